This design comes from an exercise in tuning for small area and a short achievable clock period on the open sky130 flow, not from production work. In this exercise RTL edits were held to simulation tests only and were not proved equivalent to the original. The runs stand in the order in which they began. Some may have run side by side, so a run need not build on the results above it, and the first need not be the original design. Some runs may be left out. An edit can pass the tests and still lose a function that they never use. Power figures rest on the tool's default switching activity, not on a simulated workload.

**flow/run.sh**
```bash
#!/bin/bash
# synth_recipe.tcl (not shown) runs the flow's synth.tcl, then flattens the netlist and writes it again
# the make line also repeats each setting of config.mk as NAME=value (left out here)
make -C /OpenROAD-flow-scripts/flow DESIGN_CONFIG=/design/flow/config.mk WORK_HOME=/design/flow/orfs CLKGATE_MAP_FILE= SYNTH_SCRIPT=/design/flow/synth_recipe.tcl finish
```
**flow/config.mk**
```make
export PLATFORM = sky130hd
export DESIGN_NAME = regFile_alu
export DESIGN_NICKNAME = regFile_alu
export VERILOG_FILES = /design/flow/design.v
export SDC_FILE = /design/flow/constraint.sdc
export NUM_CORES = 4
export LEC_CHECK = 0
export CAP_MARGIN = 20
export CORE_MARGIN = 2
export CORE_UTILIZATION = 45
export PLACE_DENSITY = 0.6
export SLEW_MARGIN = 20
```
**flow/constraint.sdc**
```tcl
create_clock -name core_clock -period 4.0 [get_ports {clk}]
set_input_delay 0.8000 -clock core_clock [delete_from_list [all_inputs] [get_ports {clk}]]
set_output_delay 0.8000 -clock core_clock [all_outputs]
set_load 0.01 [all_outputs]
```
**flow/design.v**
```verilog
module regFile_alu(
	input clk,				 
   input regWrite,		 
   input [4:0] rs1,		 
   input [4:0] rs2,		 
   input [4:0] rd,		 
   input [31:0] data,	 
   output reg [31:0] rv1,	 
   output reg [31:0] rv2,	 
	input [3:0]  control,
	input [1:0] mux,				 
	output reg [31:0] immGen,
	output reg [31:0] result,
	output reg [1:0]  zero
   );
	reg [31:0] registers [0:31];
	always @(posedge clk) begin 
		rv1 <= (rs1 == 0) ? 32'd0 : registers[rs1];
		rv2 <= (rs2 == 0) ? 32'd0 : registers[rs2];
		if(regWrite && rd != 0) begin
			registers[rd] <= data;
			if(rs1 == rd)
				rv1 <= data;
			if(rs2 == rd)
				rv2 <= data;
		end
	end
	always @(posedge clk) begin
		case(control)
			4'b0000: result <= rv1 & rv2;
			4'b0001: result <= rv1 | rv2;
			4'b0010: result <= rv1 + rv2;
			4'b0110: result <= rv1 - rv2;
			default: result <= 0;
		endcase
		if(result == 0)
			zero <= 1;					 
		else
			zero <= 0;					 
		immGen = 543254;				 
		if(mux == 1)
			result  <= rv1 + immGen;	 
	end
endmodule
```
==> results of run 1 <==
==> cells by family (layout without fill, tap and decap cells) <==
group,Yosys count,in the layout,synth area share [%]
other cells,2,67,0.01370
xor+xnor,86,86,1.375
compound gates,585,585,7.697
simple gates,563,563,4.959
fa+ha+maj,65,65,1.365
mux,704,704,22.25
flops,1121,1121,59.66
buf+inv,324,727,2.680
==> metal layers <==
metal	track usage [%]	part of all wire (%)	up-vias
met2	45.41	47	1938
met5	0	0.046	-
met1	39.83	40	18790
met4	9.932	3.4	12
li1	-	-	14960
met3	4.863	9.2	331
==> layout make-up <==
type                    instances  share of cell area (%)
repair buffers                482                   7.081
clock inverters                60                   1.051
flip-flops and latches       1121                   50.59
inverters                      25                  0.1452
multi-input cells            2068                   32.82
well taps                    1625                   3.146
diodes                          2                0.007745
clock buffers                 160                   5.158
==> critical path: stages (launching register included) <==
cell,delay [ps]
dfxtp_1,320
or4_4,540
or3_1,440
buf_4,180
o31ai_1,230
xor2_1,190
ha_1,280
a21o_1,190
a31o_2,220
a211oi_1,230
o211ai_1,120
buf_4,170
a311oi_2,250
xor2_1,200
o211ai_1,100
==> flip-flops by register name, indices dropped and copies added, names as in the netlist <==
name	flops
zero	1
rv2	32
registers	1024
result	32
rv1	32
==> worst paths after layout <==
kind           endpoint  slack (ps)
min reg2reg     zero[0]         520
min             zero[0]         520
max          result[24]         220
max reg2reg  result[24]         220
==> through the flow <==
| step | hold WS (ps) | power (mW) | worst slack, ps |
|---|---|---|---|
| floorplan | 538.5 | 16.02 | 15.89 |
| global placement | 515.1 | 18.11 | -296.0 |
| detailed placement | 514.4 | 18.13 | -266.4 |
| CTS | 523.4 | 29.35 | 146.4 |
| global route | 558.8 | 30.16 | 13.88 |
| finish | 524.6 | 29.22 | 215.8 |
==> power by group <==
part	internal, mW	switching (mW)	total (mW)	leakage (nW)
registers	13.1	0.354	13.4	10.1
clock network	6.66	4.64	11.3	1.97
logic	2.06	2.41	4.47	9.60
total	21.8	7.41	29.2	21.6
==> synth_stat cells, types with 25 or more instances <==
master	number	area [sq um]
o211ai_1	29	217.7
clkbuf_1	165	619.3
a21oi_1	98	490.5
edfxtp_1	1024	30750
o21ai_0	55	275.3
nand3_1	25	125.1
ha_1	35	437.9
nor2_1	94	352.8
maj3_1	29	290.3
nand4_1	65	406.6
mux2i_1	243	2432
buf_4	46	345.3
o2111ai_1	49	429.2
a31oi_1	64	400.4
nor2b_1	60	375.4
o31ai_1	29	217.7
buf_2	64	320.3
xnor2_1	53	464.2
nand2_1	232	870.8
mux4_2	406	9144
o221ai_1	28	245.2
a221oi_1	53	464.2
mux2_2	55	619.3
a32o_1	32	320.3
xor2_1	33	289.0
dfxtp_1	97	1942
inv_1	25	93.84
==> layout by cell type, fill, tap and decap left out, types with 24 or more instances in the layout <==
cell type	synthesis	layout
maj3_1	29	29
xor2_1	33	33
clkdlybuf4s50_1	0	118
o221ai_1	28	28
nor2b_1	60	55
a221oi_1	53	53
conb_1	2	65
nor2_4	0	32
o211ai_1	29	29
a31oi_1	64	64
nand2_1	232	231
clkbuf_16	0	120
mux2_2	55	55
a21oi_1	98	96
a32o_1	32	32
buf_4	46	280
buf_2	64	24
nand3_1	25	25
inv_1	25	24
o21ai_0	55	54
o31ai_1	29	29
mux2i_1	243	243
nand4_1	65	65
edfxtp_1	1024	1024
a21o_1	24	24
xnor2_1	53	53
dfxtp_1	97	97
o2111ai_1	49	49
buf_12	0	55
mux4_2	406	406
ha_1	35	35
nor2_1	94	62
==> qor.csv, run 1 <==
stage,metric,value,unit
final_layout,final_area,0.06462,sq mm
die,io_pins,185,
detailed_routing,drtAntennaViolNets,0,
yosys,ys_seq_area_share,59.66,%
final_layout,regArea,0.03269,sq mm
sta,rsz0062_at_grt,false,
place,dp.cells,5321,
worst_setup_path,reg2regPathDepth,14,
final_layout,utilization,53.30,%
clock_network,cts-resized-gates,0,
sta,min_period_over_period,94.61,%
worst_setup_path,critPathLaunchType,flop,
yosys,avgSynthCellArea,15.88,sq um
power,ir_drop,434.8,uV
clock_network,cts_hold_buf,0,
grt,overflow,0,
sta,slew_headroom,20.07,%
die,die_width,353.0,microns
die,num_rows,128,
yosys,postSynth.asyncResetShare,0,%
detailed_routing,vias_per_cell,6.499,
status,status,"complete, no violations",
detailed_routing,wire_per_inst,32.42,microns
yosys,synth_cell_types,68,
final_layout,drive_gt1_share,27.35,%
flow_run,maxCapViolCount,0,
worst_setup_path,startpoint,rv2[4],
grt,grt_pass1_vias,35300,
grt,grt_use_total,28.51,%
yosys,synth_area,0.05480,sq mm
die,coreArea,0.1212,sq mm
sta,setup-tns-final,0,ps
final_layout,nNetsFinal,3905,
clock_network,htreeDepth,3,
sta,finClkSkew,29.28,ps
grt,grt_start_max_net_pins,74,
sta,drv_slew,0,
worst_setup_path,crit_required,4600,ps
worst_setup_path,arrival,4380,ps
worst_setup_path,cp_max_fo,6,
clock_network,cts_root_buf,clkbuf_16,
yosys,yosysWarnings,1,
place,place_congestion,0.9220,
place,place_area,0.06070,sq mm
clock_network,clock_sinks,1121,
worst_setup_path,end_kind,flop,
detailed_routing,vias,36030,
sta,timing.fmax,264.3,MHz
final_layout,area_growth,17.92,%
clock_network,cts_tree,built,
final_layout,num-fill-cells,9765,
die,start_util,45.20,%
clock_network,cts.clk_slew.worst_paths,60,ps
clock_network,numCtsBuffers,116,
power,p_leak,21.64,nW
detailed_routing,drt_iter0_drc,4735,
sta,tightest_slew,1189,ps
yosys,synth-edff-count,1024,
grt,grt_pass1_wl,254900,microns
place,dp_hpwl,113200,microns
power,power_density,452.1,mW/mm^2
yosys,ys.flop_type,edfxtp_1,
die,die_area,0.1246,sq mm
sta,setup_violations,0,
place,portBuffers,151,
worst_setup_path,timing.rr.start,rv2[4],
clock_network,clock_latency,750,ps
die,die_h,353.0,microns
worst_setup_path,path_class,reg -> reg,
sta,final_hold_viol_count,0,
grt,antenna_found_initial,14,
clock_network,clockBufferDepth,3,
final_layout,multiInputGateArea,0.02121,sq mm
detailed_routing,drc,0,
yosys,synthCells,3450,
final_layout,layout.cells.non_filler,5543,
worst_hold_path,hold_path.class,reg -> reg,
clock_network,post-cts-setup-buffers,0,
worst_hold_path,min-delay-start,result[5],
detailed_routing,drt-pass1-iter-count,5,
yosys,ys_ff_latch,1121,
detailed_routing,drt_wl_total,179700,microns
sta,period_needed,3784,ps
worst_hold_path,hold_depth,3,
==> run 2: changes to the inputs <==
==> flow/design.v (replaced) <==
module regFile_alu(
	input clk,
	input regWrite,
	input [4:0] rs1,
	input [4:0] rs2,
	input [4:0] rd,
	input [31:0] data,
	output reg [31:0] rv1,
	output reg [31:0] rv2,
	input [3:0]  control,
	input [1:0] mux,
	output [31:0] immGen,
	output reg [31:0] result,
	output [1:0]  zero
   );
	localparam [31:0] IMM = 32'd543254;
	wire we = regWrite & (rd != 5'd0);
	wire wt1 = we & (rs1 == rd);	 
	wire wt2 = we & (rs2 == rd);	 
	wire [31:0] q [1:31];
	reg  [31:0] rd1, rd2;	 
	genvar k;
	generate
		for (k = 1; k < 32; k = k + 1) begin : g
			reg [31:0] r;
			always @(posedge clk)
				if (we && rd == k)
					r <= data;
			assign q[k] = r;
		end
	endgenerate
	integer i;
	always @* begin
		rd1 = 32'd0;
		rd2 = 32'd0;
		for (i = 1; i < 32; i = i + 1) begin
			rd1 = rd1 | (q[i] & {32{rs1 == i}});
			rd2 = rd2 | (q[i] & {32{rs2 == i}});
		end
	end
	always @(posedge clk) begin
		rv1 <= wt1 ? data : rd1;
		rv2 <= wt2 ? data : rd2;
	end
	function [31:0] padd(input [31:0] a, input [31:0] b, input ci);
		reg [31:0] g, p, gn, pn;
		integer l, n;
		begin
			g = a & b;
			p = a ^ b;
			g[0] = g[0] | (p[0] & ci);
			gn = g; pn = p;
			for (l = 0; l < 5; l = l + 1) begin
				for (n = 0; n < 32; n = n + 1)
					if (n[l]) begin
						gn[n] = g[n] | (p[n] & g[((n >> l) << l) - 1]);
						pn[n] = p[n] & p[((n >> l) << l) - 1];
					end
				g = gn; p = pn;
			end
			padd = (a ^ b) ^ {g[30:0], ci};
		end
	endfunction
	wire [31:0] sum_add = padd(rv1, rv2, 1'b0);
	wire [31:0] sum_sub = padd(rv1, ~rv2, 1'b1);
	wire [31:0] sum_imm = padd(rv1, IMM, 1'b0);
	reg [31:0] alu;
	always @* begin
		if (mux == 2'b01)
			alu = sum_imm;
		else case (control)
			4'b0000: alu = rv1 & rv2;
			4'b0001: alu = rv1 | rv2;
			4'b0010: alu = sum_add;
			4'b0110: alu = sum_sub;
			default: alu = 32'd0;
		endcase
	end
	reg z;
	always @(posedge clk) begin
		result <= alu;
		z <= (result == 32'd0);
	end
	assign zero = {1'b0, z};
	assign immGen = IMM;
endmodule
--- a/flow/config.mk
+++ b/flow/config.mk
@@ -9,4 +9,5 @@
 export CORE_MARGIN = 2
 export CORE_UTILIZATION = 45
 export PLACE_DENSITY = 0.6
+export SETUP_SLACK_MARGIN = 2.0
 export SLEW_MARGIN = 20
==> qor.csv, run 2 <==
stage,metric,value,unit
worst_hold_path,hold_depth,4,
yosys,ys_top_cells_by_area,"edfxtp_1, a22oi_1, a221oi_1, a22o_1, dfxtp_1",
yosys,avgSynthCellArea,13.66,sq um
final_layout,area_growth,35.66,%
clock_network,cts_tree,built,
power,power_density,445.4,mW/mm^2
clock_network,clock_sinks,1089,
worst_setup_path,critPathMaxStageDelay,470,ps
die,die_h,332.3,microns
worst_setup_path,end_kind,flop,
clock_network,htreeDepth,3,
power,ir_drop,361.7,uV
final_layout,largest_reg_flops,992,
detailed_routing,vias_per_cell,7.678,
sta,fin_hold_ws,553.3,ps
yosys,ys.flop_type,edfxtp_1,
grt,grt_start_max_net_pins,41,
detailed_routing,vias,43910,
grt,overflow,0,
detailed_routing,drc,0,
yosys,synthCells,3551,
sta,rsz0062_at_grt,true,
worst_setup_path,crit_required,4630,ps
worst_setup_path,path_depth,12,
worst_setup_path,cp_max_fo,5,
sta,drv_slew,0,
place,place_congestion,0.9669,
grt,grt_pass1_vias,40200,
place,place_area,0.05536,sq mm
die,num_rows,120,
clock_network,cts_root_buf,clkbuf_16,
worst_setup_path,critPathLaunchType,flop,
place,dp_hpwl,135700,microns
clock_network,clockBufferDepth,3,
yosys,postSynth.asyncResetShare,0,%
sta,final_hold_viol_count,0,
yosys,synth_area,0.04852,sq mm
detailed_routing,drt_iter0_drc,9742,
yosys,netlist.area_leader.share,61.40,%
power,total_power,29.31,mW
die,die_width,332.3,microns
clock_network,clock_latency,750,ps
final_layout,layout_commonest_cell,edfxtp_1,
die,coreArea,0.1071,sq mm
worst_setup_path,cpLargestDelayFamily,compound AO/OA/AOI/OAI gates,
clock_network,numCtsBuffers,112,
yosys,synth-edff-count,992,
yosys,ys_ff_latch,1089,
grt,grt_pass1_wl,331700,microns
detailed_routing,drtAntennaViolNets,0,
worst_hold_path,hold_path.class,in -> reg,
worst_setup_path,path_class,reg -> reg,
worst_setup_path,cpMostUsedCell,fa_2,
final_layout,nNetsFinal,4364,
sta,slew_headroom,23.52,%
detailed_routing,drt-pass1-iter-count,11,
final_layout,layout.cells.non_filler,5719,
worst_setup_path,worstPathCellList,"ha_4, inv_2, fa_2, nor2b_4, o311ai_4, a2111oi_4, or3_4, fa_2, mux2i_1, xnor2_1, o221ai_1, a21boi_1",
worst_setup_path,crit_slowest_cell,or3_4,
detailed_routing,drt_wl_total,253600,microns
clock_network,cts.clk_slew.worst_paths,60,ps
grt,grt_use_total,43.60,%
yosys,yosysWarnings,1,
final_layout,layout_common_cells,"edfxtp_1, a22oi_1, buf_4",
sta,setup_violations,0,
yosys,synth_cell_types,76,
yosys,synthTopCellsByCount,"edfxtp_1, a22oi_1, a221oi_1",
yosys,yosysTopAreaCell,edfxtp_1,
die,io_pins,185,
worst_setup_path,reg2regPathDepth,12,
sta,period_needed,3145,ps
detailed_routing,wire_per_inst,44.34,microns
sta,timing.fmax,318.0,MHz
sta,finClkSkew,43.06,ps
grt,antenna_found_initial,18,
die,start_util,45.32,%
sta,tightest_slew,1144,ps
status,status,"complete, no violations",
power,p_leak,22.70,nW
final_layout,drive_gt1_share,35.28,%
final_layout,top_register,g.r,
worst_setup_path,arrival,3770,ps
yosys,ys_seq_area_share,65.40,%
place,dp.cells,5112,
die,die_area,0.1105,sq mm
yosys,synth_most_common_cell,edfxtp_1,
sta,min_period_over_period,78.62,%
place,portBuffers,151,
flow_run,maxCapViolCount,0,
clock_network,cts_hold_buf,0,
worst_setup_path,path_buf_inv,1,
final_layout,final_area,0.06582,sq mm
[run 2: changes by cell type in the layout (fill, tap and decap cells not counted), moves of 98 or more]
cell | previous run | this run
nand2_1 | 231 | 41
mux2i_1 | 243 | 24
a221oi_2 | 0 | 145
a22o_1 | 0 | 243
buf_6 | 1 | 206
a22oi_1 | 23 | 393
mux4_2 | 406 | 0
buf_12 | 55 | 153
[run 2: path summary, 6_finish.rpt]
path / startpoint / to / slack (ps)
worst min register to register: result[20] / z / 560
worst max register to register: rv2[0] / result[17] / 860
worst max-delay path: rv2[0] / result[17] / 860
worst min-delay path: control[0] / result[27] / 550
[run 2: worst register-to-register path, cell delays in order (launching register included)]
cell and delay [ps]:
dfxtp_4 390, ha_4 140, inv_2 30, fa_2 320, nor2b_4 140, o311ai_4 360, a2111oi_4 170, or3_4 470
fa_2 340, mux2i_1 170, xnor2_1 160, o221ai_1 160, a21boi_1 180
[run 2: logic make-up after synthesis]
logic type,count (synthesis),synth area share (%)
compound gates,1226,20.01
flops,1089,65.40
simple gates,665,6.850
buf+inv,385,3.329
fa+ha+maj,108,2.940
xor+xnor,49,0.8846
mux,27,0.5648
other cells,2,0.01548
[run 2: area by class of cell]
cell class                      instances  area (sq um)
Tap cell                             1403          1755
Fill cell                            7900         41240
Multi-Input combinational cell       2108         18350
Clock buffer                          137          3028
Antenna cell                           16         40.04
Timing Repair Buffer                  788          9256
Clock inverter                         76         996.0
Inverter                              102         390.4
Sequential cell                      1089         32000
[run 2: through the flow]
stage / utilization [%] / worst slack, ps / TNS, ps
final: 61.48 / 855.3 / 0
after global routing: 61.45 / 795.6 / 0
after CTS: 58.96 / 949.5 / 0
after detailed placement: 51.71 / -174.2 / -305.7
after global placement: 51.70 / -150.3 / -242.6
after floorplan: - / 1033 / 0
[run 2: timing repair]
action / in CTS / in global routing
pin swaps: 125 / 189
resized for setup: 885 / 280
gates cloned: 10 / 9
buffers inserted: 230 / 127
endpoints found under the setup margin: 1137 / 218
[run 2: layer usage]
| metal | vias to the layer above | routed length, microns | GRT usage, % | share of wire [%] |
|---|---|---|---|---|
| li1 | 16090 | - | - | - |
| met1 | 20750 | 79300 | 52.06 | 31 |
| met2 | 5340 | 101800 | 62.36 | 40 |
| met3 | 1717 | 45860 | 19.38 | 18 |
| met4 | 14 | 26540 | 31.79 | 10 |
| met5 | - | 105 | 0 | 0.041 |
[run 2: power breakdown]
part / internal [mW] / switching [mW] / total, mW
combinational: 2.05 / 2.58 / 4.64
sequential: 12.8 / 0.436 / 13.2
clock: 6.70 / 4.77 / 11.5
total: 21.5 / 7.79 / 29.3
--- run 3: outline of the changes from run 2 ---
flow/design.v: 86 -> 4128 lines; modules unchanged: 0
  regFile_alu: edited, 86 -> 4110 lines, shown in part
  c_inv: new, 1 line
  c_nand2: new, 1 line
  c_nand3: new, 1 line
  c_nand4: new, 1 line
  c_nor2: new, 1 line
  c_or3: new, 1 line
  c_and2: new, 1 line
  c_and2b: new, 1 line
  c_xor2: new, 1 line
  c_xnor2: new, 1 line
  c_a21oi: new, 1 line
  c_o21ai: new, 1 line
  c_a22oi: new, 3 lines
  c_a222oi: new, 3 lines
==> module regFile_alu, changes in run 3, first 63 of 4149 lines <==
@@ -15,67 +15,65 @@
    );
 	localparam [31:0] IMM = 32'd543254;
 	wire we = regWrite & (rd != 5'd0);
+	wire [31:1] wek;	 
+	wire [31:1] sel1, sel2;	 
 	wire wt1 = we & (rs1 == rd);	 
 	wire wt2 = we & (rs2 == rd);	 
-	wire [31:0] q [1:31];
-	reg  [31:0] rd1, rd2;	 
+	wire [31:0] rn1, rn2;	 
 	genvar k;
 	generate
-		for (k = 1; k < 32; k = k + 1) begin : g
-			reg [31:0] r;
-			always @(posedge clk)
-				if (we && rd == k)
-					r <= data;
-			assign q[k] = r;
+		for (k = 1; k < 32; k = k + 1) begin : dec
+			assign wek[k] = we & (rd == k);
+			assign sel1[k] = (rs1 == k) & ~wek[k];
+			assign sel2[k] = (rs2 == k) & ~wek[k];
 		end
 	endgenerate
-	integer i;
-	always @* begin
-		rd1 = 32'd0;
-		rd2 = 32'd0;
-		for (i = 1; i < 32; i = i + 1) begin
-			rd1 = rd1 | (q[i] & {32{rs1 == i}});
-			rd2 = rd2 | (q[i] & {32{rs2 == i}});
-		end
-	end
+	reg [31:0] r1, r2, r3, r4, r5, r6, r7, r8, r9, r10, r11, r12, r13, r14, r15, r16,
+	           r17, r18, r19, r20, r21, r22, r23, r24, r25, r26, r27, r28, r29, r30, r31;
 	always @(posedge clk) begin
-		rv1 <= wt1 ? data : rd1;
-		rv2 <= wt2 ? data : rd2;
+		if (wek[1]) r1 <= data;
+		if (wek[2]) r2 <= data;
+		if (wek[3]) r3 <= data;
+		if (wek[4]) r4 <= data;
+		if (wek[5]) r5 <= data;
+		if (wek[6]) r6 <= data;
+		if (wek[7]) r7 <= data;
+		if (wek[8]) r8 <= data;
+		if (wek[9]) r9 <= data;
+		if (wek[10]) r10 <= data;
+		if (wek[11]) r11 <= data;
+		if (wek[12]) r12 <= data;
+		if (wek[13]) r13 <= data;
+		if (wek[14]) r14 <= data;
+		if (wek[15]) r15 <= data;
+		if (wek[16]) r16 <= data;
+		if (wek[17]) r17 <= data;
+		if (wek[18]) r18 <= data;
+		if (wek[19]) r19 <= data;
+		if (wek[20]) r20 <= data;
+		if (wek[21]) r21 <= data;
+		if (wek[22]) r22 <= data;
+		if (wek[23]) r23 <= data;
+		if (wek[24]) r24 <= data;
==> module c_inv as of run 3 <==
module c_inv(input a, output y); assign y = ~a; endmodule
==> module c_nand2 as of run 3 <==
module c_nand2(input a, input b, output y); assign y = ~(a & b); endmodule
==> module c_nand3 as of run 3 <==
module c_nand3(input a, input b, input c, output y); assign y = ~(a & b & c); endmodule
==> module c_nand4 as of run 3 <==
module c_nand4(input a, input b, input c, input d, output y); assign y = ~(a & b & c & d); endmodule
==> module c_nor2 as of run 3 <==
module c_nor2(input a, input b, output y); assign y = ~(a | b); endmodule
==> module c_or3 as of run 3 <==
module c_or3(input a, input b, input c, output y); assign y = a | b | c; endmodule
==> module c_and2 as of run 3 <==
module c_and2(input a, input b, output y); assign y = a & b; endmodule
==> module c_and2b as of run 3 <==
module c_and2b(input a, input bn, output y); assign y = a & ~bn; endmodule
==> module c_xor2 as of run 3 <==
module c_xor2(input a, input b, output y); assign y = a ^ b; endmodule
==> module c_xnor2 as of run 3 <==
module c_xnor2(input a, input b, output y); assign y = ~(a ^ b); endmodule
==> module c_a21oi as of run 3 <==
module c_a21oi(input a1, input a2, input b1, output y); assign y = ~((a1 & a2) | b1); endmodule
==> module c_o21ai as of run 3 <==
module c_o21ai(input a1, input a2, input b1, output y); assign y = ~((a1 | a2) & b1); endmodule
==> module c_a22oi as of run 3 <==
module c_a22oi(input a1, input a2, input b1, input b2, output y);
	assign y = ~((a1 & a2) | (b1 & b2));
endmodule
==> module c_a222oi as of run 3 <==
module c_a222oi(input a1, input a2, input b1, input b2, input c1, input c2, output y);
	assign y = ~((a1 & a2) | (b1 & b2) | (c1 & c2));
endmodule
--- a/flow/config.mk
+++ b/flow/config.mk
@@ -11,3 +11,5 @@
 export PLACE_DENSITY = 0.6
 export SETUP_SLACK_MARGIN = 2.0
 export SLEW_MARGIN = 20
+export SYNTH_HIERARCHICAL = 1
+export SYNTH_MINIMUM_KEEP_SIZE = 0
==> qor.csv, run 3 <==
stage,metric,value,unit
status,status,"complete, no violations",
yosys,yosysTopAreaCell,edfxtp_1,
clock_network,numCtsBuffers,110,
yosys,ys_top_cells_by_area,"edfxtp_1, a222oi_1, dfxtp_1, a21oi_2, xnor2_1",
sta,setup_ws,1156,ps
power,power_density,478.8,mW/mm^2
yosys,synth_most_common_cell,edfxtp_1,
detailed_routing,drc,0,
power,p_leak,21.92,nW
yosys,avgSynthCellArea,14.46,sq um
grt,grt_pass1_wl,286300,microns
yosys,postSynth.asyncResetShare,0,%
worst_setup_path,end_kind,flop,
detailed_routing,vias,41680,
final_layout,layout_common_cells,"edfxtp_1, a222oi_1, buf_4",
place,place_ws,77.50,ps
grt,antenna_found_initial,18,
worst_setup_path,timing.rr.start,rv1[4],
clock_network,clockBufferDepth,3,
die,coreArea,0.1054,sq mm
power,total_power,31.23,mW
yosys,synth_area,0.04794,sq mm
sta,period_needed,2844,ps
yosys,ys.flop_type,edfxtp_1,
worst_setup_path,arrival,3420,ps
die,die_h,330.4,microns
yosys,synth_cell_types,36,
worst_setup_path,cpLargestDelayFamily,simple AND/OR/NAND/NOR gates,
die,die_width,330.4,microns
sta,timing.fmax,351.6,MHz
worst_hold_path,worstHoldEndpoint,z,
yosys,synthMuxAreaShare,0,%
die,num_rows,119,
detailed_routing,drt-pass1-iter-count,14,
yosys,synthCells,3315,
worst_setup_path,worst_r2r_endpoint,result[26],
clock_network,clock_latency,710,ps
worst_setup_path,crit_required,4580,ps
grt,grt_start_max_net_pins,34,
final_layout,area_growth,36.05,%
sta,min_period_over_period,71.10,%
die,start_util,45.48,%
worst_setup_path,rrSetupSlack,1440,ps
worst_setup_path,path_buf_inv,6,
grt,grt_use_total,37.20,%
detailed_routing,vias_per_cell,7.192,
worst_setup_path,crit_slowest_cell,or3_1,
worst_hold_path,hold_depth,3,
place,dp_hpwl,128000,microns
worst_setup_path,worstPathCellList,"buf_8, buf_6, nand2b_4, nor4b_4, buf_4, nor4_4, clkbuf_16, buf_4, buf_4, a222oi_1, nand4_1, or3_1",
worst_setup_path,cpMostUsedCell,buf_4,
final_layout,drive_gt1_share,35.31,%
detailed_routing,wire_per_inst,36.88,microns
sta,finClkSkew,24.96,ps
final_layout,nNetsFinal,4362,
clock_network,clock_sinks,1089,
place,portBuffers,151,
detailed_routing,drtAntennaViolNets,0,
worst_setup_path,critPathLaunchType,input port,
sta,drv_slew,0,
clock_network,cts_root_buf,clkbuf_16,
yosys,synthXorXnorAreaFrac,3.033,%
worst_setup_path,reg2regPathDepth,11,
yosys,netlist.area_leader.share,62.13,%
clock_network,cts_tree,built,
sta,rsz0062_at_grt,true,
clock_network,htreeDepth,3,
grt,overflow,0,
detailed_routing,drt_iter0_drc,10410,
sta,final_hold_viol_count,0,
grt,grt_pass1_vias,39660,
worst_hold_path,min-delay-start,result[14],
yosys,yosysWarnings,7,
yosys,synth_adder_area_share,0.6681,%
yosys,synth-edff-count,992,
worst_setup_path,critPathMaxStageDelay,450,ps
place,place_congestion,1.025,
clock_network,cts_hold_buf,0,
yosys,ys_seq_area_share,66.18,%
clock_network,cts.clk_slew.worst_paths,70,ps
final_layout,layout_commonest_cell,edfxtp_1,
yosys,synth_top_family_by_area,compound AO/OA/AOI/OAI gates,
worst_setup_path,path_class,in -> reg,
yosys,ys_ff_latch,1089,
die,io_pins,185,
flow_run,maxCapViolCount,0,
sta,setup_violations,0,
yosys,synth-compound-area-share,19.88,%
yosys,synthTopCellsByCount,"edfxtp_1, a222oi_1, nand2_1",
worst_setup_path,cp_max_fo,5,
power,ir_drop,345.6,uV
detailed_routing,drt_wl_total,213700,microns
worst_setup_path,startpoint,rd[1],
sta,tightest_slew,891.0,ps
sta,slew_headroom,40.41,%
yosys,synthSimpleGateAreaFrac,8.712,%
die,die_area,0.1092,sq mm
worst_hold_path,hold_path.class,reg -> reg,
==> run 3: worst max path at each step <==
stage | end | slack (ps) | cells after the start
after global placement | rv2[2] | 60 | 10
after CTS | rv2[20] | 1350 | 11
after global routing | rv2[7] | 1190 | 11
final | rv2[5] | 1160 | 12
after floorplan | rv1[0] | -230 | 8
after detailed placement | rv2[2] | 80 | 10
==> run 3: per-layer routing <==
metal	global-route usage (%)	routed length (microns)	up-vias	part of all wire, %
met5	0	97	-	0.045
met4	22.73	15030	14	7.0
met1	46.08	72110	20500	34
met3	10.27	30360	795	14
li1	-	-	16690	-
met2	58.17	96100	3673	45
==> run 3: metrics by stage <==
step / setup TNS, ps / hold slack (ps) / util, % / instances / instance area [sq um]
floorplan: -11770 / 544.0 / - / 3474 / 48860
global placement: 0 / 502.0 / 51.84 / 5204 / 54650
detailed placement: 0 / 514.1 / 51.85 / 5204 / 54660
CTS: 0 / 531.9 / 59.20 / 5677 / 62410
global route: 0 / 569.8 / 61.87 / 5792 / 65220
finish: 0 / 524.2 / 61.87 / 5795 / 65230
==> run 3: cell families (layout without fill, tap and decap cells) <==
family,count (synthesis),in the layout
adders and majority gates,32,32
other,2,164
buffers and inverters,148,1075
xor gates and xnor gates,166,166
AOI/OAI and AO/OA,1037,1037
and+or+nand+nor,841,841
DFF,1089,1089
==> run 3: layout make-up <==
cell class                      count  area [sq um]
Fill cell                        7830         40190
Antenna cell                        3         7.507
Timing Repair Buffer              780          8092
Inverter                           89         339.1
Clock inverter                     75         877.1
Sequential cell                  1089         31980
Multi-Input combinational cell   2237         19320
Clock buffer                      131          2873
Tap cell                         1391          1740
==> run 3: what timing repair did <==
item / CTS / global route
gates cloned: 16 / 4
endpoints found under the setup margin: 1125 / 190
setup buffers: 251 / 111
pin swaps: 165 / 246
resized for setup: 914 / 386
==> run 3: where the power goes <==
group | internal (mW) | leakage, nW | switching, mW | total (mW)
logic | 2.97 | 10.3 | 4.25 | 7.22
clock network | 6.29 | 1.81 | 4.47 | 10.8
registers | 12.8 | 9.77 | 0.500 | 13.3
==> run 3: tightest hold or removal path: cells and delay by family, from the launching register on <==
kind	cells	cell delay (ps)
simple gates	3	150
flops	1	330
==> run 3: modules after synthesis (local to each module, per instance) <==
module       cell area, sq um  flip-flops and latches  times used
c_inv                   3.754                       0          88
c_and2                  6.256                       0          31
c_nand4                 6.256                       0         128
c_nor2                  3.754                       0         171
regFile_alu             33630                    1089           1
c_a21oi                 8.758                       0         175
c_nand3                 5.005                       0          64
c_a222oi                10.01                       0         736
c_nand2                 3.754                       0         194
c_xor2                  8.758                       0          60
c_or3                   6.256                       0          64
c_xnor2                 8.758                       0          96
c_o21ai                 5.005                       0         126
--- run 4: outline of the changes from run 3 ---
flow/design.v: 4128 -> 7948 lines; modules unchanged: 14
  regFile_alu: edited, 4110 -> 7928 lines, shown in part
  c_a22o: new, 1 line
  c_o211a: new, 1 line
==> module regFile_alu, changes in run 4, first 52 of 6179 lines <==
@@ -14,54 +14,70 @@
 	output [1:0]  zero
    );
 	localparam [31:0] IMM = 32'd543254;
-	wire we = regWrite & (rd != 5'd0);
-	wire [31:1] wek;	 
-	wire [31:1] sel1, sel2;	 
-	wire wt1 = we & (rs1 == rd);	 
-	wire wt2 = we & (rs2 == rd);	 
-	wire [31:0] rn1, rn2;	 
+	wire [3:0] pan1, pan2, qan;
+	wire [7:0] pbn1, pbn2, qbn;
 	genvar k;
 	generate
-		for (k = 1; k < 32; k = k + 1) begin : dec
-			assign wek[k] = we & (rd == k);
-			assign sel1[k] = (rs1 == k) & ~wek[k];
-			assign sel2[k] = (rs2 == k) & ~wek[k];
+		for (k = 0; k < 4; k = k + 1) begin : pda
+			assign pan1[k] = ~(rs1[1:0] == k);
+			assign pan2[k] = ~(rs2[1:0] == k);
+			assign qan[k] = ~(regWrite & (rd[1:0] == k));
+		end
+		for (k = 0; k < 8; k = k + 1) begin : pdb
+			assign pbn1[k] = ~(rs1[4:2] == k);
+			assign pbn2[k] = ~(rs2[4:2] == k);
+			assign qbn[k] = ~(rd[4:2] == k);
+		end
+	endgenerate
+	wire [31:1] wek, wekn;	 
+	generate
+		for (k = 1; k < 32; k = k + 1) begin : wdec
+			assign wek[k] = ~(qan[k % 4] | qbn[k / 4]);
+			assign wekn[k] = qan[k % 4] | qbn[k / 4];
 		end
 	endgenerate
+	wire we = regWrite & (rd != 5'd0);
+	wire wt1 = we & (rs1 == rd);	 
+	wire wt2 = we & (rs2 == rd);	 
+	wire nwt1 = ~wt1, nwt2 = ~wt2;
+	wire [31:1] sel1, sel2;	 
+	wire [31:0] rn1, rn2;	 
 	reg [31:0] r1, r2, r3, r4, r5, r6, r7, r8, r9, r10, r11, r12, r13, r14, r15, r16,
 	           r17, r18, r19, r20, r21, r22, r23, r24, r25, r26, r27, r28, r29, r30, r31;
+	wire [31:0] d1, d2, d3, d4, d5, d6, d7, d8, d9, d10, d11, d12, d13, d14, d15, d16,
+	            d17, d18, d19, d20, d21, d22, d23, d24, d25, d26, d27, d28, d29, d30, d31;
 	always @(posedge clk) begin
-		if (wek[1]) r1 <= data;
-		if (wek[2]) r2 <= data;
-		if (wek[3]) r3 <= data;
-		if (wek[4]) r4 <= data;
-		if (wek[5]) r5 <= data;
==> module c_a22o as of run 4 <==
module c_a22o(input a1, input a2, input b1, input b2, output y); assign y = (a1 & a2) | (b1 & b2); endmodule
==> module c_o211a as of run 4 <==
module c_o211a(input a1, input a2, input b1, input c1, output y); assign y = (a1 | a2) & b1 & c1; endmodule
--- a/flow/config.mk
+++ b/flow/config.mk
@@ -8,8 +8,10 @@
 export CAP_MARGIN = 20
 export CORE_MARGIN = 2
 export CORE_UTILIZATION = 45
+export CTS_CLUSTER_DIAMETER = 60
+export CTS_CLUSTER_SIZE = 30
 export PLACE_DENSITY = 0.6
-export SETUP_SLACK_MARGIN = 2.0
+export SETUP_SLACK_MARGIN = 1.7
 export SLEW_MARGIN = 20
 export SYNTH_HIERARCHICAL = 1
 export SYNTH_MINIMUM_KEEP_SIZE = 0
==> qor.csv, run 4 <==
stage,metric,value,unit
sta,finClkSkew,33.12,ps
worst_hold_path,min-delay-start,r8[1],
detailed_routing,vias,50040,
worst_setup_path,arrival,3020,ps
die,die_area,0.1076,sq mm
sta,slew_headroom,24.24,%
die,coreArea,0.1038,sq mm
detailed_routing,vias_per_cell,7.454,
yosys,synthMuxAreaShare,0,%
power,p_leak,24.03,nW
worst_setup_path,crit_slowest_cell,a222oi_1,
clock_network,clock_sinks,1089,
worst_setup_path,worstPathCellList,"buf_6, nand2b_4, buf_8, nor2_2, buf_4, a222oi_1, nand3_2, o21ai_4, nand3_1",
sta,rsz0062_at_grt,true,
place,place_congestion,1.010,
yosys,yosysWarnings,7,
detailed_routing,drtAntennaViolNets,0,
die,start_util,45.54,%
worst_setup_path,end_kind,flop,
yosys,synthXorXnorAreaFrac,3.076,%
detailed_routing,wire_per_inst,34.97,microns
power,power_density,570.6,mW/mm^2
yosys,synth_cell_types,37,
worst_setup_path,critPathLaunchType,input port,
sta,setup_violations,0,
yosys,ys_top_cells_by_area,"dfxtp_1, a22o_1, a222oi_1, nand2_1, a21oi_2",
detailed_routing,drt_iter0_drc,12550,
final_layout,area_growth,25.23,%
die,die_h,328.1,microns
worst_setup_path,critPathMaxStageDelay,710,ps
detailed_routing,drc,0,
place,dp_hpwl,141300,microns
final_layout,utilization,57.03,%
yosys,yosysTopAreaCell,dfxtp_1,
status,status,"complete, no violations",
die,die_width,328.1,microns
final_layout,layout_commonest_cell,dfxtp_1,
die,io_pins,185,
worst_hold_path,hold_depth,1,
sta,period_needed,2425,ps
yosys,postSynth.asyncResetShare,0,%
place,dp.cells,6398,
final_layout,num-fill-cells,9072,
flow_run,maxCapViolCount,0,
worst_setup_path,timing.rr.start,rv2[3],
yosys,netlist.area_leader.share,46.12,%
worst_setup_path,worst_r2r_endpoint,result[15],
power,total_power,33.77,mW
worst_setup_path,rrSetupSlack,1650,ps
detailed_routing,drt-pass1-iter-count,17,
worst_hold_path,hold_path.class,reg -> reg,
grt,grt_pass1_vias,45910,
yosys,avgSynthCellArea,10.13,sq um
clock_network,clock_latency,720,ps
sta,setup_ws,1575,ps
power,ir_drop,523.0,uV
yosys,synth-edff-count,0,
yosys,synth-compound-area-share,37.89,%
grt,grt_start_max_net_pins,35,
die,num_rows,118,
worst_setup_path,reg2regPathDepth,9,
place,place_area,0.05316,sq mm
sta,tightest_slew,1135,ps
yosys,ys.flop_type,dfxtp_1,
clock_network,htreeDepth,3,
yosys,synth_area,0.04727,sq mm
final_layout,final_area,0.05919,sq mm
yosys,ys_ff_latch,1089,
grt,overflow,0,
grt,antenna_found_initial,9,
worst_setup_path,path_class,in -> reg,
clock_network,clockBufferDepth,3,
detailed_routing,drt_wl_total,234800,microns
yosys,synth_adder_area_share,0.6777,%
final_layout,regArea,0.02204,sq mm
sta,min_period_over_period,60.62,%
clock_network,numCtsBuffers,92,
final_layout,multiInputGateArea,0.02671,sq mm
sta,drv_slew,0,
yosys,synthTopCellsByCount,"dfxtp_1, a22o_1, a222oi_1",
place,portBuffers,151,
sta,timing.fmax,412.4,MHz
yosys,ys_seq_area_share,46.12,%
worst_hold_path,worstHoldEndpoint,r8[1],
final_layout,layout.cells.non_filler,6713,
worst_setup_path,crit_required,4590,ps
final_layout,nNetsFinal,5310,
sta,fin_hold_ws,498.8,ps
sta,final_hold_viol_count,0,
clock_network,cts_root_buf,clkbuf_16,
yosys,synth_top_family_by_area,compound AO/OA/AOI/OAI gates,
final_layout,layout_common_cells,"dfxtp_1, a22o_1, a222oi_1",
clock_network,cts_hold_buf,0,
clock_network,cts.clk_slew.worst_paths,80,ps
yosys,synthSimpleGateAreaFrac,10.62,%
yosys,synth_most_common_cell,dfxtp_1,
final_layout,drive_gt1_share,20.82,%
clock_network,cts_tree,built,
sta,setup-tns-final,0,ps
yosys,synthCells,4668,
grt,grt_pass1_wl,329000,microns
grt,grt_use_total,41.24,%
worst_setup_path,cp_max_fo,13,
place,place_ws,75.26,ps
run 4: power by group:
part	internal [mW]	switching, mW	leakage (nW)
sequential	13.1	2.21	9.10
clock	4.89	4.98	1.59
combinational	3.65	4.93	13.3
run 4: area by class of cell:
type	count	share of cell area (%)
multi-input cells	3455	45.12
diodes	1	0.004228
flip-flops and latches	1089	37.23
repair inverters	1	0.01268
well taps	1380	2.917
repair buffers	511	8.491
clock buffers	103	4.130
clock inverters	68	1.355
inverters	105	0.7356
run 4: worst max-delay path: cells and delay by family:
family	cells	cell delay (ps)
buffers and inverters	3	470
AOI/OAI and AO/OA	2	1000
and+or+nand+nor	4	730
run 4: worst max-delay path by stage:
stage,depth (start not counted),end,slack [ps],startpoint
2_1_floorplan,6,rv1[0],980,rs1[4]
3_3_place_gp,10,rv1[0],60,rs1[3]
3_5_place_dp,9,rv1[0],80,rs1[3]
4_1_cts,2,rv1[9],1590,rv1[9]
5_1_grt,9,result[15],1580,rv2[3]
6_report,9,rv1[27],1580,rs1[0]
run 4: modules after synthesis (local to each module, per instance), a selection:
module | flops+latches | copies in the design
c_nand2 | 0 | 450
c_inv | 0 | 88
c_and2 | 0 | 31
regFile_alu | 1089 | 1
c_nand4 | 0 | 32
c_a22o | 0 | 992
c_xnor2 | 0 | 96
c_a222oi | 0 | 640
c_nor2 | 0 | 233
c_xor2 | 0 | 60
c_o21ai | 0 | 254
c_a21oi | 0 | 175
run 4: per-layer routing:
| layer | GRT usage, % | vias up | part of all wire [%] |
|---|---|---|---|
| li1 | - | 20640 | - |
| met1 | 53.23 | 24210 | 37 |
| met2 | 60.07 | 4342 | 41 |
| met3 | 13.05 | 840 | 15 |
| met4 | 24.69 | 8 | 7.2 |
| met5 | 0 | - | 0.025 |
run 4: logic make-up (layout without fill, tap and decap cells):
logic type / after synthesis / after routing
and+or+nand+nor: 1154 / 1162
xor gates and xnor gates: 166 / 166
AOI/OAI and AO/OA: 2062 / 2062
buffers and inverters: 163 / 788
adders and majority gates: 32 / 32
DFF: 1089 / 1089
other: 2 / 34
run 4: timing repair:
item,4_1_cts,5_1_grt
gates resized for setup,415,164
pin swaps,38,43
cloned,12,5
setup buffers,80,46
setup endpoints to repair,788,314
==> run 5: too many edits to list; what changed since run 4 <==
flow/design.v: 7948 -> 7434 lines; modules unchanged: 16
  regFile_alu: edited, 7928 -> 7414 lines, shown in part
==> module regFile_alu, changes in run 5, first 126 of 9667 lines <==
@@ -192,61 +192,61 @@
 	wire n_93;
 	wire n_94;
 	wire n_95;
-	wire n_96;
+	wire i_96;
 	wire n_97;
 	wire n_98;
-	wire n_99;
+	wire i_99;
 	wire n_100;
-	wire n_101;
+	wire i_101;
 	wire n_102;
 	wire n_103;
 	wire n_104;
-	wire n_105;
+	wire i_105;
 	wire n_106;
-	wire n_107;
+	wire i_107;
 	wire n_108;
 	wire n_109;
 	wire n_110;
-	wire n_111;
+	wire i_111;
 	wire n_112;
-	wire n_113;
+	wire i_113;
 	wire n_114;
 	wire n_115;
 	wire n_116;
-	wire n_117;
+	wire i_117;
 	wire n_118;
-	wire n_119;
+	wire i_119;
 	wire n_120;
 	wire n_121;
 	wire n_122;
-	wire n_123;
+	wire i_123;
 	wire n_124;
-	wire n_125;
-	wire i_126;
+	wire i_125;
+	wire n_126;
 	wire n_127;
 	wire n_128;
-	wire n_129;
+	wire i_129;
 	wire n_130;
-	wire n_131;
+	wire i_131;
 	wire n_132;
 	wire n_133;
 	wire n_134;
-	wire n_135;
+	wire i_135;
 	wire n_136;
-	wire n_137;
+	wire i_137;
 	wire n_138;
 	wire n_139;
 	wire n_140;
 	wire n_141;
-	wire n_142;
+	wire i_142;
 	wire n_143;
 	wire n_144;
 	wire n_145;
 	wire n_146;
 	wire n_147;
-	wire n_148;
+	wire i_148;
 	wire n_149;
-	wire n_150;
+	wire i_150;
 	wire n_151;
 	wire n_152;
 	wire n_153;
@@ -254,9 +254,9 @@
 	wire n_155;
 	wire n_156;
 	wire n_157;
-	wire n_158;
+	wire i_158;
 	wire n_159;
-	wire n_160;
+	wire i_160;
 	wire n_161;
 	wire n_162;
 	wire n_163;
@@ -264,15 +264,15 @@
 	wire n_165;
 	wire n_166;
 	wire n_167;
-	wire n_168;
+	wire i_168;
 	wire n_169;
-	wire n_170;
+	wire i_170;
 	wire n_171;
 	wire n_172;
 	wire n_173;
 	wire n_174;
 	wire n_175;
-	wire n_176;
+	wire i_176;
 	wire n_177;
 	wire n_178;
 	wire n_179;
@@ -281,9 +281,9 @@
 	wire n_182;
 	wire n_183;
 	wire n_184;
-	wire n_185;
-	wire i_186;
-	wire n_187;
+	wire i_185;
+	wire n_186;
+	wire i_187;
 	wire n_188;
 	wire n_189;
 	wire n_190;
@@ -300,7 +300,7 @@
removed: flow/run.sh
==> flow/flow/run.sh (new file) <==
#!/bin/bash
# The standard layout (standard.sh), with two resizer settings changed:
# the ports get plain buffers (buf_2) instead of the delay cells the
# default pick lands on, and gate sizing may change a cell's footprint.
# make's full output goes to standard.log here; ORFS keeps each step's log
# under orfs/logs/.
set -euo pipefail
bash standard.sh MATCH_CELL_FOOTPRINT=0 \
  "BUFFER_PORTS_ARGS=-buffer_cell sky130_fd_sc_hd__buf_2" finish > standard.log 2>&1
==> flow/standard.sh (new file) <==
#!/bin/bash
# synth_recipe.tcl (not shown) runs the flow's synth.tcl, then flattens the netlist and writes it again
# the make line also repeats each setting of config.mk as NAME=value (left out here)
make -C /OpenROAD-flow-scripts/flow DESIGN_CONFIG=/design/flow/config.mk WORK_HOME=/design/flow/orfs CLKGATE_MAP_FILE= SYNTH_SCRIPT=/design/flow/synth_recipe.tcl "${@:-finish}"
==> qor.csv, run 5 <==
stage,metric,value,unit
status,status,"complete, no violations",
die,io_pins,185,
final_layout,drive_gt1_share,21.36,%
yosys,ys_ff_latch,1089,
yosys,synth_most_common_cell,dfxtp_1,
yosys,yosysTopAreaCell,dfxtp_1,
detailed_routing,vias_per_cell,7.424,
worst_setup_path,arrival,3010,ps
yosys,ys_seq_area_share,47.50,%
yosys,ys.flop_type,dfxtp_1,
yosys,synth_cell_types,37,
worst_setup_path,worstPathCellList,"buf_4, nand2b_4, buf_12, nor2_2, buf_12, a222oi_1, nand3_2, o21ai_4, nand3_1",
power,p_seq_share,47.6,%
clock_network,cts_root_buf,clkbuf_16,
worst_setup_path,path_class,in -> reg,
worst_setup_path,crit_required,4580,ps
final_layout,area_growth,23.45,%
worst_setup_path,cp_max_fo,32,
detailed_routing,drt_iter0_drc,11790,
worst_setup_path,crit_slowest_cell,a222oi_1,
grt,grt_start_max_net_pins,41,
detailed_routing,drt_wl_total,222400,microns
detailed_routing,drt-pass1-iter-count,15,
power,p_sw,11.13,mW
sta,setup-tns-final,0,ps
flow_run,maxCapViolCount,0,
clock_network,cts_tree,built,
power,p_clk_share,31.7,%
power,p_comb_share,20.7,%
place,place_area,0.05028,sq mm
sta,timing.fmax,412.1,MHz
grt,antenna_found_initial,12,
clock_network,cts.clk_slew.worst_paths,80,ps
yosys,synthTopCellsByCount,"dfxtp_1, a22o_1, a222oi_1",
yosys,ys_top_cells_by_area,"dfxtp_1, a22o_1, a222oi_1, nand2_1, nand3_1",
detailed_routing,drc,0,
clock_network,cts_hold_buf,0,
detailed_routing,drtAntennaViolNets,0,
power,total_power,32.50,mW
clock_network,clock_latency,720,ps
final_layout,layout_commonest_cell,dfxtp_1,
sta,setup_violations,0,
sta,period_needed,2427,ps
yosys,postSynth.asyncResetShare,0,%
sta,slew_headroom,25.70,%
clock_network,clockBufferDepth,3,
sta,drv_slew,0,
final_layout,layout_common_cells,"dfxtp_1, a22o_1, a222oi_1",
power,ir_drop,430.0,uV
sta,fin_hold_ws,484.0,ps
grt,grt_use_total,40.61,%
die,num_rows,117,
detailed_routing,wire_per_inst,34.90,microns
worst_setup_path,cpMostUsedCell,buf_12,
sta,finClkSkew,27.62,ps
grt,overflow,0,
clock_network,htreeDepth,3,
yosys,avgSynthCellArea,10.39,sq um
die,start_util,45.24,%
place,portBuffers,151,
worst_hold_path,hold_path.class,in -> reg,
die,die_width,323.4,microns
yosys,yosysWarnings,7,
final_layout,num-fill-cells,8873,
worst_setup_path,end_kind,flop,
yosys,netlist.area_leader.share,47.50,%
die,coreArea,0.1014,sq mm
yosys,synth_area,0.04590,sq mm
clock_network,numCtsBuffers,97,
clock_network,clock_sinks,1089,
die,die_h,323.4,microns
power,power_density,573.7,mW/mm^2
grt,grt_pass1_wl,312100,microns
power,intPower,21.37,mW
worst_setup_path,critPathMaxStageDelay,510,ps
grt,grt_pass1_vias,42820,
place,place_congestion,1.006,
place,dp_hpwl,128000,microns
sta,rsz0062_at_grt,true,
worst_setup_path,critPathLaunchType,input port,
yosys,synthCells,4416,
die,die_area,0.1046,sq mm
detailed_routing,vias,47300,
power,p_leak,23.31,nW
power,switching_share,34.24,%
yosys,synth-edff-count,0,
sta,final_hold_viol_count,0,
sta,tightest_slew,1115,ps
sta,min_period_over_period,60.66,%
final_layout,nNetsFinal,4968,
final_layout,final_area,0.05666,sq mm
## run 5: cells by family (layout without fill, tap and decap cells)
family                     Yosys count  in the layout  share of synthesized area (%)
DFF                               1089           1089                          47.50
other                                2             42                        0.01636
xor gates and xnor gates           166            166                          3.168
adders and majority gates           32             32                         0.6979
buffers and inverters              177            711                          1.764
and+or+nand+nor                   1011           1025                          9.768
AOI/OAI and AO/OA                 1939           1939                          37.09
## run 5: Yosys stat by module (local to each module, per instance)
module / area, sq um / flip-flops and latches / cells
c_a21oi: 8.758 / 0 / 1
c_a22o: 8.758 / 0 / 1
c_xnor2: 8.758 / 0 / 1
c_and2: 6.256 / 0 / 1
c_nand4: 6.256 / 0 / 1
c_inv: 3.754 / 0 / 1
c_xor2: 8.758 / 0 / 1
c_nand3: 5.005 / 0 / 1
c_a222oi: 10.01 / 0 / 1
regFile_alu: 23430 / 1089 / 1361
c_nor2: 3.754 / 0 / 1
c_o21ai: 5.005 / 0 / 1
c_nand2: 3.754 / 0 / 1
## run 5: layer usage
layer  GRT usage [%]  share of wire [%]  vias to the layer above
met3           13.08                 14                      793
li1                -                  -                    19570
met1           51.47                 37                    23070
met4           27.58                8.1                       12
met5               0              0.096                        -
met2           58.58                 41                     3858
## run 5: area by class of cell
cell class	count	area [sq um]	share of cell area, %
clock inverters	76	1006	1.775
inverters	119	494.2	0.8723
flip-flops and latches	1089	21960	38.77
repair inverters	3	22.52	0.03975
diodes	9	22.52	0.03975
multi-input cells	3195	25660	45.29
clock buffers	105	2479	4.375
repair buffers	408	3296	5.817
well taps	1368	1712	3.021
## run 5: per-stage QoR
step | setup slack (ps) | util, % | std cells
3_3_place_gp | 422.0 | 49.56 | 6062
6_report | 1573 | 55.85 | 6372
3_5_place_dp | 403.5 | 49.56 | 6062
2_1_floorplan | 981.3 | - | 4447
4_1_cts | 1684 | 54.62 | 6319
5_1_grt | 1648 | 55.83 | 6363
## run 5: path summary, 6_finish.rpt
| check | start | end | slack [ps] | cells after the start |
|---|---|---|---|---|
| max reg2reg | rv1[0] | result[26] | 1750 | 13 |
| min | mux[1] | result[26] | 480 | 4 |
| max | rs1[1] | rv1[25] | 1570 | 9 |
| min reg2reg | r5[2] | r5[2] | 490 | 1 |
## run 5: power by group through the flow
stage | clock network, mW | logic, mW | registers (mW)
floorplan | 0 | 4.20 | 14.8
global placement | 0 | 5.85 | 15.4
detailed placement | 0 | 5.97 | 15.4
CTS | 10.3 | 6.32 | 15.2
global route | 10.7 | 7.21 | 15.7
finish | 10.3 | 6.74 | 15.5
## run 5: critical path, delay by kind of cell
| family | cells | cell delay, ps |
|---|---|---|
| AND/OR/NAND/NOR | 4 | 750 |
| buffers and inverters | 3 | 540 |
| AO/OA/AOI/OAI | 2 | 890 |
## run 5: what timing repair did
action | 4_1_cts | 5_1_grt
endpoints found under the setup margin | 321 | 148
hold endpoints to repair | 0 | 0
pin swaps | 39 | 47
gates resized for setup | 256 | 174
cloned | 17 | 3
setup buffers | 59 | 41
==> run 6: too many edits to list; what changed since run 5 <==
flow/design.v: 7434 -> 7987 lines; modules unchanged: 16
  regFile_alu: edited, 7414 -> 7966 lines, shown in part
  c_or2: new, 1 line
==> module regFile_alu, changes in run 6, first 92 of 4681 lines <==
@@ -29,18 +29,12 @@
 			assign qbn[k] = ~(rd[4:2] == k);
 		end
 	endgenerate
-	wire [31:1] wek, wekn;	 
-	generate
-		for (k = 1; k < 32; k = k + 1) begin : wdec
-			assign wek[k] = ~(qan[k % 4] | qbn[k / 4]);
-			assign wekn[k] = qan[k % 4] | qbn[k / 4];
-		end
-	endgenerate
+	wire [31:1] weka, wekb, wekna, weknb;
 	wire we = regWrite & (rd != 5'd0);
 	wire wt1 = we & (rs1 == rd);	 
 	wire wt2 = we & (rs2 == rd);	 
 	wire nwt1 = ~wt1, nwt2 = ~wt2;
-	wire [31:1] sel1, sel2;	 
+	wire [31:1] sel1a, sel1b, sel2a, sel2b;	 
 	wire [31:0] rn1, rn2;	 
 	reg [31:0] r1, r2, r3, r4, r5, r6, r7, r8, r9, r10, r11, r12, r13, r14, r15, r16,
 	           r17, r18, r19, r20, r21, r22, r23, r24, r25, r26, r27, r28, r29, r30, r31;
@@ -3179,6 +3173,192 @@
 	wire n_3080;
 	wire n_3081;
 	wire n_3082;
+	wire n_3083;
+	wire n_3084;
+	wire n_3085;
+	wire n_3086;
+	wire n_3087;
+	wire n_3088;
+	wire n_3089;
+	wire n_3090;
+	wire n_3091;
+	wire n_3092;
+	wire n_3093;
+	wire n_3094;
+	wire n_3095;
+	wire n_3096;
+	wire n_3097;
+	wire n_3098;
+	wire n_3099;
+	wire n_3100;
+	wire n_3101;
+	wire n_3102;
+	wire n_3103;
+	wire n_3104;
+	wire n_3105;
+	wire n_3106;
+	wire n_3107;
+	wire n_3108;
+	wire n_3109;
+	wire n_3110;
+	wire n_3111;
+	wire n_3112;
+	wire n_3113;
+	wire n_3114;
+	wire n_3115;
+	wire n_3116;
+	wire n_3117;
+	wire n_3118;
+	wire n_3119;
+	wire n_3120;
+	wire n_3121;
+	wire n_3122;
+	wire n_3123;
+	wire n_3124;
+	wire n_3125;
+	wire n_3126;
+	wire n_3127;
+	wire n_3128;
+	wire n_3129;
+	wire n_3130;
+	wire n_3131;
+	wire n_3132;
+	wire n_3133;
+	wire n_3134;
+	wire n_3135;
+	wire n_3136;
+	wire n_3137;
+	wire n_3138;
+	wire n_3139;
+	wire n_3140;
+	wire n_3141;
+	wire n_3142;
+	wire n_3143;
+	wire n_3144;
+	wire n_3145;
+	wire n_3146;
+	wire n_3147;
+	wire n_3148;
+	wire n_3149;
==> module c_or2 as of run 6 <==
module c_or2(input a, input b, output y); assign y = a | b; endmodule
--- a/flow/config.mk
+++ b/flow/config.mk
@@ -7,10 +7,10 @@
 export LEC_CHECK = 0
 export CAP_MARGIN = 20
 export CORE_MARGIN = 2
-export CORE_UTILIZATION = 45
+export CORE_UTILIZATION = 50
 export CTS_CLUSTER_DIAMETER = 60
 export CTS_CLUSTER_SIZE = 30
-export PLACE_DENSITY = 0.6
+export PLACE_DENSITY = 0.65
 export SETUP_SLACK_MARGIN = 1.7
 export SLEW_MARGIN = 20
 export SYNTH_HIERARCHICAL = 1
==> qor.csv, run 6 <==
stage,metric,value,unit
worst_setup_path,crit_slowest_cell,a222oi_1,
die,die_area,0.09537,sq mm
detailed_routing,drt_wl_total,200700,microns
grt,grt_use_total,39.81,%
yosys,postSynth.asyncResetShare,0,%
clock_network,cts.clk_slew.worst_paths,90,ps
sta,setup-tns-final,0,ps
sta,period_needed,2446,ps
clock_network,numCtsBuffers,82,
detailed_routing,drt-pass1-iter-count,15,
sta,drv_slew,0,
worst_setup_path,cpMostUsedCell,nand3_1,
detailed_routing,drt_iter0_drc,13160,
status,status,"complete, no violations",
worst_setup_path,cp-endpoint,rv2[26],
detailed_routing,wire_per_inst,31.44,microns
worst_setup_path,worst_r2r_endpoint,result[24],
grt,overflow,0,
grt,antenna_found_initial,7,
worst_setup_path,arrival,3020,ps
final_layout,regArea,0.02197,sq mm
yosys,ys_top_cells_by_area,"dfxtp_1, a22o_1, a222oi_1, nand2_1, nand3_1",
worst_setup_path,crit_required,4570,ps
yosys,synth_area,0.04646,sq mm
die,start_util,50.60,%
final_layout,layout_common_cells,"dfxtp_1, a22o_1, a222oi_1",
sta,rsz0062_at_grt,true,
place,place_ws,488.3,ps
die,num_rows,111,
worst_setup_path,worstPathCellList,"buf_12, or3b_4, buf_4, nor2_2, a222oi_1, nand3_1, o21ai_2, nand3_1",
die,io_pins,185,
final_layout,nNetsFinal,5125,
yosys,yosysWarnings,7,
worst_hold_path,hold_path.class,reg -> reg,
yosys,synthTopCellsByCount,"dfxtp_1, a22o_1, a222oi_1",
detailed_routing,drtAntennaViolNets,0,
worst_setup_path,path_depth,8,
worst_setup_path,critPathLaunchType,input port,
worst_setup_path,cp_max_fo,7,
sta,final_hold_viol_count,0,
final_layout,num-fill-cells,7651,
place,place_congestion,0.9737,
final_layout,drive_gt1_share,20.26,%
yosys,netlist.area_leader.share,46.93,%
clock_network,htreeDepth,3,
power,p_sw,10.79,mW
detailed_routing,vias_per_cell,7.432,
final_layout,area_growth,20.81,%
power,power_density,563.1,mW/mm^2
worst_setup_path,path_class,in -> reg,
final_layout,layout_commonest_cell,dfxtp_1,
final_layout,multiInputGateArea,0.02570,sq mm
clock_network,cts_tree,built,
sta,setup_ws,1554,ps
yosys,yosysTopAreaCell,dfxtp_1,
power,ir_drop,419.0,uV
yosys,synth-edff-count,0,
clock_network,cts_root_buf,clkbuf_16,
power,p_comb_share,21.8,%
worst_setup_path,startpoint,rs2[4],
place,portBuffers,151,
power,switching_share,34.16,%
power,p_clk_share,29.1,%
power,p_leak,23.15,nW
worst_setup_path,path_buf_inv,2,
yosys,ys_seq_area_share,46.93,%
yosys,synthCells,4520,
worst_setup_path,timing.rr.start,rv1[0],
yosys,ys.flop_type,dfxtp_1,
worst_setup_path,reg2regPathDepth,13,
clock_network,clock_latency,710,ps
power,p_seq_share,49.1,%
sta,setup_violations,0,
grt,grt_pass1_wl,287600,microns
die,die_h,308.8,microns
die,coreArea,0.09180,sq mm
clock_network,clock_sinks,1089,
sta,timing.fmax,408.9,MHz
sta,tightest_slew,1098,ps
detailed_routing,drc,0,
clock_network,cts_hold_buf,0,
sta,slew_headroom,26.80,%
place,dp_hpwl,126100,microns
worst_setup_path,rrSetupSlack,1640,ps
sta,min_period_over_period,61.14,%
yosys,ys_ff_latch,1089,
sta,finClkSkew,34.72,ps
flow_run,maxCapViolCount,0,
yosys,synth_most_common_cell,dfxtp_1,
grt,grt_pass1_vias,42020,
detailed_routing,vias,47440,
yosys,synth_cell_types,33,
worst_setup_path,end_kind,flop,
clock_network,clockBufferDepth,3,
power,intPower,20.81,mW
worst_setup_path,cpLargestDelayFamily,compound AO/OA/AOI/OAI gates,
yosys,avgSynthCellArea,10.28,sq um
worst_setup_path,critPathMaxStageDelay,690,ps
grt,grt_start_max_net_pins,34,
die,die_width,308.8,microns
[run 6: power by group through the flow]
stage	clock network, mW	registers (mW)	logic (mW)
2_1_floorplan	0	14.8	4.24
3_3_place_gp	0	15.4	5.72
3_5_place_dp	0	15.4	5.86
4_1_cts	9.22	15.3	6.43
5_1_grt	9.59	15.7	7.40
6_report	9.20	15.5	6.89
[run 6: cell families (layout without fill, tap and decap cells)]
family                   Yosys count  count (layout)  synth area share, %
AO/OA/AOI/OAI                   1938            1938                36.62
AND/OR/NAND/NOR                 1139            1146                10.96
flip-flops                      1089            1089                46.93
XOR/XNOR                         166             166                3.130
buffers and inverters            154             735                1.651
adder cells (fa/ha/maj)           32              32               0.6895
other                              2              34              0.01617
[run 6: worst min-delay path by stage]
| stage | from | end | slack [ps] | cells past startpoint |
|---|---|---|---|---|
| floorplan | r10[0] | r10[0] | 460 | 1 |
| detailed placement | r14[0] | r14[0] | 480 | 1 |
| CTS | mux[1] | result[27] | 480 | 4 |
| finish | r31[7] | r31[7] | 500 | 1 |
| global route | r22[8] | r22[8] | 510 | 1 |
| global placement | r7[25] | r7[25] | 470 | 1 |
[run 6: per-layer routing]
layer	track usage [%]	vias to the layer above	share of wire [%]
met3	12.07	605	15
met2	58.28	3938	42
met4	14.09	12	4.4
met1	55.35	22900	39
met5	0.3033	-	0.053
li1	-	19990	-
[run 6: Yosys stat by module (local to each module, per instance), a selection]
module	cell area (sq um)	cells	flops+latches
c_a222oi	10.01	1	0
c_xnor2	8.758	1	0
c_inv	3.754	1	0
c_xor2	8.758	1	0
c_o21ai	5.005	1	0
c_nand3	5.005	1	0
c_a21oi	8.758	1	0
c_nand2	3.754	1	0
c_nor2	3.754	1	0
[run 6: per-stage QoR]
| stage | instances | power, mW | hold WS (ps) | area, sq um | util [%] |
|---|---|---|---|---|---|
| global route | 6382 | 32.70 | 512.9 | 56120 | 61.13 |
| floorplan | 4551 | 19.00 | 459.9 | 46980 | - |
| CTS | 6314 | 30.95 | 475.3 | 54940 | 59.85 |
| global placement | 6084 | 21.12 | 471.9 | 50330 | 54.83 |
| finish | 6383 | 31.60 | 496.9 | 56120 | 61.13 |
| detailed placement | 6084 | 21.25 | 476.5 | 50340 | 54.84 |
[run 6: repair_timing]
| item | 4_1_cts | 5_1_grt |
|---|---|---|
| endpoints found under the setup margin | 141 | 220 |
| cloned | 3 | 7 |
| gates resized for setup | 232 | 139 |
| pin swaps | 39 | 74 |
| setup buffers | 74 | 61 |
[run 6: final cells by class]
| cell class | instances | area share [%] |
|---|---|---|
| repair buffers | 480 | 6.276 |
| multi-input cells | 3315 | 45.79 |
| clock buffers | 92 | 3.852 |
| clock inverters | 61 | 1.456 |
| flip-flops and latches | 1089 | 39.15 |
| inverters | 102 | 0.7023 |
| well taps | 1243 | 2.771 |
| diodes | 1 | 0.004459 |
## Run 7: large edit since run 6, in outline
flow/design.v: 7987 -> 8019 lines; modules unchanged: 17
  regFile_alu: edited, 7966 -> 7998 lines, shown in part
==> module regFile_alu, changes in run 7, first 127 of 9263 lines <==
@@ -625,30 +625,30 @@
 	wire n_532;
 	wire n_533;
 	wire n_534;
-	wire n_535;
-	wire n_536;
-	wire n_537;
-	wire n_538;
-	wire n_539;
-	wire n_540;
-	wire n_541;
-	wire n_542;
+	wire i_535;
+	wire i_536;
+	wire i_537;
+	wire i_538;
+	wire i_539;
+	wire i_540;
+	wire i_541;
+	wire i_542;
 	wire n_543;
 	wire n_544;
-	wire n_545;
+	wire i_545;
 	wire n_546;
 	wire n_547;
 	wire n_548;
-	wire n_549;
+	wire i_549;
 	wire n_550;
-	wire n_551;
+	wire i_551;
 	wire n_552;
 	wire n_553;
-	wire n_554;
-	wire i_555;
+	wire i_554;
+	wire n_555;
 	wire n_556;
-	wire i_557;
-	wire n_558;
+	wire n_557;
+	wire i_558;
 	wire n_559;
 	wire n_560;
 	wire n_561;
@@ -657,67 +657,67 @@
 	wire n_564;
 	wire n_565;
 	wire n_566;
-	wire i_567;
-	wire n_568;
+	wire n_567;
+	wire i_568;
 	wire n_569;
 	wire i_570;
 	wire n_571;
 	wire n_572;
-	wire i_573;
-	wire n_574;
+	wire n_573;
+	wire i_574;
 	wire n_575;
-	wire i_576;
-	wire n_577;
+	wire n_576;
+	wire i_577;
 	wire n_578;
 	wire n_579;
-	wire i_580;
+	wire n_580;
 	wire n_581;
-	wire n_582;
+	wire i_582;
 	wire n_583;
-	wire i_584;
-	wire n_585;
-	wire i_586;
+	wire n_584;
+	wire i_585;
+	wire n_586;
 	wire n_587;
-	wire n_588;
+	wire i_588;
 	wire n_589;
 	wire n_590;
-	wire n_591;
-	wire i_592;
+	wire i_591;
+	wire n_592;
 	wire n_593;
-	wire n_594;
+	wire i_594;
 	wire n_595;
-	wire i_596;
+	wire n_596;
 	wire n_597;
 	wire n_598;
 	wire n_599;
-	wire n_600;
+	wire i_600;
 	wire n_601;
-	wire n_602;
+	wire i_602;
 	wire n_603;
 	wire n_604;
-	wire i_605;
+	wire n_605;
 	wire n_606;
-	wire n_607;
+	wire i_607;
 	wire n_608;
-	wire i_609;
-	wire n_610;
+	wire n_609;
+	wire i_610;
 	wire n_611;
-	wire n_612;
+	wire i_612;
 	wire n_613;
 	wire n_614;
 	wire n_615;
 	wire n_616;
-	wire i_617;
+	wire n_617;
 	wire n_618;
-	wire i_619;
--- a/flow/config.mk
+++ b/flow/config.mk
@@ -8,8 +8,8 @@
 export CAP_MARGIN = 20
 export CORE_MARGIN = 2
 export CORE_UTILIZATION = 50
-export CTS_CLUSTER_DIAMETER = 60
-export CTS_CLUSTER_SIZE = 30
+export CTS_CLUSTER_DIAMETER = 100
+export CTS_CLUSTER_SIZE = 25
 export PLACE_DENSITY = 0.65
 export SETUP_SLACK_MARGIN = 1.7
 export SLEW_MARGIN = 20
==> qor.csv, run 7 <==
stage,metric,value,unit
yosys,ys_top_cells_by_area,"dfxtp_1, a22o_1, a222oi_1, nand2_1, nand3_1",
sta,period_needed,2557,ps
sta,timing.fmax,391.0,MHz
worst_setup_path,arrival,3120,ps
yosys,netlist.area_leader.share,47.08,%
flow_run,maxCapViolCount,0,
die,io_pins,185,
grt,antenna_found_initial,1,
final_layout,multiInputGateArea,0.02533,sq mm
detailed_routing,drt-pass1-iter-count,15,
clock_network,clockBufferDepth,3,
yosys,synth_area,0.04631,sq mm
clock_network,clock_latency,680,ps
yosys,yosysWarnings,7,
worst_setup_path,worst_r2r_endpoint,result[25],
place,dp.cells,6059,
worst_setup_path,end_kind,flop,
sta,setup_violations,0,
power,power_density,522.7,mW/mm^2
yosys,postSynth.asyncResetShare,0,%
grt,grt_pass1_wl,292000,microns
final_layout,regArea,0.02197,sq mm
yosys,synthTopCellsByCount,"dfxtp_1, a22o_1, a222oi_1",
worst_setup_path,cp_max_fo,7,
place,dp_hpwl,132100,microns
place,portBuffers,151,
die,die_area,0.09507,sq mm
final_layout,layout_commonest_cell,dfxtp_1,
detailed_routing,wire_per_inst,32.97,microns
power,ir_drop,356.5,uV
clock_network,htreeDepth,2,
sta,slew_headroom,21.46,%
yosys,synthCells,4536,
yosys,ys.flop_type,dfxtp_1,
place,place_congestion,0.9709,
detailed_routing,vias,47180,
worst_setup_path,cp-endpoint,rv2[8],
final_layout,drive_gt1_share,17.84,%
yosys,synth_cell_types,32,
detailed_routing,drt_iter0_drc,13480,
sta,final_hold_viol_count,0,
die,start_util,50.52,%
sta,tightest_slew,1178,ps
sta,rsz0062_at_grt,true,
final_layout,layout.cells.non_filler,6254,
power,p_leak,22.18,nW
sta,finClkSkew,26.84,ps
grt,overflow,0,
grt,grt_start_max_net_pins,36,
die,die_h,308.3,microns
yosys,synth-edff-count,0,
die,die_width,308.3,microns
sta,setup_ws,1443,ps
yosys,ys_seq_area_share,47.08,%
detailed_routing,drt_wl_total,206200,microns
final_layout,num-fill-cells,7799,
grt,grt_use_total,41.06,%
worst_setup_path,path_class,in -> reg,
clock_network,cts_tree,built,
detailed_routing,vias_per_cell,7.544,
yosys,avgSynthCellArea,10.21,sq um
clock_network,clock_sinks,1089,
worst_setup_path,crit_required,4560,ps
worst_setup_path,critPathLaunchType,input port,
sta,min_period_over_period,63.93,%
worst_hold_path,hold_path.class,reg -> reg,
detailed_routing,drc,0,
clock_network,cts.clk_slew.worst_paths,110,ps
sta,drv_slew,0,
yosys,ys_ff_latch,1089,
die,coreArea,0.09166,sq mm
yosys,synth_most_common_cell,dfxtp_1,
die,num_rows,111,
status,status,"complete, no violations",
grt,grt_pass1_vias,41550,
yosys,yosysTopAreaCell,dfxtp_1,
worst_setup_path,timing.rr.start,rv1[13],
place,place_ws,468.8,ps
worst_setup_path,reg2regPathDepth,11,
final_layout,area_growth,17.33,%
worst_setup_path,startpoint,rs2[4],
clock_network,numCtsBuffers,51,
detailed_routing,drtAntennaViolNets,0,
final_layout,layout_common_cells,"dfxtp_1, a22o_1, a222oi_1",
final_layout,n_antenna_cell,0,
final_layout,nNetsFinal,5118,
worst_setup_path,rrSetupSlack,1620,ps
clock_network,cts_root_buf,clkbuf_16,
sta,setup-tns-final,0,ps
## run 7: cell count changes after synthesis, sizes merged
cell,change
o21ai,+34
inv,+16
and2,-31
xor2,+5
xnor2,-5
a21oi,-34
nand2,+33
nor2,-2
## run 7: power breakdown
group	leakage [nW]	switching (mW)	total (mW)	internal (mW)
Sequential	9.09	2.50	15.6	13.1
Clock	0.670	3.67	6.01	2.34
Combinational	12.4	3.56	6.79	3.23
Total	22.2	9.73	28.4	18.7
## run 7: layout make-up
cell class	count	share of cell area (%)
clock buffer	51	2.349
clock inverter	7	0.1543
inverter	118	0.8359
multi-input combinational	3314	46.61
sequential	1089	40.44
tap	1186	2.731
timing repair buffer	489	6.881
## run 7: repair_timing
action | CTS | global route
pin swaps | 66 | 124
hold buffers | 0 | 0
setup buffers | 56 | 74
endpoints found under the setup margin | 182 | 190
cloned | 5 | 2
resized for setup | 192 | 182
## run 7: cells by family (layout without fill, tap and decap cells)
group / after synthesis / after routing / synth area share (%)
and+or+nand+nor: 1139 / 1145 / 10.83
DFF: 1089 / 1089 / 47.08
adders and majority gates: 32 / 32 / 0.6917
buffers and inverters: 170 / 665 / 1.786
xor gates and xnor gates: 166 / 166 / 3.139
AOI/OAI and AO/OA: 1938 / 1938 / 36.46
other: 2 / 33 / 0.01622
## run 7: Yosys stat by module, one instance, submodules excluded
module       times used  flops+latches  area, sq um
regFile_alu           1           1089        23140
c_a222oi            640              0        10.01
c_a21oi              69              0        8.758
c_a22o              992              0        8.758
c_xnor2              73              0        8.758
c_xor2               83              0        8.758
c_nand4              32              0        6.256
c_or2                62              0        6.256
c_nand3             256              0        5.005
c_o21ai             237              0        5.005
c_inv               118              0        3.754
c_nand2             424              0        3.754
c_nor2              271              0        3.754
## run 7: worst min path at each step
stage / from / end / slack (ps) / cells after the start
final: r31[0] / r31[0] / 510 / 1
after CTS: r8[26] / r8[26] / 510 / 1
after global routing: r1[31] / r1[31] / 520 / 1
after detailed placement: r31[22] / r31[22] / 480 / 1
after global placement: r1[31] / r1[31] / 470 / 1
after floorplan: r10[0] / r10[0] / 460 / 1
## run 7: critical path, cell delays in order
cell and delay [ps]:
buf_6 100, buf_6 120, or3b_4 240, buf_12 160
nor2_4 90, buf_6 120, a222oi_1 740, nand3_1 320
o21ai_4 330, nand3_2 90
## run 7: metrics by stage
| step | power, mW | utilization (%) | area (sq um) | hold WS [ps] |
|---|---|---|---|---|
| 2_1_floorplan | 18.96 | - | 46820 | 459.9 |
| 3_3_place_gp | 21.25 | 54.80 | 50230 | 473.1 |
| 3_5_place_dp | 21.38 | 54.81 | 50240 | 475.9 |
| 4_1_cts | 27.61 | 57.65 | 52850 | 505.3 |
| 5_1_grt | 29.45 | 59.28 | 54340 | 518.8 |
| 6_report | 28.40 | 59.28 | 54340 | 507.0 |
## run 7: layer usage
metal	up-vias	share of wire, %	global-route usage [%]
li1	19890	-	-
met1	22830	40	58.73
met2	3953	40	57.06
met3	504	16	13.96
met4	2	4.0	14.03
met5	-	0.0058	0.1034
--- run 8: outline of the changes from run 7 ---
flow/design.v: 8019 -> 8374 lines; modules unchanged: 17
  regFile_alu: edited, 7998 -> 8353 lines, shown in part
==> module regFile_alu, changes in run 8, first 77 of 8513 lines <==
@@ -14,21 +14,6 @@
 	output [1:0]  zero
    );
 	localparam [31:0] IMM = 32'd543254;
-	wire [3:0] pan1, pan2, qan;
-	wire [7:0] pbn1, pbn2, qbn;
-	genvar k;
-	generate
-		for (k = 0; k < 4; k = k + 1) begin : pda
-			assign pan1[k] = ~(rs1[1:0] == k);
-			assign pan2[k] = ~(rs2[1:0] == k);
-			assign qan[k] = ~(regWrite & (rd[1:0] == k));
-		end
-		for (k = 0; k < 8; k = k + 1) begin : pdb
-			assign pbn1[k] = ~(rs1[4:2] == k);
-			assign pbn2[k] = ~(rs2[4:2] == k);
-			assign qbn[k] = ~(rd[4:2] == k);
-		end
-	endgenerate
 	wire [31:1] weka, wekb, wekna, weknb;
 	wire we = regWrite & (rd != 5'd0);
 	wire wt1 = we & (rs1 == rd);	 
@@ -73,16 +58,20 @@
 		r30 <= d30;
 		r31 <= d31;
 	end
+	reg [31:0] x1, x2;
+	wire [31:0] xn1, xn2;
 	always @(posedge clk) begin
 		rv1 <= rn1;
 		rv2 <= rn2;
+		x1 <= xn1;
+		x2 <= xn2;
 	end
 	wire sel_imm = (mux == 2'b01);
 	wire sel_add = ~sel_imm & (control == 4'b0010);
 	wire sel_sub = ~sel_imm & (control == 4'b0110);
 	wire sel_and = ~sel_imm & (control == 4'b0000);
 	wire sel_or  = ~sel_imm & (control == 4'b0001);
-	wire [31:0] lgn = ~(({32{sel_and}} & rv1 & rv2) | ({32{sel_or}} & (rv1 | rv2)));
+	wire [31:0] lgn = ~(({32{sel_and}} & x1 & x2) | ({32{sel_or}} & (x1 | x2)));
 	wire [31:0] alu;
 	reg z;
 	always @(posedge clk) begin
@@ -3191,21 +3180,21 @@
 	wire n_3098;
 	wire n_3099;
 	wire n_3100;
-	wire n_3101;
-	wire n_3102;
-	wire n_3103;
-	wire n_3104;
-	wire n_3105;
-	wire n_3106;
-	wire n_3107;
-	wire n_3108;
-	wire n_3109;
-	wire n_3110;
-	wire n_3111;
-	wire n_3112;
-	wire n_3113;
-	wire n_3114;
-	wire n_3115;
+	wire i_3101;
+	wire i_3102;
+	wire i_3103;
+	wire i_3104;
+	wire i_3105;
+	wire i_3106;
+	wire i_3107;
+	wire i_3108;
+	wire i_3109;
+	wire i_3110;
+	wire i_3111;
+	wire i_3112;
+	wire i_3113;
+	wire i_3114;
==> qor.csv, run 8 <==
stage,metric,value,unit
sta,finClkSkew,25.36,ps
sta,final_hold_viol_count,0,
yosys,avgSynthCellArea,10.20,sq um
power,intPower,19.69,mW
clock_network,cts_tree,built,
yosys,synthCells,4704,
clock_network,numCtsBuffers,54,
final_layout,layout.cells.non_filler,6506,
final_layout,drive_gt1_share,17.42,%
grt,overflow,0,
die,coreArea,0.09501,sq mm
sta,period_needed,2414,ps
clock_network,cts.clk_slew.worst_paths,90,ps
final_layout,num-fill-cells,8162,
die,start_util,50.48,%
grt,grt_pass1_vias,42430,
grt,grtUsageMet2,56.48,%
grt,grt.busiest_layer,met2,
final_layout,n_antenna_cell,0,
sta,timing.fmax,414.2,MHz
yosys,ys_seq_area_share,48.13,%
place,dp_hpwl,135400,microns
clock_network,clockBufferDepth,3,
sta,slew_headroom,19.82,%
final_layout,nNetsFinal,5289,
yosys,synth_area,0.04796,sq mm
detailed_routing,wire_per_inst,31.61,microns
final_layout,regArea,0.02321,sq mm
sta,tightest_slew,1198,ps
clock_network,cts_root_buf,clkbuf_16,
yosys,synth-edff-count,0,
clock_network,htreeDepth,2,
grt,antenna_found_initial,3,
die,die_width,313.7,microns
yosys,ys_top_cells_by_area,"dfxtp_1, a22o_1, a222oi_1, nand3_1, nand2_1",
final_layout,multiInputGateArea,0.02582,sq mm
flow_run,maxCapViolCount,0,
yosys,ys_ff_latch,1153,
detailed_routing,drtAntennaViolNets,0,
die,num_rows,113,
power,p_clk_share,21.8,%
detailed_routing,drt_iter0_drc,13030,
yosys,ys.flop_type,dfxtp_1,
power,total_power,29.63,mW
worst_setup_path,end_kind,flop,
sta,drv_slew,0,
sta,setup_violations,0,
power,p_seq_share,55.3,%
yosys,synth_cell_types,27,
status,status,"complete, no violations",
clock_network,clock_latency,700,ps
detailed_routing,drc,0,
detailed_routing,vias_per_cell,7.401,
place,dp.cells,6329,
sta,setup-tns-final,0,ps
worst_setup_path,arrival,2990,ps
yosys,yosysTopAreaCell,dfxtp_1,
worst_setup_path,critPathLaunchType,input port,
final_layout,layout_common_cells,"dfxtp_1, a22o_1, a222oi_1",
final_layout,layout_commonest_cell,dfxtp_1,
yosys,synthTopCellsByCount,"dfxtp_1, a22o_1, a222oi_1",
yosys,synth_most_common_cell,dfxtp_1,
detailed_routing,drt_wl_total,205600,microns
sta,min_period_over_period,60.36,%
power,switching_share,33.53,%
yosys,yosysWarnings,7,
clock_network,clock_sinks,1153,
power,p_comb_share,22.9,%
power,p_sw,9.934,mW
worst_setup_path,path_class,in -> reg,
worst_setup_path,cp_max_fo,8,
grt,grt_use_total,38.99,%
die,io_pins,185,
grt,met1_usage,55.64,%
grt,grt_start_max_net_pins,36,
place,portBuffers,151,
grt,grt_pass1_wl,292900,microns
detailed_routing,drt-pass1-iter-count,14,
die,die_h,313.7,microns
place,place_congestion,0.9792,
worst_setup_path,crit_required,4580,ps
yosys,postSynth.asyncResetShare,0,%
die,die_area,0.09841,sq mm
final_layout,area_growth,17.30,%
detailed_routing,vias,48150,
clock_network,cts_hold_buf,0,
power,power_density,526.6,mW/mm^2
power,ir_drop,389.5,uV
worst_hold_path,hold_path.class,reg -> reg,
sta,rsz0062_at_grt,true,
yosys,netlist.area_leader.share,48.13,%
power,p_leak,23.31,nW
grt,use_met3,11.12,%
-- run 8: metrics by stage --
step | setup slack [ps] | utilization, % | cell area (sq um) | hold slack (ps)
5_1_grt | 1632 | 59.21 | 56260 | 520.6
3_3_place_gp | 726.5 | 54.61 | 51890 | 473.1
2_1_floorplan | 1706 | - | 48150 | 459.9
3_5_place_dp | 678.8 | 54.62 | 51890 | 476.7
4_1_cts | 1558 | 56.79 | 53960 | 493.7
6_report | 1586 | 59.21 | 56260 | 503.7
-- run 8: cell type report --
cell class,count,share of cell area [%]
clock inverters,6,0.1624
well taps,1265,2.813
repair buffers,481,6.341
inverters,133,0.9742
flip-flops and latches,1153,41.26
repair inverters,1,0.01334
clock buffers,57,2.535
multi-input cells,3410,45.90
-- run 8: worst paths after layout --
kind / depth (start not counted) / to / slack (ps) / startpoint
worst max-delay path: 11 / x2[16] / 1590 / rs2[4]
worst min-delay path: 1 / r26[8] / 500 / r26[8]
worst max register to register: 13 / result[19] / 1750 / x1[3]
worst min register to register: 1 / r26[8] / 500 / r26[8]
-- run 8: modules after synthesis, one instance, submodules excluded --
module	times used	flip-flops and latches	cells inside
c_o21ai	237	0	1
c_a21oi	69	0	1
c_nand4	32	0	1
c_inv	133	0	1
c_a222oi	640	0	1
c_a22o	992	0	1
c_nand2	440	0	1
c_or2	62	0	1
c_nand3	376	0	1
c_xor2	83	0	1
regFile_alu	1	1153	1296
c_nor2	271	0	1
c_xnor2	73	0	1
-- run 8: layer usage --
layer	up-vias	share of wire (%)
li1	20480	-
met1	23180	39
met2	3981	42
met3	507	15
met4	6	4.1
met5	-	0.032
-- run 8: timing repair --
item,4_1_cts,5_1_grt
buffers inserted,12,94
cloned,0,8
endpoints found under the setup margin,130,168
hold endpoints to repair,0,0
gates resized for setup,129,330
pin swaps,19,105
-- run 8: kinds of logic (layout without fill, tap and decap cells) --
| logic type | count (synthesis) | after routing | share of synthesized area (%) |
|---|---|---|---|
| adder cells (fa/ha/maj) | 32 | 32 | 0.6679 |
| AO/OA/AOI/OAI | 1938 | 1938 | 35.21 |
| other | 2 | 33 | 0.01566 |
| XOR/XNOR | 166 | 166 | 3.032 |
| flip-flops | 1153 | 1153 | 48.13 |
| AND/OR/NAND/NOR | 1239 | 1241 | 11.30 |
| buffers and inverters | 174 | 678 | 1.644 |
-- run 8: critical path, stage by stage --
cell,delay [ps]
buf_12,110
clkinvlp_4,150
buf_6,160
nand3_4,80
nor2_4,60
buf_4,170
buf_2,190
a222oi_1,440
nand3_1,340
o21ai_4,360
nand3_1,120
-- run 8: power groups by stage --
| stage | clock (mW) | sequential (mW) | combinational, mW |
|---|---|---|---|
| finish | 6.47 | 16.4 | 6.78 |
| global route | 6.91 | 16.6 | 7.32 |
| CTS | 6.50 | 16.1 | 6.14 |
| detailed placement | 0 | 16.3 | 5.94 |
| global placement | 0 | 16.3 | 5.80 |
| floorplan | 0 | 15.6 | 4.23 |
## Run 9: large edit since run 8, in outline
flow/design.v: 8374 -> 8178 lines; modules unchanged: 17
  regFile_alu: edited, 8353 -> 8157 lines, shown in part
==> module regFile_alu, changes in run 9, first 96 of 8528 lines <==
@@ -58,20 +58,16 @@
 		r30 <= d30;
 		r31 <= d31;
 	end
-	reg [31:0] x1, x2;
-	wire [31:0] xn1, xn2;
 	always @(posedge clk) begin
 		rv1 <= rn1;
 		rv2 <= rn2;
-		x1 <= xn1;
-		x2 <= xn2;
 	end
 	wire sel_imm = (mux == 2'b01);
 	wire sel_add = ~sel_imm & (control == 4'b0010);
 	wire sel_sub = ~sel_imm & (control == 4'b0110);
 	wire sel_and = ~sel_imm & (control == 4'b0000);
 	wire sel_or  = ~sel_imm & (control == 4'b0001);
-	wire [31:0] lgn = ~(({32{sel_and}} & x1 & x2) | ({32{sel_or}} & (x1 | x2)));
+	wire [31:0] lgn = ~(({32{sel_and}} & rv1 & rv2) | ({32{sel_or}} & (rv1 | rv2)));
 	wire [31:0] alu;
 	reg z;
 	always @(posedge clk) begin
@@ -3116,21 +3112,21 @@
 	wire n_3034;
 	wire n_3035;
 	wire n_3036;
-	wire n_3037;
-	wire n_3038;
-	wire n_3039;
-	wire n_3040;
-	wire n_3041;
-	wire n_3042;
-	wire n_3043;
-	wire n_3044;
-	wire n_3045;
-	wire n_3046;
-	wire n_3047;
-	wire n_3048;
-	wire n_3049;
-	wire n_3050;
-	wire n_3051;
+	wire i_3037;
+	wire i_3038;
+	wire i_3039;
+	wire i_3040;
+	wire i_3041;
+	wire i_3042;
+	wire i_3043;
+	wire i_3044;
+	wire i_3045;
+	wire i_3046;
+	wire i_3047;
+	wire i_3048;
+	wire i_3049;
+	wire i_3050;
+	wire i_3051;
 	wire n_3052;
 	wire n_3053;
 	wire n_3054;
@@ -3180,21 +3176,21 @@
 	wire n_3098;
 	wire n_3099;
 	wire n_3100;
-	wire i_3101;
-	wire i_3102;
-	wire i_3103;
-	wire i_3104;
-	wire i_3105;
-	wire i_3106;
-	wire i_3107;
-	wire i_3108;
-	wire i_3109;
-	wire i_3110;
-	wire i_3111;
-	wire i_3112;
-	wire i_3113;
-	wire i_3114;
-	wire i_3115;
+	wire n_3101;
+	wire n_3102;
+	wire n_3103;
+	wire n_3104;
+	wire n_3105;
+	wire n_3106;
+	wire n_3107;
+	wire n_3108;
+	wire n_3109;
+	wire n_3110;
+	wire n_3111;
+	wire n_3112;
+	wire n_3113;
+	wire n_3114;
+	wire n_3115;
 	wire n_3116;
 	wire n_3117;
 	wire n_3118;
--- a/flow/config.mk
+++ b/flow/config.mk
@@ -10,6 +10,7 @@
 export CORE_UTILIZATION = 50
 export CTS_CLUSTER_DIAMETER = 100
 export CTS_CLUSTER_SIZE = 25
+export GPL_ROUTABILITY_DRIVEN = 0
 export PLACE_DENSITY = 0.65
 export SETUP_SLACK_MARGIN = 1.7
 export SLEW_MARGIN = 20
==> qor.csv, run 9 <==
stage,metric,value,unit
grt,grt.busiest_layer,met2,
detailed_routing,drt_iter0_drc,12840,
flow_run,maxCapViolCount,0,
clock_network,clock_latency,680,ps
worst_setup_path,end_kind,flop,
final_layout,layout_commonest_cell,dfxtp_1,
final_layout,layout_common_cells,"dfxtp_1, a22o_1, a222oi_1",
worst_setup_path,path_depth,10,
sta,slew_headroom,25.49,%
sta,min_period_over_period,61.46,%
yosys,ys_ff_latch,1089,
final_layout,drive_gt1_share,16.72,%
grt,grt_pass1_wl,282600,microns
worst_setup_path,cpLargestDelayFamily,compound AO/OA/AOI/OAI gates,
worst_setup_path,worst_r2r_endpoint,result[25],
sta,period_needed,2458,ps
place,portBuffers,151,
die,coreArea,0.09180,sq mm
grt,grt_use_total,39.03,%
clock_network,cts.clk_slew.worst_paths,100,ps
worst_setup_path,crit_slowest_cell,a222oi_1,
yosys,synthCells,4576,
die,start_util,50.50,%
worst_setup_path,timing.rr.start,rv1[6],
yosys,yosysTopAreaCell,dfxtp_1,
worst_setup_path,rrSetupSlack,1710,ps
detailed_routing,vias_per_cell,7.504,
die,num_rows,111,
grt,use_met3,12.46,%
worst_setup_path,reg2regPathDepth,12,
worst_setup_path,cp_max_fo,8,
status,status,"complete, no violations",
die,die_width,308.5,microns
power,p_sw,9.493,mW
power,p_clk_share,21.5,%
yosys,yosysWarnings,7,
power,total_power,28.16,mW
worst_hold_path,worstHoldEndpoint,r31[9],
worst_setup_path,critPathLaunchType,input port,
grt,grt_pass1_vias,41850,
clock_network,cts_root_buf,clkbuf_16,
sta,tightest_slew,1118,ps
detailed_routing,drtAntennaViolNets,0,
place,place_ws,557.0,ps
sta,setup_violations,0,
place,dp_hpwl,127900,microns
detailed_routing,drc,0,
yosys,ys_top_cells_by_area,"dfxtp_1, a22o_1, a222oi_1, nand2_1, nand3_1",
worst_hold_path,hold_depth,1,
yosys,ys_seq_area_share,47.03,%
clock_network,numCtsBuffers,50,
final_layout,area_growth,16.46,%
die,io_pins,185,
yosys,synth_area,0.04636,sq mm
final_layout,num-fill-cells,7866,
sta,drv_slew,0,
worst_hold_path,min-delay-start,r31[9],
sta,final_hold_viol_count,0,
yosys,synth-edff-count,0,
worst_setup_path,cpMostUsedCell,buf_12,
yosys,synthTopCellsByCount,"dfxtp_1, a22o_1, a222oi_1",
grt,grt_start_max_net_pins,34,
worst_setup_path,arrival,3010,ps
power,p_comb_share,23.4,%
die,die_h,308.5,microns
worst_setup_path,path_class,in -> reg,
detailed_routing,vias,47370,
clock_network,cts_hold_buf,0,
final_layout,nNetsFinal,5114,
power,switching_share,33.71,%
sta,timing.fmax,406.8,MHz
grt,grtUsageMet2,55.70,%
clock_network,htreeDepth,2,
worst_setup_path,path_buf_inv,4,
worst_setup_path,critPathMaxStageDelay,770,ps
power,p_seq_share,55.1,%
die,die_area,0.09517,sq mm
sta,setup-tns-final,0,ps
yosys,avgSynthCellArea,10.13,sq um
sta,finClkSkew,37.58,ps
grt,met1_usage,54.31,%
yosys,netlist.area_leader.share,47.03,%
power,intPower,18.67,mW
clock_network,cts_tree,built,
clock_network,clockBufferDepth,3,
clock_network,clock_sinks,1089,
worst_setup_path,worstPathCellList,"buf_12, clkinvlp_4, nand2_4, buf_12, nor2_4, buf_6, a222oi_1, nand3_1, o21ai_4, nand3_2",
detailed_routing,wire_per_inst,31.21,microns
detailed_routing,drt-pass1-iter-count,14,
power,p_leak,22.09,nW
worst_hold_path,hold_path.class,reg -> reg,
yosys,postSynth.asyncResetShare,0,%
yosys,synth_most_common_cell,dfxtp_1,
yosys,synth_cell_types,27,
detailed_routing,drt_wl_total,197100,microns
worst_setup_path,crit_required,4560,ps
sta,setup_ws,1542,ps
grt,antenna_found_initial,10,
power,ir_drop,318.6,uV
sta,rsz0062_at_grt,true,
power,power_density,521.7,mW/mm^2
yosys,ys.flop_type,dfxtp_1,
grt,overflow,0,
-- run 9: cell families after synthesis --
kind of cell	after synthesis	synth area share, %
AOI/OAI and AO/OA	1938	36.42
xor gates and xnor gates	166	3.136
adders and majority gates	32	0.6910
buffers and inverters	174	1.700
DFF	1089	47.03
other	2	0.01620
and+or+nand+nor	1175	11.00
-- run 9: metrics by stage --
stage               instance area (sq um)  utilization (%)  cells  hold slack (ps)
detailed placement                  50220            54.71   6171            476.3
floorplan                           46550                -   4607            459.9
CTS                                 52080            56.73   6238            503.0
finish                              53990            58.81   6313            507.8
global placement                    50210            54.70   6171            472.4
global route                        53970            58.79   6308            516.0
-- run 9: area by class of cell --
| class | instances | area, sq um | area share, % |
|---|---|---|---|
| antenna | 5 | 12.51 | 0.02318 |
| clock buffer | 51 | 1276 | 2.364 |
| clock inverter | 7 | 103.9 | 0.1924 |
| inverter | 133 | 536.8 | 0.9943 |
| multi-input combinational | 3345 | 25270 | 46.81 |
| sequential | 1089 | 21960 | 40.67 |
| tap | 1243 | 1555 | 2.881 |
| timing repair buffer | 439 | 3266 | 6.049 |
| timing repair inverter | 1 | 5.005 | 0.009271 |
-- run 9: per-module statistics from Yosys (local to each module, per instance), a selection --
| module | cells inside | cell area (sq um) |
|---|---|---|
| c_a222oi | 1 | 10.01 |
| c_or2 | 1 | 6.256 |
| c_nand2 | 1 | 3.754 |
| c_xnor2 | 1 | 8.758 |
| c_a21oi | 1 | 8.758 |
| c_nand3 | 1 | 5.005 |
| c_nand4 | 1 | 6.256 |
-- run 9: worst max path at each step --
stage                 from  endpoint  slack (ps)
floorplan            rd[1]    rv1[0]        1650
global placement    rs1[1]   rv1[16]         600
detailed placement  rs2[2]   rv2[30]         560
CTS                 rs2[0]   rv2[31]        1530
global route        rs2[4]    rv2[5]        1570
finish              rs1[1]   rv1[31]        1540
-- run 9: timing repair --
item / 4_1_cts / 5_1_grt
endpoints found under the setup margin: 121 / 125
pin swaps: 44 / 132
setup buffers: 9 / 64
cloned: 0 / 6
gates resized for setup: 132 / 306
-- run 9: worst reg2reg max path: cells and delay by family (launching register included) --
| kind | cells | cell delay [ps] |
|---|---|---|
| AOI/OAI and AO/OA | 4 | 580 |
| DFF | 1 | 470 |
| and+or+nand+nor | 3 | 310 |
| buffers and inverters | 3 | 430 |
| xor gates and xnor gates | 2 | 420 |
-- run 9: routing by layer --
layer  routed length [microns]  share of wire (%)  vias up
met3                     30930                 16      601
met4                      9631                4.9       12
met2                     80420                 41     4046
li1                          -                  -    19960
met5                        79              0.040        -
met1                     75990                 39    22760
-- run 9: power groups by stage --
stage          sequential [mW]  combinational [mW]  clock [mW]
4_1_cts                   15.3                5.97        6.07
6_report                  15.5                6.59        6.06
5_1_grt                   15.7                7.13        6.41
3_3_place_gp              15.4                5.63           0
3_5_place_dp              15.4                5.76           0
2_1_floorplan             14.8                4.15           0
==> run 10: changes to the inputs <==
--- a/flow/config.mk
+++ b/flow/config.mk
@@ -16,3 +16,4 @@
 export SLEW_MARGIN = 20
 export SYNTH_HIERARCHICAL = 1
 export SYNTH_MINIMUM_KEEP_SIZE = 0
+export TNS_END_PERCENT = 20
==> qor.csv, run 10 <==
stage,metric,value,unit
final_layout,area_growth,14.99,%
worst_hold_path,hold_path.class,reg -> reg,
sta,min_period_over_period,62.35,%
worst_setup_path,cpLargestDelayFamily,compound AO/OA/AOI/OAI gates,
die,die_h,308.5,microns
final_layout,layout_commonest_cell,dfxtp_1,
yosys,synthMuxAreaShare,0,%
yosys,synth-compound-area-share,36.42,%
die,die_width,308.5,microns
worst_hold_path,min-delay-start,r8[4],
sta,setup_ws,1506,ps
power,p_clk_share,21.7,%
sta,tightest_slew,1095,ps
worst_setup_path,end_kind,flop,
yosys,synth_area,0.04636,sq mm
yosys,ys_top_cells_by_area,"dfxtp_1, a22o_1, a222oi_1, nand2_1, nand3_1",
grt,grt_pass1_wl,282200,microns
clock_network,cts.clk_slew.worst_paths,100,ps
yosys,ys.flop_type,dfxtp_1,
worst_hold_path,hold_depth,1,
power,total_power,27.84,mW
yosys,synth_top_family_by_area,compound AO/OA/AOI/OAI gates,
detailed_routing,vias,46910,
detailed_routing,drt-pass1-iter-count,15,
worst_setup_path,worst_r2r_endpoint,result[25],
sta,setup-tns-final,0,ps
yosys,synthTopCellsByCount,"dfxtp_1, a22o_1, a222oi_1",
grt,overflow,0,
detailed_routing,wire_per_inst,31.16,microns
place,place_ws,557.0,ps
clock_network,htreeDepth,2,
yosys,postSynth.asyncResetShare,0,%
clock_network,clock_sinks,1089,
die,num_rows,111,
final_layout,layout_common_cells,"dfxtp_1, a22o_1, a222oi_1",
sta,finClkSkew,35.90,ps
flow_run,maxCapViolCount,0,
sta,final_hold_viol_count,0,
clock_network,cts_tree,built,
worst_setup_path,critPathMaxStageDelay,820,ps
yosys,synthSimpleGateAreaFrac,11.00,%
detailed_routing,drtAntennaViolNets,0,
worst_setup_path,cp_max_fo,16,
worst_setup_path,rrSetupSlack,1680,ps
worst_setup_path,timing.rr.start,rv2[2],
sta,slew_headroom,27.02,%
worst_setup_path,path_buf_inv,4,
yosys,synth_most_common_cell,dfxtp_1,
worst_setup_path,worstPathCellList,"buf_6, clkinvlp_4, nand2_4, buf_4, nor2_1, buf_6, a222oi_1, nand3_1, o21ai_1, nand3_1",
place,dp_hpwl,127900,microns
worst_setup_path,path_class,in -> reg,
final_layout,multiInputGateArea,0.02494,sq mm
worst_setup_path,crit_required,4540,ps
grt,grt_use_total,39.00,%
sta,fin_hold_ws,504.4,ps
status,status,"complete, no violations",
clock_network,numCtsBuffers,50,
yosys,netlist.area_leader.share,47.03,%
detailed_routing,drc,0,
final_layout,drive_gt1_share,15.08,%
yosys,yosysWarnings,7,
power,power_density,522.3,mW/mm^2
power,ir_drop,319.1,uV
die,io_pins,185,
grt,antenna_found_initial,8,
power,p_seq_share,55.6,%
die,start_util,50.50,%
power,p_leak,21.82,nW
yosys,synth_cell_types,27,
yosys,synthXorXnorAreaFrac,3.136,%
place,portBuffers,151,
worst_setup_path,crit_slowest_cell,a222oi_1,
yosys,avgSynthCellArea,10.13,sq um
sta,timing.fmax,400.9,MHz
yosys,synth-edff-count,0,
worst_hold_path,worstHoldEndpoint,r8[4],
detailed_routing,drt_iter0_drc,13030,
detailed_routing,drt_wl_total,195700,microns
final_layout,regArea,0.02191,sq mm
worst_setup_path,critPathLaunchType,input port,
clock_network,clock_latency,680,ps
sta,setup_violations,0,
yosys,synthCells,4576,
yosys,ys_ff_latch,1089,
grt,grt_pass1_vias,41770,
sta,drv_slew,0,
yosys,yosysTopAreaCell,dfxtp_1,
yosys,ys_seq_area_share,47.03,%
grt,grt_start_max_net_pins,34,
die,die_area,0.09517,sq mm
worst_setup_path,arrival,3030,ps
die,coreArea,0.09180,sq mm
yosys,synth_adder_area_share,0.6910,%
sta,period_needed,2494,ps
detailed_routing,vias_per_cell,7.469,
sta,rsz0062_at_grt,true,
power,p_sw,9.335,mW
power,switching_share,33.53,%
final_layout,nNetsFinal,5081,
clock_network,clockBufferDepth,3,
clock_network,cts_root_buf,clkbuf_16,
power,intPower,18.51,mW
worst_setup_path,reg2regPathDepth,12,
final_layout,num-fill-cells,7926,
power,p_comb_share,22.7,%
[run 10: worst register-to-register path: stages (launching register included)]
cell        delay (ps)
dfxtp_2            510
xor2_2             260
nor2_1             120
a21oi_4            200
o21ai_4             70
buf_12             150
a21oi_4            190
clkinvlp_4         130
buf_12             160
a21oi_2            140
xor2_1              80
nand2_1             70
nand4_1            120
[run 10: routing by layer]
metal  global-route usage [%]  vias to the layer above  wire (microns)
li1                         -                    19870               -
met5                   0.6202                        -              35
met3                    12.42                      598           30540
met2                    55.39                     3941           79910
met1                    54.20                    22490           75710
met4                    16.15                        6            9468
[run 10: final cells by class]
class                           count  share of cell area (%)
Timing Repair Buffer              408                   5.577
Clock buffer                       51                   2.394
Clock inverter                      7                  0.1948
Antenna cell                        5                 0.02347
Inverter                          133                  0.9929
Sequential cell                  1089                   41.11
Multi-Input combinational cell   3344                   46.79
Tap cell                         1243                   2.918
[run 10: per-module statistics from Yosys, one instance, submodules excluded]
module	times used	flip-flops and latches
c_nor2	271	0
c_inv	133	0
c_nand4	32	0
c_a21oi	69	0
c_o21ai	237	0
c_or2	62	0
c_xor2	83	0
regFile_alu	1	1089
c_a22o	992	0
c_xnor2	73	0
c_nand3	312	0
c_a222oi	640	0
c_nand2	440	0
[run 10: cell families (layout without fill, tap and decap cells)]
kind of cell,after synthesis,in the layout
AOI/OAI and AO/OA,1938,1938
xor gates and xnor gates,166,166
adders and majority gates,32,32
buffers and inverters,174,599
DFF,1089,1089
other,2,38
and+or+nand+nor,1175,1175
[run 10: power by group through the flow]
stage,sequential (mW),clock (mW),combinational [mW]
after floorplan,14.8,0,4.15
after global placement,15.4,0,5.63
after detailed placement,15.4,0,5.76
after CTS,15.3,6.07,5.96
after global routing,15.7,6.41,6.86
final,15.5,6.05,6.31
[run 10: worst max path at each step]
stage / startpoint / end / cells past startpoint
2_1_floorplan: rd[1] / rv1[0] / 5
3_3_place_gp: rs1[1] / rv1[16] / 10
3_5_place_dp: rs2[2] / rv2[30] / 8
4_1_cts: rs2[1] / rv2[15] / 9
5_1_grt: rs2[4] / rv2[3] / 9
6_report: rs2[1] / rv2[1] / 10
[run 10: through the flow]
step                cell area, sq um  instances  util (%)
floorplan                      46550       4607         -
detailed placement             50220       6171     54.71
global route                   53290       6275     58.05
CTS                            51960       6237     56.60
finish                         53310       6280     58.07
global placement               50210       6171     54.70
[run 10: repair_timing]
action / 4_1_cts / 5_1_grt
hold buffers: 0 / 0
pin swaps: 19 / 102
gates cloned: 0 / 2
setup buffers: 8 / 36
resized for setup: 91 / 237
setup endpoints to repair: 121 / 134
endpoints found under the hold margin: 0 / 0

what the ideal ports hide:
The results above use ideal ports. As a check the final layouts listed here were re-extracted and re-timed, cells and wires unchanged. Step 1: set_driving_cell puts a clkbuf_16 on clk and a buf_2 on each other input, an assumption about the parent block. Step 2 also shifts input and output timing later by t, the mid clock arrival at the registers, as if the neighbouring blocks saw the same clock. a / b / c = ideal ports / drivers / drivers and shift; a / b = the first two.
| run | t (ns) | setup slack, ns | hold WS [ns] | worst setup path after step 2 |
|---|---|---|---|---|
| run 1 | 0.808 | 0.216 / 0.216 / -0.269 | 0.525 / 0.521 / 0.525 | input to register |
| run 2 | 0.806 | 0.855 / 0.855 / 0.855 | 0.553 / 0.497 / 0.563 | register to register |
| run 3 | 0.766 | 1.156 / 1.184 / 0.418 | 0.524 / 0.524 / 0.524 | input to register |
| run 4 | 0.784 | 1.575 / 1.614 / 0.830 | 0.499 / 0.499 / 0.499 | input to register |
| run 5 | 0.780 | 1.573 / 1.517 / 0.737 | 0.484 / 0.430 / 0.494 | input to register |
| run 6 | 0.758 | 1.554 / 1.526 / 0.768 | 0.497 / 0.459 / 0.497 | input to register |
| run 7 | 0.738 | 1.443 / 1.480 / 0.742 | 0.507 / 0.507 / 0.507 | input to register |
| run 8 | 0.768 | 1.586 / 1.483 / 0.715 | 0.504 / 0.504 / 0.504 | input to register |
| run 9 | 0.726 | 1.542 / 1.474 / 0.749 | 0.508 / 0.508 / 0.508 | input to register |
| run 10 | 0.724 | 1.506 / 1.399 / 0.675 | 0.504 / 0.504 / 0.504 | input to register |
Met with ideal ports but missed after step 2: setup timing in run 1. For run 8, which loses most, drivers alone change the setup slack by -0.103 ns; drivers and shift together by -0.871 ns.
